This is an optimization exercise on Yosys and OpenROAD, whose aim is small area, not a production implementation. The RTL was checked by simulation tests, not by an equivalence proof against the original design. Runs are listed by start time; runs that overlapped did not see each other's results, and the first one shown may already differ from the original design. Some runs may be left out. An edit can pass the tests and still lose a function that they never use. No driver is modelled on the clock port, so clocking that relies on it looks cheaper here than on a real chip. Power is estimated from default activity; no workload was simulated.

File: flow/config.mk
export PLATFORM = sky130hd
export DESIGN_NAME = cache
export DESIGN_NICKNAME = cache
export VERILOG_FILES = /design/flow/design.v
export SDC_FILE = /design/flow/constraint.sdc
export NUM_CORES = 8
export LEC_CHECK = 0
export CAP_MARGIN = 20
export CORE_MARGIN = 2
export CORE_UTILIZATION = 40
export SLEW_MARGIN = 40
File: flow/design.v
module cache #(
    localparam ByteOffsetBits = 4,
    localparam IndexBits = 6,
    localparam TagBits = 22,
    localparam NrWordsPerLine = 4,
    localparam NrLines = 64,
    localparam LineSize = 32 * NrWordsPerLine
) (
    input logic clk_i,
    input logic rstn_i,
    input logic [31:0] addr_i,
    input logic read_en_i,
    output logic read_valid_o,
    output logic [31:0] read_word_o,
    output logic [31:0] mem_addr_o,
    output logic mem_read_en_o,
    input logic mem_read_valid_i,
    input logic [LineSize-1:0] mem_read_data_i
);
    logic [TagBits-1:0] tag_mem [0:NrLines-1];       
    logic [LineSize-1:0] data_mem [0:NrLines-1];     
    logic valid_mem [0:NrLines-1];                   
    logic [TagBits-1:0] tag;                         
    logic [IndexBits-1:0] index;                     
    logic [ByteOffsetBits-1:0] offset;               
    assign tag = addr_i[31:10];
    assign index = addr_i[9:4];
    assign offset = addr_i[3:2];
    logic hit;
    assign hit = (valid_mem[index] && (tag_mem[index] == tag) && read_en_i);
    always_comb begin
        if (hit) 
            read_word_o = data_mem[index][offset * 32 +: 32];
	else read_word_o = 32'b0;
    end
    assign read_valid_o = hit;
    assign mem_addr_o = {tag, index, 4'b0};  
    assign mem_read_en_o = !hit;
    always_ff @(posedge clk_i or negedge rstn_i) begin
        if (!rstn_i) begin
            integer i;
            for (i = 0; i < NrLines; i = i + 1) begin
                valid_mem[i] <= 1'b0;
                tag_mem[i] <= {TagBits{1'b0}};
                data_mem[i] <= {LineSize{1'b0}};
            end
        end else if (mem_read_valid_i) begin
            data_mem[index] <= mem_read_data_i;  
            tag_mem[index] <= tag;              
            valid_mem[index] <= 1'b1;           
        end
    end
endmodule
File: flow/run.sh
#!/bin/bash
# synth_recipe.tcl (not shown) runs the flow's synth.tcl, then flattens the netlist and writes it again
# the make line also repeats each setting of config.mk as NAME=value (left out here)
make -C /OpenROAD-flow-scripts/flow DESIGN_CONFIG=/design/flow/config.mk WORK_HOME=/design/flow/orfs CLKGATE_MAP_FILE= SYNTH_SCRIPT=/design/flow/synth_recipe.tcl finish
File: flow/constraint.sdc
create_clock -name core_clock -period 12.0 [get_ports {clk_i}]
set_input_delay 2.4000 -clock core_clock [delete_from_list [all_inputs] [get_ports {clk_i}]]
set_output_delay 2.4000 -clock core_clock [all_outputs]
set_load 0.01 [all_outputs]
==> results of run 1 <==
==> critical path: stages <==
cell and delay, ns:
buf_4 0.53, buf_4 0.43, nand4bb_2 0.58, nor2_4 0.99, buf_4 0.62, buf_4 0.69
a22oi_1 0.26, nand4_1 0.17, nor2_1 0.06, nand4_1 0.31, nand3_1 0.47, a31o_2 0.58
nor4_2 0.68, buf_4 0.25, buf_12 0.10
==> layout make-up <==
class                      instances  area, µm²
inverter                          18       70.1
fill                           91600     565000
clock buffer                    1484      28800
clock inverter                   266       3200
multi-input combinational      17700     162000
antenna                          125        313
timing repair buffer            1442      17500
sequential                      9664     242000
tap                            13700      17200
==> routing by layer <==
metal,GRT usage (%),up-vias,part of all wire [%]
met5,0,-,0.030
met4,24.0,90,7.9
met3,10.8,6927,13
met2,52.4,24600,42
met1,46.8,165000,37
li1,-,113000,-
==> flip-flops by register name (all words and copies together), names as in the netlist <==
register,flops
data_mem,8192
tag_mem,1408
valid_mem,64
==> worst paths after layout <==
check / slack, ns / from / endpoint / cells past startpoint
max: 0.29 / addr_i[6] / read_word_o[20] / 15
min: 0.47 / valid_mem[23]$_DFFE_PN0P_ / valid_mem[23]$_DFFE_PN0P_ / 1
max reg2reg: 10.87 / data_mem[0][20]$_DFFE_PN0P_ / data_mem[0][20]$_DFFE_PN0P_ / 1
min reg2reg: 0.47 / valid_mem[23]$_DFFE_PN0P_ / valid_mem[23]$_DFFE_PN0P_ / 1
max in group asynchronous: 7.52 / rstn_i / data_mem[32][109]$_DFFE_PN0P_ / 8
min in group asynchronous: 1.14 / rstn_i / tag_mem[47][6]$_DFFE_PN0P_ / 1
==> stage by stage <==
step / cells / setup WS [ns] / power, mW / hold WS (ns) / cell area (µm²)
floorplan: 30800 / 4.00 / 43.7 / 0.434 / 416000
CTS: 44300 / 0.695 / 77.3 / 0.470 / 470000
global placement: 42400 / 0.277 / 46.1 / 0.449 / 434000
detailed placement: 42500 / 0.736 / 46.8 / 0.453 / 438000
finish: 44500 / 0.289 / 77.6 / 0.469 / 471000
global route: 44400 / 0.529 / 79.8 / 0.479 / 471000
==> power by group <==
| group | internal (mW) | total [mW] | switching [mW] | leakage [nW] |
|---|---|---|---|---|
| clock network | 17.6 | 31.2 | 13.6 | 15.8 |
| logic | 3.58 | 7.28 | 3.70 | 77.1 |
| registers | 36.9 | 39.1 | 2.24 | 128 |
| total | 58.1 | 77.6 | 19.5 | 221 |
==> kinds of logic (layout without fill, tap and decap cells) <==
| group | count (synthesis) | after routing | synth area share, % |
|---|---|---|---|
| mux | 9215 | 9215 | 25.0 |
| flops | 9664 | 9664 | 58.2 |
| xor+xnor | 6 | 6 | 0.0126 |
| other cells | 1 | 129 | 0.000902 |
| compound gates | 5034 | 5034 | 9.13 |
| simple gates | 3473 | 3473 | 4.42 |
| buf+inv | 3382 | 3210 | 3.21 |
==> synth_stat cells, types with 30 or more instances <==
cell type | count | share of area [%]
dfrtp_1 | 9664 | 58
mux2_2 | 9140 | 25
a22oi_1 | 3188 | 5.8
clkbuf_1 | 2214 | 2.0
nand2_1 | 967 | 0.87
nand4_1 | 848 | 1.3
buf_1 | 761 | 0.69
nand3_1 | 675 | 0.81
o21ai_0 | 497 | 0.60
a221oi_1 | 496 | 1.0
a22o_1 | 491 | 1.0
buf_2 | 342 | 0.41
and3_1 | 265 | 0.40
nor4_1 | 221 | 0.33
nor3_1 | 139 | 0.17
nor2_1 | 117 | 0.11
a21oi_1 | 84 | 0.10
a2111oi_0 | 76 | 0.16
nand2b_1 | 66 | 0.099
or4_1 | 46 | 0.083
mux2i_1 | 43 | 0.10
buf_4 | 37 | 0.067
a221o_1 | 33 | 0.079
mux4_2 | 32 | 0.17
a31o_2 | 30 | 0.063
==> cells in the final DEF (no fill, tap or decap), types with 175 or more instances in the layout <==
master / count
clkbuf_8: 263
a221oi_1: 495
buf_4: 749
clkbuf_1: 254
dfrtp_1: 9664
nand3_1: 675
mux2_2: 9140
nor4_1: 175
nand4_1: 848
buf_12: 313
and3_1: 265
nand2_1: 905
o21ai_0: 497
a22oi_1: 3188
clkbuf_16: 971
a22o_1: 491
==> flow_summary.ini, run 1 <==
[clock_tree]
postCtsHoldBufs = 0
tritoncts = done
clock_sink_count = 9664
clk_path_buf_depth = 5
clock_latency_ns = 1.20
clkSlewWorstSetupHoldPaths_ns = 0.06
cts_made_buffers = 960
cts_resized = 0
cts_setup_buffers = 0
cts_max_level = 6
clk_root_buffer_cell = clkbuf_16

[yosys]
syn_area_mm2 = 0.416
fraction_of_synthesis_flops_using_an_asynchronous_set_or_reset_pin_pct = 100
synth_enable_flop_cells = 0
yosysSeqAreaShare_pct = 58.2
post_synth.cell_area_avg_um2 = 13.5
postSynth.topFlopCell = dfrtp_1
synth.ff_latch_count = 9664
postSynthCellCount = 30800
synth.yosys.warnings = 4
yosys.cell_types.count = 88

[detailed_routing]
drtAntennaViolNets = 0
via_count = 310000
wirelength_um = 1950000
detail_route.iter0.violations = 49200
first_pass_iters = 9
viasPerCell = 6.96
route.detailed.wl_per_inst_um = 43.9
drc_errors = 0

[timing]
setup_tns_ns = 0
maxClockFrequency_ghz = 0.0854
skew_ns = 0
drv_slew = 0
min_period_ns = 11.71
rsz0062_at_grt = false
final.period_utilization_pct = 97.6
finalHoldViolCount = 0
report.final.setup_viol = 0
tightestPinTransition_ns = 1.08
slew_headroom_pct = 28.2

[global_routing]
grt_usage_pct = 36.1
grt_antenna_before_repair = 236
pin_count_of_the_biggest_net_entering_global_routing = 166
vias_in_the_first_global_route = 296000
grt_pass1_wl_um = 2610000
gr-total-overflow = 0

[critical_path]
setup.worst_path.start_class = primary input
critical_path_arrival_ns = 9.31
crit_path_max_fanout = 41
path_class = in2out
end_kind = primary output
cp_data_required_time_ns = 9.60

[die]
cell_rows = 374
fp.dieW_um = 1020
die-height_um = 1020
start_util_pct = 40.1
io-pin-count = 230
core_area_mm2 = 1.04
design.die.area_mm2 = 1.05

[final_layout]
layout-drive-gt1-share_pct = 40.3
area_growth_pct = 13.4
postLayoutCoreUtil_pct = 45.5
final_nets = 30000

[pwr]
power.density_mw_per_mm2 = 165
vdd_ir_drop_max_uv = 163
static-leakage-power_nw = 221

[status]
outcome = complete, no violations

[worst_hold_path]
hold_path.class = reg2reg

[placed_design]
io_buffers = 223
place.detailed.hpwl_um = 1060000
globalplace.congestion = 0.863

[job]
maxCapViolations = 0
==> run 2: changes to the inputs <==
==> flow/design.v (replaced) <==
module cache_o22ai (input logic a1, a2, b1, b2, output logic y);
    assign y = ~((a1 | a2) & (b1 | b2));
endmodule
module cache_a222oi (input logic a1, a2, b1, b2, c1, c2, output logic y);
    assign y = ~((a1 & a2) | (b1 & b2) | (c1 & c2));
endmodule
module cache_nand2 (input logic a, b, output logic y);
    assign y = ~(a & b);
endmodule
module cache_nand4 (input logic a, b, c, d, output logic y);
    assign y = ~(a & b & c & d);
endmodule
module cache_nor2 (input logic a, b, output logic y);
    assign y = ~(a | b);
endmodule
module cache_nand3 (input logic a, b, c, output logic y);
    assign y = ~(a & b & c);
endmodule
module cache_mux64 (input logic [63:0] s, input logic [63:0] d, output logic y);
    logic [21:0] n1;
    logic [5:0] p2;
    logic [2:0] q3;
    for (genvar g = 0; g < 21; g++) begin : g_l1
        cache_a222oi u (.a1(s[3*g]), .a2(d[3*g]), .b1(s[3*g+1]), .b2(d[3*g+1]),
                        .c1(s[3*g+2]), .c2(d[3*g+2]), .y(n1[g]));
    end
    cache_nand2 u_l1_last (.a(s[63]), .b(d[63]), .y(n1[21]));
    for (genvar g = 0; g < 5; g++) begin : g_l2
        cache_nand4 u (.a(n1[4*g]), .b(n1[4*g+1]), .c(n1[4*g+2]), .d(n1[4*g+3]), .y(p2[g]));
    end
    cache_nand2 u_l2_last (.a(n1[20]), .b(n1[21]), .y(p2[5]));
    for (genvar g = 0; g < 3; g++) begin : g_l3
        cache_nor2 u (.a(p2[2*g]), .b(p2[2*g+1]), .y(q3[g]));
    end
    cache_nand3 u_l4 (.a(q3[0]), .b(q3[1]), .c(q3[2]), .y(y));
endmodule
module cache #(
    localparam ByteOffsetBits = 4,
    localparam IndexBits = 6,
    localparam TagBits = 22,
    localparam NrWordsPerLine = 4,
    localparam NrLines = 64,
    localparam LineSize = 32 * NrWordsPerLine
) (
    input logic clk_i,
    input logic rstn_i,
    input logic [31:0] addr_i,
    input logic read_en_i,
    output logic read_valid_o,
    output logic [31:0] read_word_o,
    output logic [31:0] mem_addr_o,
    output logic mem_read_en_o,
    input logic mem_read_valid_i,
    input logic [LineSize-1:0] mem_read_data_i
);
    localparam EntryBits = LineSize + TagBits;    
    logic [TagBits-1:0] tag;
    logic [IndexBits-1:0] index;
    logic [1:0] offset;
    assign tag = addr_i[31:10];
    assign index = addr_i[9:4];
    assign offset = addr_i[3:2];
    logic phase_q;
    always_ff @(posedge clk_i or negedge rstn_i) begin
        if (!rstn_i) phase_q <= 1'b0;
        else phase_q <= ~phase_q;
    end
    logic [NrLines-1:0] sel, we, nwe;
    always_comb begin
        for (int l = 0; l < NrLines; l++) begin
            sel[l] = (index == l[IndexBits-1:0]);
            we[l] = mem_read_valid_i & sel[l];
            nwe[l] = ~we[l];
        end
    end
    logic [EntryBits-1:0] din;
    assign din = {tag, mem_read_data_i} ^ {EntryBits{phase_q}};
    logic [NrLines-1:0] valid_q;
    always_ff @(posedge clk_i or negedge rstn_i) begin
        if (!rstn_i) valid_q <= '0;
        else valid_q <= valid_q | we;
    end
    logic [EntryBits-1:0] entry_q [NrLines];
    logic [EntryBits-1:0] entry_d [NrLines];
    for (genvar l = 0; l < NrLines; l++) begin : g_line
        for (genvar b = 0; b < EntryBits; b++) begin : g_bit
            cache_o22ai u_next (.a1(entry_q[l][b]), .a2(we[l]), .b1(din[b]), .b2(nwe[l]),
                                .y(entry_d[l][b]));
        end
        always_ff @(posedge clk_i) entry_q[l] <= entry_d[l];
    end
    logic [EntryBits-1:0] col;
    for (genvar b = 0; b < EntryBits; b++) begin : g_col
        logic [NrLines-1:0] d;
        for (genvar l = 0; l < NrLines; l++) begin : g_d
            assign d[l] = entry_q[l][b];
        end
        cache_mux64 u_mux (.s(sel), .d(d), .y(col[b]));
    end
    logic valid_sel;
    cache_mux64 u_vmux (.s(sel), .d(valid_q), .y(valid_sel));
    logic [LineSize-1:0] line;
    logic [TagBits-1:0] line_tag;
    assign {line_tag, line} = col ^ {EntryBits{phase_q}};
    logic hit;
    assign hit = valid_sel && (line_tag == tag) && read_en_i;
    assign read_word_o = line[offset * 32 +: 32];
    assign read_valid_o = hit;
    assign mem_addr_o = {tag, index, 4'b0};
    assign mem_read_en_o = !hit;
endmodule
==> flow/flow/run.sh (new file) <==
#!/bin/bash
# Own layout flow: the standard flow (standard.sh) step by step, with
#  - the standard synthesis, unchanged;
#  - small cells only for buffering and sizing in placement and routing, so
#    that repair_design fixes slew and capacitance with buf_1/buf_2 trees;
#  - clock tree synthesis without dummy loads, with larger sink clusters;
#  - port buffers of buf_2.
# Each step's full output goes to a log file of its own in this folder.
set -euo pipefail

P=sky130_fd_sc_hd__
BIG="${P}buf_4 ${P}buf_6 ${P}buf_8 ${P}buf_12 ${P}buf_16 ${P}bufbuf_8 ${P}bufbuf_16 \
${P}clkbuf_4 ${P}clkbuf_8 ${P}clkbuf_16 ${P}clkdlybuf4s15_1 ${P}clkdlybuf4s15_2 \
${P}clkdlybuf4s18_1 ${P}clkdlybuf4s18_2 ${P}clkdlybuf4s25_1 ${P}clkdlybuf4s25_2 \
${P}clkdlybuf4s50_1 ${P}clkdlybuf4s50_2 ${P}dlymetal6s2s_1 ${P}dlymetal6s4s_1 ${P}dlymetal6s6s_1 \
${P}*_8 ${P}*_12 ${P}*_16"

bash standard.sh synth > log_1_synth.txt 2>&1

export BUFFER_PORTS_ARGS="-buffer_cell ${P}buf_2"
export DONT_USE_CELLS="$BIG"
bash standard.sh floorplan > log_2_floorplan.txt 2>&1
bash standard.sh place > log_3_place.txt 2>&1

# CTS may use the clock buffers; its timing repair afterwards sees the same list
export DONT_USE_CELLS="${P}buf_6 ${P}buf_8 ${P}buf_12 ${P}buf_16 ${P}bufbuf_8 ${P}bufbuf_16"
export CTS_ARGS="-sink_clustering_enable -repair_clock_nets -dont_use_dummy_load \
-sink_clustering_size 25 -sink_clustering_max_diameter 80 -buf_list ${P}clkbuf_16"
bash standard.sh cts > log_4_cts.txt 2>&1

export DONT_USE_CELLS="$BIG"
unset CTS_ARGS
bash standard.sh route > log_5_route.txt 2>&1
bash standard.sh finish > log_6_finish.txt 2>&1
==> flow/standard.sh (new file) <==
#!/bin/bash
# synth_recipe.tcl (not shown) runs the flow's synth.tcl, then flattens the netlist and writes it again
# the make line also repeats each setting of config.mk as NAME=value (left out here)
make -C /OpenROAD-flow-scripts/flow DESIGN_CONFIG=/design/flow/config.mk WORK_HOME=/design/flow/orfs CLKGATE_MAP_FILE= SYNTH_SCRIPT=/design/flow/synth_recipe.tcl "${@:-finish}"
==> flow/config.mk (replaced) <==
export PLATFORM = sky130hd
export DESIGN_NAME = cache
export DESIGN_NICKNAME = cache
export VERILOG_FILES = /design/flow/design.v
export SDC_FILE = /design/flow/constraint.sdc
export NUM_CORES = 8
export LEC_CHECK = 0
export CAP_MARGIN = 10
export CORE_MARGIN = 2
export CORE_UTILIZATION = 45
export SLEW_MARGIN = 10
export SYNTH_HIERARCHICAL = 1
export SYNTH_MINIMUM_KEEP_SIZE = 0
removed: flow/run.sh
==> flow_summary.ini, run 2 <==
[status]
outcome = finished with violations
violations = max-slew violations

[placed_design]
io_buffers = 223
globalplace.congestion = 0.914
dpl-instance-area_mm2 = 0.323
place.detailed.hpwl_um = 872000

[final_layout]
mostFrequentLayoutCells = o22ai_1 (9,602), dfxtp_1 (9,600), a222oi_1 (3,171)
final_cell_area_mm2 = 0.334
sequential_cell_area_mm2 = 0.194
area_growth_pct = 12.0
layout-drive-gt1-share_pct = 7.59
layout_commonest_cell = o22ai_1
final_nets = 26500
multi_input_comb_area_mm2 = 0.108
fillers = 58400
max_flop_register = entry_q
largest_registers = entry_q x9600, valid_q x64, phase_q x1
largest_register_ff_count = 9600

[yosys]
yosysSeqAreaShare_pct = 64.9
syn_area_mm2 = 0.298
synth_largest_type_area_fraction_pct = 64.4
yosys.cell_types.count = 36
fraction_of_synthesis_flops_using_an_asynchronous_set_or_reset_pin_pct = 0.673
synth.yosys.warnings = 10
synth_enable_flop_cells = 0
post_synth.cell_area_avg_um2 = 12.1
synth.most_common_cell = o22ai_1
netlist_top_cells_count = o22ai_1 (9,602), dfxtp_1 (9,600), a222oi_1 (3,171)
yosys.area.top_type = dfxtp_1
synth.ff_latch_count = 9665
postSynth.topFlopCell = dfxtp_1
postSynthCellCount = 24800
yosys-top-cells-area = dfxtp_1 (64%), o22ai_1 (20%), a222oi_1 (11%), nand4_1 (1.6%), nor2_1 (0.67%)

[pwr]
power.total_mw = 64.2
vdd_ir_drop_max_uv = 153
power.density_mw_per_mm2 = 192
static-leakage-power_nw = 117

[job]
maxCapViolations = 0

[timing]
slew_headroom_pct = -0.672
finalHoldViolCount = 0
skew_ns = 0.0827
drv_slew = 9
final.period_utilization_pct = 95.9
rsz0062_at_grt = false
report.final.setup_viol = 0
tightestPinTransition_ns = 1.51
maxClockFrequency_ghz = 0.0869
setup_tns_ns = 0
min_period_ns = 11.51

[critical_path]
critical_path_arrival_ns = 9.11
worst_r2r_path_depth = 7
crit_path_max_fanout = 17
cp_data_required_time_ns = 9.60
setup.worst_path.start_class = primary input
end_kind = primary output
path_class = in2out

[detailed_routing]
wirelength_um = 1570000
drc_errors = 0
first_pass_iters = 14
via_count = 297000
drtAntennaViolNets = 0
detail_route.iter0.violations = 67500
route.detailed.wl_per_inst_um = 44.6
viasPerCell = 8.44

[clock_tree]
cts_setup_buffers = 0
clkSlewWorstSetupHoldPaths_ns = 0.03
cts_max_level = 5
tritoncts = done
cts_made_buffers = 456
clk_path_buf_depth = 4
clock_latency_ns = 1.17
postCtsHoldBufs = 0
cts_resized = 0
clk_root_buffer_cell = clkbuf_16
clock_sink_count = 9665

[global_routing]
vias_in_the_first_global_route = 273000
pin_count_of_the_biggest_net_entering_global_routing = 107
grt_usage_pct = 44.1
gr-total-overflow = 0
grt_antenna_before_repair = 152
grt_pass1_wl_um = 2140000

[worst_hold_path]
min_delay_path_depth = 1
hold_path.class = reg2reg

[die]
design.die.area_mm2 = 0.670
fp.dieW_um = 818
cell_rows = 299
die-height_um = 818
start_util_pct = 45.1
io-pin-count = 230
core_area_mm2 = 0.662
## run 2: layout make-up
type                       instances  area share (%)
timing repair buffer            1148            2.79
tap                             8729            3.27
clock buffer                     456            3.41
inverter                          73           0.227
antenna                          126          0.0943
multi-input combinational      15000            32.2
sequential                      9665            58.0
## run 2: metrics by stage
step / worst slack [ns] / cells / utilization, % / hold WS (ns)
floorplan: 0.00352 / 24800 / - / 0.421
global placement: 1.38 / 34600 / 48.8 / 0.428
detailed placement: 1.41 / 34600 / 48.8 / 0.436
CTS: 1.40 / 35000 / 50.5 / 0.444
global route: 1.03 / 35000 / 50.5 / 0.451
finish: 0.487 / 35100 / 50.5 / 0.444
## run 2: cells by family after synthesis
| kind of cell | Yosys count | synth area share, % |
|---|---|---|
| AND/OR/NAND/NOR | 1928 | 3.20 |
| multiplexers | 33 | 0.245 |
| buffers and inverters | 148 | 0.237 |
| other | 1 | 0.00126 |
| AO/OA/AOI/OAI | 12800 | 30.8 |
| flip-flops | 9665 | 64.9 |
| XOR/XNOR | 197 | 0.578 |
## run 2: power by group
group	total, mW	internal (mW)	switching (mW)
clock network	17.1	6.76	10.3
registers	40.8	37.8	2.98
logic	6.24	2.94	3.30
total	64.2	47.5	16.6
## run 2: worst paths after layout
check,from,to,slack (ns)
setup reg to reg,phase_q$_DFF_PN0_,entry_q[11][29]$_DFF_P_,6.37
setup / recovery,addr_i[8],read_word_o[26],0.49
hold / removal,entry_q[5][57]$_DFF_P_,entry_q[5][57]$_DFF_P_,0.44
hold reg to reg,entry_q[5][57]$_DFF_P_,entry_q[5][57]$_DFF_P_,0.44
min in group asynchronous,rstn_i,valid_q[57]$_DFF_PN0_,1.07
max in group asynchronous,rstn_i,phase_q$_DFF_PN0_,9.59
## run 2: critical path: stages
cell and delay [ns]:
buf_2 0.25, nand2_1 0.97, nor2_4 0.51, buf_4 0.44, buf_4 0.38, a222oi_1 1.26, nand4_1 0.75, nor2_1 0.60
nand3_1 0.35, mux4_2 0.71, xnor2_1 0.20, buf_2 0.18
## run 2: metal layers
metal | global-route usage, % | part of all wire [%]
met1 | 53.0 | 34
met2 | 61.2 | 39
met3 | 19.5 | 17
met4 | 34.2 | 9.7
met5 | 0.591 | 0.071
## run 2: per-module statistics from Yosys, one instance, submodules excluded, a selection
module        area, µm²  flip-flops and latches  cells inside  copies in the design
cache_nand3        5.00                       0             1                   151
cache_nor2         3.75                       0             1                   453
cache_nand2        3.75                       0             1                   302
cache_a222oi       10.0                       0             1                  3171
cache_nand4        6.26                       0             1                   755
cache            198000                    9665         10300                     1
cache_o22ai        6.26                       0             1                  9600
==> run 3: changes to the inputs <==
--- a/flow/design.v
+++ b/flow/design.v
@@ -60,11 +60,6 @@
     assign tag = addr_i[31:10];
     assign index = addr_i[9:4];
     assign offset = addr_i[3:2];
-    logic phase_q;
-    always_ff @(posedge clk_i or negedge rstn_i) begin
-        if (!rstn_i) phase_q <= 1'b0;
-        else phase_q <= ~phase_q;
-    end
     logic [NrLines-1:0] sel, we, nwe;
     always_comb begin
         for (int l = 0; l < NrLines; l++) begin
@@ -74,7 +69,7 @@
         end
     end
     logic [EntryBits-1:0] din;
-    assign din = {tag, mem_read_data_i} ^ {EntryBits{phase_q}};
+    assign din = {tag, mem_read_data_i};
     logic [NrLines-1:0] valid_q;
     always_ff @(posedge clk_i or negedge rstn_i) begin
         if (!rstn_i) valid_q <= '0;
@@ -82,12 +77,17 @@
     end
     logic [EntryBits-1:0] entry_q [NrLines];
     logic [EntryBits-1:0] entry_d [NrLines];
+    logic [NrLines-1:0] pol_q, pol_d;
     for (genvar l = 0; l < NrLines; l++) begin : g_line
         for (genvar b = 0; b < EntryBits; b++) begin : g_bit
             cache_o22ai u_next (.a1(entry_q[l][b]), .a2(we[l]), .b1(din[b]), .b2(nwe[l]),
                                 .y(entry_d[l][b]));
         end
-        always_ff @(posedge clk_i) entry_q[l] <= entry_d[l];
+        cache_nand2 u_pol (.a(pol_q[l]), .b(nwe[l]), .y(pol_d[l]));
+        always_ff @(posedge clk_i) begin
+            entry_q[l] <= entry_d[l];
+            pol_q[l] <= pol_d[l];
+        end
     end
     logic [EntryBits-1:0] col;
     for (genvar b = 0; b < EntryBits; b++) begin : g_col
@@ -97,14 +97,19 @@
         end
         cache_mux64 u_mux (.s(sel), .d(d), .y(col[b]));
     end
-    logic valid_sel;
+    logic valid_sel, pol_sel;
     cache_mux64 u_vmux (.s(sel), .d(valid_q), .y(valid_sel));
-    logic [LineSize-1:0] line;
-    logic [TagBits-1:0] line_tag;
-    assign {line_tag, line} = col ^ {EntryBits{phase_q}};
-    logic hit;
-    assign hit = valid_sel && (line_tag == tag) && read_en_i;
-    assign read_word_o = line[offset * 32 +: 32];
+    cache_mux64 u_pmux (.s(sel), .d(pol_q), .y(pol_sel));
+    logic [LineSize-1:0] line_raw;
+    logic [TagBits-1:0] tag_raw;
+    assign {tag_raw, line_raw} = col;
+    logic tag_eq0, tag_eq1, hit;
+    assign tag_eq0 = (tag_raw == tag);
+    assign tag_eq1 = (tag_raw == ~tag);
+    assign hit = valid_sel && (pol_sel ? tag_eq1 : tag_eq0) && read_en_i;
+    logic [31:0] word_raw;
+    assign word_raw = line_raw[offset * 32 +: 32];
+    assign read_word_o = word_raw ^ {32{pol_sel}};
     assign read_valid_o = hit;
     assign mem_addr_o = {tag, index, 4'b0};
     assign mem_read_en_o = !hit;
==> flow/run.sh (new file) <==
#!/bin/bash
# synth_recipe.tcl (not shown) runs the flow's synth.tcl, then flattens the netlist and writes it again
# the make line also repeats each setting of config.mk as NAME=value (left out here)
make -C /OpenROAD-flow-scripts/flow DESIGN_CONFIG=/design/flow/config.mk WORK_HOME=/design/flow/orfs CLKGATE_MAP_FILE= SYNTH_SCRIPT=/design/flow/synth_recipe.tcl finish
--- a/flow/config.mk
+++ b/flow/config.mk
@@ -5,9 +5,11 @@
 export SDC_FILE = /design/flow/constraint.sdc
 export NUM_CORES = 8
 export LEC_CHECK = 0
-export CAP_MARGIN = 10
+export CAP_MARGIN = 20
 export CORE_MARGIN = 2
 export CORE_UTILIZATION = 45
-export SLEW_MARGIN = 10
+export CTS_CLUSTER_DIAMETER = 80
+export CTS_CLUSTER_SIZE = 25
+export SLEW_MARGIN = 20
 export SYNTH_HIERARCHICAL = 1
 export SYNTH_MINIMUM_KEEP_SIZE = 0
removed: flow/flow/run.sh
removed: flow/standard.sh
==> flow_summary.ini, run 3 <==
[status]
outcome = finished with violations
violations = max-slew violations

[global_routing]
grt_antenna_before_repair = 137
pin_count_of_the_biggest_net_entering_global_routing = 129
gr-total-overflow = 0
vias_in_the_first_global_route = 269000
grt_pass1_wl_um = 2060000
grt_usage_pct = 41.9

[detailed_routing]
route.detailed.wl_per_inst_um = 42.0
viasPerCell = 8.12
via_count = 289000
detail_route.iter0.violations = 60300
first_pass_iters = 15
drc_errors = 0
drtAntennaViolNets = 0
wirelength_um = 1490000

[die]
io-pin-count = 230
fp.dieW_um = 819
die-height_um = 819
design.die.area_mm2 = 0.671
start_util_pct = 45.1
cell_rows = 299
core_area_mm2 = 0.663

[yosys]
yosys.cell_types.count = 44
area_fraction_in_compound_gates_after_synthesis_pct = 30.9
yosys-top-cells-area = dfxtp_1 (65%), o22ai_1 (20%), a222oi_1 (11%), nand4_1 (1.6%), nor2_1 (0.68%)
yosys.area.top_type = dfxtp_1
synth.ff_latch_count = 9728
yosysSeqAreaShare_pct = 65.3
postSynthCellCount = 24800
synth.yosys.warnings = 10
synth_enable_flop_cells = 0
synth_xor_area_share_pct = 0.126
post_synth_fa_ha_maj_area_fraction_pct = 0
synth_largest_type_area_fraction_pct = 64.7
yosys.area_share.simple_pct = 3.30
fraction_of_synthesis_flops_using_an_asynchronous_set_or_reset_pin_pct = 0.658
synth.most_common_cell = dfxtp_1
synth_top_family_by_area = compound AO/OA/AOI/OAI gates
multiplexer_share_of_the_synthesized_area_pct = 0.241
syn_area_mm2 = 0.299
netlist_top_cells_count = dfxtp_1 (9,664), o22ai_1 (9,602), a222oi_1 (3,195)
postSynth.topFlopCell = dfxtp_1
post_synth.cell_area_avg_um2 = 12.1

[critical_path]
highest_cell_delay_on_the_worst_timing_path_ns = 0.92
critPathTopFamily = simple AND/OR/NAND/NOR gates
worst_setup_path_startpoint = addr_i[6]
timing.critical_path.mode_cell = nand3_1
crit_chain = clkdlybuf4s50_1, nor2_1, nand3_1, nor2_4, buf_4, buf_4, a222oi_1, nand4_1, nor2_1, nand3_1, nand3_1, a211oi_2, nand3_1, clkdlybuf4s50_1
end_kind = primary output
path_class = in2out
cp_data_required_time_ns = 9.60
rr_startpoint = entry_q[43][142]$_DFF_P_
setup.worst_path.start_class = primary input
crit_path_top_delay_cell = nor2_4
crit_path_max_fanout = 42
worstPathBufferInverterCount = 4
critical_path_arrival_ns = 9.30

[placed_design]
io_buffers = 223
globalplace.congestion = 0.912
place.detailed.hpwl_um = 838000
number_of_placed_cells_counting_well_taps = 34800

[timing]
finalHoldViolCount = 0
min_period_ns = 11.70
maxClockFrequency_ghz = 0.0854
rsz0062_at_grt = false
final.period_utilization_pct = 97.5
skew_ns = 0
tightestPinTransition_ns = 1.64
drv_slew = 67
slew_headroom_pct = -9.03
setup_tns_ns = 0
report.final.setup_viol = 0
timing.hold.ws_ns = 0.398

[clock_tree]
clock_latency_ns = 1.18
cts_made_buffers = 453
cts_setup_buffers = 0
clock_sink_count = 9728
cts_max_level = 5
cts_resized = 0
tritoncts = done
clk_root_buffer_cell = clkbuf_16
postCtsHoldBufs = 0
clk_path_buf_depth = 4
clkSlewWorstSetupHoldPaths_ns = 0.09

[pwr]
vdd_ir_drop_max_uv = 151
power.density_mw_per_mm2 = 197
power.total_mw = 66.1
static-leakage-power_nw = 119

[final_layout]
mostFrequentLayoutCells = dfxtp_1 (9,664), o22ai_1 (9,602), a222oi_1 (3,195)
largest_register_ff_count = 9600
area_growth_pct = 12.5
largest_registers = entry_q x9600, pol_q x64, valid_q x64
final-instance-count-excl-fill = 35600
fillers = 58500
layout_commonest_cell = dfxtp_1
final_nets = 26500
layout-drive-gt1-share_pct = 7.42
max_flop_register = entry_q

[job]
maxCapViolations = 0

[worst_hold_path]
worstHoldStart = pol_q[27]$_DFF_P_
hold_path.class = reg2reg
==> run 3: path summary, 6_finish.rpt <==
check,endpoint,slack (ns),cells after the start
max in group asynchronous,valid_q[35]$_DFF_PN0_,9.52,2
min in group asynchronous,valid_q[3]$_DFF_PN0_,1.12,1
setup reg to reg,entry_q[43][142]$_DFF_P_,11.15,1
setup / recovery,mem_read_en_o,0.30,14
hold / removal,pol_q[27]$_DFF_P_,0.40,1
hold reg to reg,pol_q[27]$_DFF_P_,0.40,1
==> run 3: logic make-up after synthesis <==
kind of cell              count (synthesis)
DFF                                    9728
xor gates and xnor gates                 43
AOI/OAI and AO/OA                     12800
buffers and inverters                   134
other                                     1
muxes                                    32
and+or+nand+nor                        2005
==> run 3: where the power goes <==
group	total (mW)	internal, mW	switching [mW]
Combinational	6.48	3.05	3.43
Sequential	41.0	38.1	2.97
Clock	18.6	7.73	10.8
==> run 3: through the flow <==
| step | worst slack, ns | util [%] | instance area, µm² |
|---|---|---|---|
| floorplan | 0.0110 | - | 299000 |
| global placement | 0.846 | 48.6 | 322000 |
| detailed placement | 0.842 | 48.6 | 322000 |
| CTS | 0.837 | 50.7 | 336000 |
| global route | 0.627 | 50.7 | 336000 |
| finish | 0.296 | 50.8 | 336000 |
==> run 3: area by class of cell <==
class	count	area [µm²]	share of cell area (%)
sequential	9728	195000	58.0
timing repair buffer	1193	10900	3.25
inverter	76	771	0.229
antenna	137	343	0.102
multi-input combinational	14900	104000	31.0
tap	8879	11100	3.30
clock inverter	118	1680	0.498
clock buffer	542	12100	3.60
==> run 3: per-module statistics from Yosys, one instance, submodules excluded, excerpt <==
module        cells inside  area, µm²
cache_o22ai              1       6.26
cache_nor2               1       3.75
cache                10200     198000
cache_nand3              1       5.00
cache_a222oi             1       10.0
cache_nand2              1       3.75
cache_nand4              1       6.26
==> run 3: routing by layer <==
| layer | part of all wire [%] | vias to the layer above | routed length (µm) | track usage (%) |
|---|---|---|---|---|
| met3 | 16 | 6173 | 233000 | 16.6 |
| met4 | 8.8 | 87 | 131000 | 30.3 |
| met5 | 0.053 | - | 795 | 0.261 |
| met2 | 40 | 25600 | 604000 | 59.4 |
| li1 | - | 113000 | - | - |
| met1 | 35 | 144000 | 525000 | 51.7 |
==> run 4: changes to the inputs <==
==> flow/design.v (replaced) <==
module cache_a222oi (input logic a1, a2, b1, b2, c1, c2, output logic y);
    assign y = ~((a1 & a2) | (b1 & b2) | (c1 & c2));
endmodule
module cache_a21oi (input logic a1, a2, b1, output logic y);
    assign y = ~((a1 & a2) | b1);
endmodule
module cache_nand2 (input logic a, b, output logic y);
    assign y = ~(a & b);
endmodule
module cache_nand4 (input logic a, b, c, d, output logic y);
    assign y = ~(a & b & c & d);
endmodule
module cache_nor2 (input logic a, b, output logic y);
    assign y = ~(a | b);
endmodule
module cache_nand3 (input logic a, b, c, output logic y);
    assign y = ~(a & b & c);
endmodule
module cache_mux64 (input logic [63:0] s, input logic [63:0] d, output logic y);
    logic [21:0] n1;
    logic [5:0] p2;
    logic [2:0] q3;
    for (genvar g = 0; g < 21; g++) begin : g_l1
        cache_a222oi u (.a1(s[3*g]), .a2(d[3*g]), .b1(s[3*g+1]), .b2(d[3*g+1]),
                        .c1(s[3*g+2]), .c2(d[3*g+2]), .y(n1[g]));
    end
    cache_nand2 u_l1_last (.a(s[63]), .b(d[63]), .y(n1[21]));
    for (genvar g = 0; g < 5; g++) begin : g_l2
        cache_nand4 u (.a(n1[4*g]), .b(n1[4*g+1]), .c(n1[4*g+2]), .d(n1[4*g+3]), .y(p2[g]));
    end
    cache_nand2 u_l2_last (.a(n1[20]), .b(n1[21]), .y(p2[5]));
    for (genvar g = 0; g < 3; g++) begin : g_l3
        cache_nor2 u (.a(p2[2*g]), .b(p2[2*g+1]), .y(q3[g]));
    end
    cache_nand3 u_l4 (.a(q3[0]), .b(q3[1]), .c(q3[2]), .y(y));
endmodule
module cache #(
    localparam ByteOffsetBits = 4,
    localparam IndexBits = 6,
    localparam TagBits = 22,
    localparam NrWordsPerLine = 4,
    localparam NrLines = 64,
    localparam LineSize = 32 * NrWordsPerLine
) (
    input logic clk_i,
    input logic rstn_i,
    input logic [31:0] addr_i,
    input logic read_en_i,
    output logic read_valid_o,
    output logic [31:0] read_word_o,
    output logic [31:0] mem_addr_o,
    output logic mem_read_en_o,
    input logic mem_read_valid_i,
    input logic [LineSize-1:0] mem_read_data_i
);
    localparam NrPairs = 75;
    localparam TagPairs = TagBits / 2;
    logic [TagBits-1:0] tag;
    logic [IndexBits-1:0] index;
    logic [1:0] offset;
    assign tag = addr_i[31:10];
    assign index = addr_i[9:4];
    assign offset = addr_i[3:2];
    logic [NrPairs-1:0] x_in, y_in, bus1;
    always_comb begin
        for (int h = 0; h < 2; h++) begin
            for (int j = 0; j < 32; j++) begin
                x_in[32*h + j] = mem_read_data_i[64*h + j];
                y_in[32*h + j] = mem_read_data_i[64*h + 32 + j];
            end
        end
        for (int i = 0; i < TagPairs; i++) begin
            x_in[64 + i] = tag[2*i];
            y_in[64 + i] = tag[2*i + 1];
        end
    end
    assign bus1 = y_in & {NrPairs{mem_read_valid_i}};
    logic pend_q;
    logic [IndexBits-1:0] pend_idx_q;
    logic [NrPairs-1:0] wb_q;
    always_ff @(posedge clk_i or negedge rstn_i) begin
        if (!rstn_i) pend_q <= 1'b0;
        else pend_q <= mem_read_valid_i;
    end
    always_ff @(posedge clk_i) begin
        pend_idx_q <= index;
        wb_q <= x_in;
    end
    logic [NrLines-1:0] sel, w1, w2, hold;
    always_comb begin
        for (int l = 0; l < NrLines; l++) begin
            sel[l] = (index == l[IndexBits-1:0]);
            w1[l] = mem_read_valid_i & sel[l];
            w2[l] = pend_q & (pend_idx_q == l[IndexBits-1:0]) & ~w1[l];
            hold[l] = ~(w1[l] | w2[l]);
        end
    end
    logic [NrLines-1:0] valid_q;
    always_ff @(posedge clk_i or negedge rstn_i) begin
        if (!rstn_i) valid_q <= '0;
        else valid_q <= valid_q | w1;
    end
    logic [NrPairs-1:0] a_q [NrLines];
    logic [NrPairs-1:0] b_q [NrLines];
    logic [NrPairs-1:0] a_d [NrLines];
    logic [NrLines-1:0] ra_q, rb_q, ra_d;
    for (genvar l = 0; l < NrLines; l++) begin : g_line
        for (genvar p = 0; p < NrPairs; p++) begin : g_pair
            cache_a222oi u_next (.a1(b_q[l][p]), .a2(hold[l]), .b1(bus1[p]), .b2(sel[l]),
                                 .c1(wb_q[p]), .c2(w2[l]), .y(a_d[l][p]));
        end
        cache_a21oi u_ref (.a1(rb_q[l]), .a2(hold[l]), .b1(w1[l]), .y(ra_d[l]));
        always_ff @(posedge clk_i) begin
            a_q[l] <= a_d[l];
            b_q[l] <= a_q[l];
            ra_q[l] <= ra_d[l];
            rb_q[l] <= ra_q[l];
        end
    end
    logic [NrPairs-1:0] col_a, col_b;
    for (genvar p = 0; p < NrPairs; p++) begin : g_col
        logic [NrLines-1:0] da, db;
        for (genvar l = 0; l < NrLines; l++) begin : g_d
            assign da[l] = a_q[l][p];
            assign db[l] = b_q[l][p];
        end
        cache_mux64 u_mux_a (.s(sel), .d(da), .y(col_a[p]));
        cache_mux64 u_mux_b (.s(sel), .d(db), .y(col_b[p]));
    end
    logic valid_sel, ref_a, ref_b;
    cache_mux64 u_vmux (.s(sel), .d(valid_q), .y(valid_sel));
    cache_mux64 u_ramux (.s(sel), .d(ra_q), .y(ref_a));
    cache_mux64 u_rbmux (.s(sel), .d(rb_q), .y(ref_b));
    logic k0, k1, bypass;
    assign k1 = ref_a;
    assign k0 = ~(ref_a ^ ref_b);
    assign bypass = pend_q & (pend_idx_q == index);
    logic [31:0] u, v, wbw, word_rot, word_byp;
    assign u = offset[1] ? col_a[63:32] : col_a[31:0];
    assign v = offset[1] ? col_b[63:32] : col_b[31:0];
    assign wbw = offset[1] ? wb_q[63:32] : wb_q[31:0];
    logic pick_v, flip;
    assign pick_v = offset[0] ^ k0;
    assign flip = k1 ^ (offset[0] & k0);
    assign word_rot = (pick_v ? v : u) ^ {32{flip}};
    assign word_byp = offset[0] ? ~u : wbw;
    assign read_word_o = bypass ? word_byp : word_rot;
    logic [TagPairs-1:0] ta, tb;
    assign ta = col_a[NrPairs-1:64];
    assign tb = col_b[NrPairs-1:64];
    logic [TagPairs-1:0] tx, ty;
    always_comb begin
        for (int i = 0; i < TagPairs; i++) begin
            tx[i] = tag[2*i];
            ty[i] = tag[2*i + 1];
        end
    end
    logic m0, m1, m2, m3, mb, match;
    assign m0 = (ta == tx) && (tb == ty);        
    assign m1 = (ta == ~ty) && (tb == tx);       
    assign m2 = (ta == ~tx) && (tb == ~ty);      
    assign m3 = (ta == ty) && (tb == ~tx);       
    assign mb = (wb_q[NrPairs-1:64] == tx) && (ta == ~ty);
    always_comb begin
        if (bypass) match = mb;
        else case ({k1, k0})
            2'd0: match = m0;
            2'd1: match = m1;
            2'd2: match = m2;
            default: match = m3;
        endcase
    end
    logic hit;
    assign hit = valid_sel && match && read_en_i;
    assign read_valid_o = hit;
    assign mem_addr_o = {tag, index, 4'b0};
    assign mem_read_en_o = !hit;
endmodule
==> flow/flow/run.sh (new file) <==
#!/bin/bash
# Own layout flow: the standard flow (standard.sh), step by step, with
#  - the standard synthesis, unchanged;
#  - port buffers of buf_2;
#  - clock tree synthesis without dummy loads and with larger sink clusters.
# Each step's full output goes to a log file of its own in this folder.
set -euo pipefail
P=sky130_fd_sc_hd__

bash standard.sh synth > log_1_synth.txt 2>&1

export BUFFER_PORTS_ARGS="-buffer_cell ${P}buf_2"
bash standard.sh floorplan > log_2_floorplan.txt 2>&1
bash standard.sh place > log_3_place.txt 2>&1

export CTS_ARGS="-sink_clustering_enable -repair_clock_nets -dont_use_dummy_load \
-sink_clustering_size 25 -sink_clustering_max_diameter 80 -buf_list ${P}clkbuf_16"
bash standard.sh cts > log_4_cts.txt 2>&1
unset CTS_ARGS

bash standard.sh route > log_5_route.txt 2>&1
bash standard.sh finish > log_6_finish.txt 2>&1
==> flow/standard.sh (new file) <==
#!/bin/bash
# synth_recipe.tcl (not shown) runs the flow's synth.tcl, then flattens the netlist and writes it again
# the make line also repeats each setting of config.mk as NAME=value (left out here)
make -C /OpenROAD-flow-scripts/flow DESIGN_CONFIG=/design/flow/config.mk WORK_HOME=/design/flow/orfs CLKGATE_MAP_FILE= SYNTH_SCRIPT=/design/flow/synth_recipe.tcl "${@:-finish}"
--- a/flow/config.mk
+++ b/flow/config.mk
@@ -8,8 +8,6 @@
 export CAP_MARGIN = 20
 export CORE_MARGIN = 2
 export CORE_UTILIZATION = 45
-export CTS_CLUSTER_DIAMETER = 80
-export CTS_CLUSTER_SIZE = 25
-export SLEW_MARGIN = 20
+export SLEW_MARGIN = 30
 export SYNTH_HIERARCHICAL = 1
 export SYNTH_MINIMUM_KEEP_SIZE = 0
removed: flow/run.sh
==> flow_summary.ini, run 4 <==
[yosys]
multiplexer_share_of_the_synthesized_area_pct = 0.491
yosys.area.top_type = dfxtp_1
yosys.area_share.simple_pct = 3.72
synth.ff_latch_count = 9874
synth_enable_flop_cells = 0
yosysSeqAreaShare_pct = 67.5
postSynth.topFlopCell = dfxtp_1
synth_top_family_by_area = compound AO/OA/AOI/OAI gates
post_synth_fa_ha_maj_area_fraction_pct = 0.0171
synth.most_common_cell = dfxtp_1
yosys.cell_types.count = 36
post_synth.cell_area_avg_um2 = 14.3
synth_largest_type_area_fraction_pct = 66.9
netlist_top_cells_count = dfxtp_1 (9,809), a222oi_1 (8,013), nand4_1 (779)
area_fraction_in_compound_gates_after_synthesis_pct = 27.7
yosys-top-cells-area = dfxtp_1 (67%), a222oi_1 (27%), nand4_1 (1.7%), nor2_1 (0.81%), dfrtp_1 (0.55%)
postSynthCellCount = 20600
synth.yosys.warnings = 12
fraction_of_synthesis_flops_using_an_asynchronous_set_or_reset_pin_pct = 0.658
syn_area_mm2 = 0.293
synth_xor_area_share_pct = 0.293

[timing]
slew_headroom_pct = 17.0
skew_ns = 0.179
tightestPinTransition_ns = 1.25
min_period_ns = 10.79
report.final.setup_viol = 0
final.period_utilization_pct = 89.9
setup_tns_ns = 0
drv_slew = 0
finalHoldViolCount = 0
maxClockFrequency_ghz = 0.0927
rsz0062_at_grt = false

[detailed_routing]
drc_errors = 0
first_pass_iters = 15
drtAntennaViolNets = 0
route.detailed.wl_per_inst_um = 45.2
viasPerCell = 8.41
via_count = 259000
detail_route.iter0.violations = 84200
wirelength_um = 1390000

[worst_hold_path]
hold_path.class = reg2reg
min_delay_path_depth = 0

[die]
start_util_pct = 45.2
io-pin-count = 230
design.die.area_mm2 = 0.658
cell_rows = 296
die-height_um = 811
core_area_mm2 = 0.650
fp.dieW_um = 811

[critical_path]
cp_data_required_time_ns = 9.60
timing.critical_path.to = read_word_o[9]
crit_path_max_fanout = 35
worst_r2r_path_depth = 7
worst_setup_path_startpoint = addr_i[4]
end_kind = primary output
path_class = in2out
setup.worst_path.start_class = primary input
crit_path_top_delay_cell = nor2_4
critical_path_arrival_ns = 8.39
ff2ff_setup_slack_ns = 7.19
timing.rr.end = a_q[45][71]$_DFF_P_
crit_chain = buf_2, nor2b_1, nand2_1, nor2_4, a222oi_1, nand4_1, nor2_1, nand3_1, inv_1, ha_1, xnor2_4, buf_12, mux4_2, xnor2_1, nor2_1, a21oi_1, buf_2
worst_path_depth = 17
critPathTopFamily = simple AND/OR/NAND/NOR gates
highest_cell_delay_on_the_worst_timing_path_ns = 0.99
worstPathBufferInverterCount = 4
rr_startpoint = pend_idx_q[1]$_DFF_P_

[clock_tree]
tritoncts = done
cts_max_level = 5
cts_made_buffers = 465
cts_setup_buffers = 0
clk_root_buffer_cell = clkbuf_16
clock_sink_count = 9874
clock_latency_ns = 1.20
clk_path_buf_depth = 4
postCtsHoldBufs = 0
clkSlewWorstSetupHoldPaths_ns = 0.10
cts_resized = 0

[final_layout]
layout_commonest_cell = dfxtp_1
final_nets = 22200
mostFrequentLayoutCells = dfxtp_1 (9,734), a222oi_1 (8,013), nand4_1 (779)
final_cell_area_mm2 = 0.328
area_growth_pct = 11.7
layout-drive-gt1-share_pct = 9.59
largest_registers = a_q x4800, b_q x4800, wb_q x75

[pwr]
power.density_mw_per_mm2 = 200
static-leakage-power_nw = 118
vdd_ir_drop_max_uv = 184

[global_routing]
grt_pass1_wl_um = 1890000
gr-total-overflow = 0
grt_usage_pct = 39.7
pin_count_of_the_biggest_net_entering_global_routing = 107
vias_in_the_first_global_route = 238000
grt_antenna_before_repair = 103

[placed_design]
place.detailed.hpwl_um = 801000
io_buffers = 223
globalplace.congestion = 0.947
dpl-instance-area_mm2 = 0.316

[job]
maxCapViolations = 0

[status]
outcome = complete, no violations
run 4: metrics by stage:
step                      total power [mW]  hold WS [ns]  std cells  setup WS [ns]  utilization [%]
after floorplan                       45.6         0.330      20600         0.0132                -
after global placement                48.2         0.330      30200          0.967             48.5
after CTS                             65.1         0.243      30700           1.64             50.4
after detailed placement              48.5         0.335      30200           1.66             48.6
final                                 65.5         0.242      30800           1.21             50.4
after global routing                  67.3         0.250      30700           1.27             50.4
run 4: final cells by class:
| class | instances | area, µm² |
|---|---|---|
| flip-flops and latches | 9874 | 198000 |
| inverters | 66 | 248 |
| fillers | 55900 | 322000 |
| diodes | 140 | 350 |
| repair buffers | 1095 | 10200 |
| multi-input cells | 10500 | 96200 |
| well taps | 8642 | 10800 |
| clock buffers | 465 | 11600 |
run 4: per-module statistics from Yosys, one instance, submodules excluded, excerpt:
| module | flip-flops and latches | cell area [µm²] |
|---|---|---|
| cache_nand2 | 0 | 3.75 |
| cache | 9874 | 204000 |
| cache_nor2 | 0 | 3.75 |
| cache_nand3 | 0 | 5.00 |
| cache_a222oi | 0 | 10.0 |
| cache_nand4 | 0 | 6.26 |
| cache_a21oi | 0 | 8.76 |
run 4: worst min-delay path by stage:
stage | startpoint | endpoint | slack [ns]
after floorplan | a_q[0][0]$_DFF_P_ | b_q[0][0]$_DFF_P_ | 0.33
after global placement | a_q[3][54]$_DFF_P_ | b_q[3][54]$_DFF_P_ | 0.33
after detailed placement | a_q[51][15]$_DFF_P_ | b_q[51][15]$_DFF_P_ | 0.33
after CTS | a_q[55][28]$_DFF_P_ | b_q[55][28]$_DFF_P_ | 0.24
after global routing | a_q[55][28]$_DFF_P_ | b_q[55][28]$_DFF_P_ | 0.25
final | a_q[55][28]$_DFF_P_ | b_q[55][28]$_DFF_P_ | 0.24
run 4: kinds of logic after synthesis:
| logic type | Yosys count |
|---|---|
| other | 1 |
| xor gates and xnor gates | 96 |
| adders and majority gates | 4 |
| DFF | 9874 |
| muxes | 64 |
| AOI/OAI and AO/OA | 8177 |
| and+or+nand+nor | 2178 |
| buffers and inverters | 166 |
run 4: power by group:
group	internal (mW)	switching, mW
sequential	38.5	3.00
combinational	3.21	3.44
clock	6.88	10.4
run 4: metal layers:
metal	wire length, µm	global-route usage [%]
met5	909	0.592
met4	117000	29.1
met3	234000	15.0
met2	553000	54.4
met1	487000	50.6
==> run 5: changes to the inputs <==
==> flow/design.v: back to that of run 3 <==
==> flow_summary.ini, run 5 <==
[status]
outcome = complete, no violations

[critical_path]
path_class = in2out
highest_cell_delay_on_the_worst_timing_path_ns = 0.98
crit_chain = buf_2, nand2b_2, nor2_4, buf_12, a222oi_1, nand4_1, nor2_1, nand3_1, xnor2_2, nand3_1, or4_1, a211oi_2, and3_1, buf_2
crit_path_max_fanout = 34
critical_path_arrival_ns = 8.62
end_kind = primary output
crit_path_top_delay_cell = nand3_1
ff2ff_setup_slack_ns = 11.16
worstPathBufferInverterCount = 3
timing.rr.end = entry_q[23][39]$_DFF_P_
critPathTopFamily = simple AND/OR/NAND/NOR gates
rr_startpoint = entry_q[23][39]$_DFF_P_
setup.worst_path.start_class = primary input
cp_data_required_time_ns = 9.60
worst_r2r_path_depth = 1

[timing]
rsz0062_at_grt = false
final.period_utilization_pct = 91.9
tightestPinTransition_ns = 1.27
skew_ns = 0
report.final.setup_viol = 0
drv_slew = 0
slew_headroom_pct = 15.6
setup_tns_ns = 0
min_period_ns = 11.02
finalHoldViolCount = 0
maxClockFrequency_ghz = 0.0907
timing.hold.ws_ns = 0.398

[detailed_routing]
viasPerCell = 8.26
drtAntennaViolNets = 0
detail_route.iter0.violations = 65000
wirelength_um = 1520000
route.detailed.wl_per_inst_um = 43.0
first_pass_iters = 17
drc_errors = 0
via_count = 292000

[die]
io-pin-count = 230
start_util_pct = 45.1
fp.dieW_um = 819
core_area_mm2 = 0.663
design.die.area_mm2 = 0.671
die-height_um = 819
cell_rows = 299

[global_routing]
grt_usage_pct = 42.8
gr-total-overflow = 0
vias_in_the_first_global_route = 270000
grt_antenna_before_repair = 165
pin_count_of_the_biggest_net_entering_global_routing = 110
grt_pass1_wl_um = 2090000

[worst_hold_path]
min_delay_path_depth = 1
timing.hold.worst_endpoint = pol_q[61]$_DFF_P_
hold_path.class = reg2reg
worstHoldStart = pol_q[61]$_DFF_P_

[yosys]
postSynthCellCount = 24800
synth.ff_latch_count = 9728
synth.most_common_cell = dfxtp_1
synth_largest_type_area_fraction_pct = 64.7
synth.yosys.warnings = 10
netlist_top_cells_count = dfxtp_1 (9,664), o22ai_1 (9,602), a222oi_1 (3,195)
syn_area_mm2 = 0.299
yosys.area.top_type = dfxtp_1
post_synth.cell_area_avg_um2 = 12.1
synth_enable_flop_cells = 0
postSynth.topFlopCell = dfxtp_1
yosys-top-cells-area = dfxtp_1 (65%), o22ai_1 (20%), a222oi_1 (11%), nand4_1 (1.6%), nor2_1 (0.68%)
yosysSeqAreaShare_pct = 65.3
yosys.cell_types.count = 44
fraction_of_synthesis_flops_using_an_asynchronous_set_or_reset_pin_pct = 0.658

[final_layout]
area_growth_pct = 11.3
largest_register_ff_count = 9600
mostFrequentLayoutCells = dfxtp_1 (9,664), o22ai_1 (9,602), a222oi_1 (3,195)
layout-drive-gt1-share_pct = 6.98
max_flop_register = entry_q
largest_registers = entry_q x9600, pol_q x64, valid_q x64
layout_commonest_cell = dfxtp_1
final_nets = 26500

[clock_tree]
clkSlewWorstSetupHoldPaths_ns = 0.08
tritoncts = done
clk_path_buf_depth = 4
clock_latency_ns = 1.18
clk_root_buffer_cell = clkbuf_16
cts_setup_buffers = 0
cts_made_buffers = 457
cts_resized = 0
cts_max_level = 5
postCtsHoldBufs = 0
clock_sink_count = 9728

[pwr]
power.sequential.fraction_pct = 63.6
vdd_ir_drop_max_uv = 156
static-leakage-power_nw = 118
power_switching_share_pct = 25.9
share_comb_of_total_power_pct = 9.9
power.net_switching_mw = 16.7
power.density_mw_per_mm2 = 194
p_clk_share_pct = 26.5
internal_power_mw = 47.8

[placed_design]
io_buffers = 223
place.detailed.hpwl_um = 841000
globalplace.congestion = 0.918

[job]
maxCapViolations = 0
-- run 5: cell count changes after synthesis, sizes merged, moves of 66 or more --
| cell | before | now |
|---|---|---|
| nor2 | 635 | 540 |
| nor3 | 76 | 8 |
| o22ai | 0 | 9602 |
| nand2 | 338 | 446 |
| and2 | 75 | 0 |
| dfxtp | 9809 | 9664 |
| nand2b | 6 | 72 |
| a222oi | 8013 | 3195 |
| a21oi | 160 | 0 |
-- run 5: cell type report --
| class | count | area [µm²] |
|---|---|---|
| fill | 58900 | 330000 |
| antenna | 177 | 443 |
| clock buffer | 457 | 11400 |
| sequential | 9728 | 195000 |
| timing repair buffer | 1132 | 9690 |
| multi-input combinational | 14900 | 104000 |
| inverter | 76 | 773 |
| tap | 8879 | 11100 |
-- run 5: kinds of logic after synthesis --
logic type             synth area share (%)
other                               0.00125
multiplexers                          0.241
flip-flops                             65.3
buffers and inverters                 0.211
AO/OA/AOI/OAI                          30.9
XOR/XNOR                              0.126
AND/OR/NAND/NOR                        3.30
-- run 5: per-module statistics from Yosys (local to each module, per instance), a selection --
| module | flip-flops and latches | cells inside | times used | cell area (µm²) |
|---|---|---|---|---|
| cache_nand2 | 0 | 1 | 368 | 3.75 |
| cache_nand3 | 0 | 1 | 152 | 5.00 |
| cache_nor2 | 0 | 1 | 456 | 3.75 |
| cache_a222oi | 0 | 1 | 3192 | 10.0 |
| cache | 9728 | 10200 | 1 | 198000 |
| cache_nand4 | 0 | 1 | 760 | 6.26 |
| cache_o22ai | 0 | 1 | 9600 | 6.26 |
-- run 5: per-layer routing --
layer | vias to the layer above | global-route usage, % | routed length (µm)
met2 | 27200 | 60.3 | 609000
met4 | 88 | 33.0 | 143000
met3 | 7012 | 16.7 | 242000
met1 | 145000 | 52.2 | 525000
li1 | 113000 | - | -
met5 | - | 1.06 | 1280
-- run 5: through the flow --
stage / utilization (%) / setup WS, ns / area (µm²) / std cells / total power [mW]
after global routing: 50.2 / 1.27 / 333000 / 35300 / 66.4
after global placement: 48.4 / 1.48 / 320000 / 34700 / 47.2
after detailed placement: 48.4 / 1.52 / 321000 / 34700 / 47.7
after CTS: 50.1 / 1.50 / 332000 / 35200 / 64.0
after floorplan: - / 0.0110 / 299000 / 24800 / 44.9
final: 50.2 / 0.976 / 333000 / 35400 / 64.5
-- run 5: how the worst max path moves through the flow --
stage	from	end	slack, ns	cells past startpoint
2_1_floorplan	addr_i[7]	read_valid_o	0.01	13
3_3_place_gp	addr_i[9]	read_valid_o	1.48	15
3_5_place_dp	addr_i[9]	read_valid_o	1.52	15
4_1_cts	addr_i[9]	read_valid_o	1.50	15
5_1_grt	addr_i[8]	read_word_o[10]	1.27	13
6_report	addr_i[8]	read_valid_o	0.98	14
-- run 5: power by group through the flow --
stage / Sequential [mW] / Combinational [mW] / Clock, mW
floorplan: 40.9 / 3.92 / 0
global placement: 41.4 / 5.79 / 0
detailed placement: 41.6 / 6.10 / 0
CTS: 40.9 / 6.09 / 17.0
global route: 41.6 / 6.73 / 18.1
finish: 41.1 / 6.38 / 17.1
==> run 6: changes to the inputs <==
==> flow/design.v: back to that of run 4 <==
==> flow/flow/run.sh (replaced) <==
#!/bin/bash
# Own layout flow: the standard flow (standard.sh), step by step, with
#  - the standard synthesis, unchanged;
#  - port buffers of buf_1;
#  - clock tree synthesis without dummy loads and with larger sink clusters;
#  - after global routing, antenna repair with a ratio margin (post_grt.tcl).
# Each step's full output goes to a log file of its own in this folder.
set -euo pipefail
P=sky130_fd_sc_hd__
HERE=$(pwd)

bash standard.sh synth > log_1_synth.txt 2>&1

export BUFFER_PORTS_ARGS="-buffer_cell ${P}buf_1"
bash standard.sh floorplan > log_2_floorplan.txt 2>&1
bash standard.sh place > log_3_place.txt 2>&1

export CTS_ARGS="-sink_clustering_enable -repair_clock_nets -dont_use_dummy_load \
-sink_clustering_size 25 -sink_clustering_max_diameter 80 -buf_list ${P}clkbuf_16"
bash standard.sh cts > log_4_cts.txt 2>&1
unset CTS_ARGS

bash standard.sh "POST_GLOBAL_ROUTE_TCL=$HERE/flow/post_grt.tcl" route > log_5_route.txt 2>&1
bash standard.sh finish > log_6_finish.txt 2>&1
==> flow/flow/post_grt.tcl (new file) <==
# After global routing: fix antenna ratios with a margin, so that detailed
# routing is less likely to leave antenna violations that need another
# routing round.
puts "Extra antenna repair with a ratio margin..."
repair_antennas -ratio_margin 30 -iterations 5
check_placement -verbose
check_antennas
write_guides $::env(RESULTS_DIR)/route.guide
==> flow_summary.ini, run 6 <==
[global_routing]
grt-busiest-layer = met2
grt_util_met1_pct = 50.6
gr-total-overflow = 0
pin_count_of_the_biggest_net_entering_global_routing = 109
globalRouteMet2Util_pct = 54.9
grt_util_met3_pct = 15.8
grt_antenna_before_repair = 111
grt_pass1_wl_um = 1900000
grt_usage_pct = 40.1
vias_in_the_first_global_route = 239000

[timing]
min_period_ns = 11.08
slew_headroom_pct = 13.2
final.period_utilization_pct = 92.3
finalHoldViolCount = 0
tightestPinTransition_ns = 1.30
drv_slew = 0
report.final.setup_viol = 0
skew_ns = 0.133
maxClockFrequency_ghz = 0.0903
setup_tns_ns = 0
timing.hold.ws_ns = 0.256

[detailed_routing]
detail_route.iter0.violations = 90600
viasPerCell = 8.42
via_count = 261000
drtAntennaViolNets = 0
wirelength_um = 1410000
route.detailed.wl_per_inst_um = 45.5
drc_errors = 0
first_pass_iters = 17

[clock_tree]
cts_resized = 0
cts_max_level = 5
clk_root_buffer_cell = clkbuf_16
clock_latency_ns = 1.20
clkSlewWorstSetupHoldPaths_ns = 0.11
tritoncts = done
postCtsHoldBufs = 0
clock_sink_count = 9874
clk_path_buf_depth = 4
cts_setup_buffers = 0
cts_made_buffers = 468

[final_layout]
postLayoutCoreUtil_pct = 50.5
area_growth_pct = 11.7
fillers = 56300
sequential_cell_area_mm2 = 0.198
largest_registers = a_q x4800, b_q x4800, wb_q x75
layout_commonest_cell = dfxtp_1
multi_input_comb_area_mm2 = 0.0963
layout-drive-gt1-share_pct = 8.73
final_nets = 22200
mostFrequentLayoutCells = dfxtp_1 (9,734), a222oi_1 (8,013), nand4_1 (779)

[pwr]
vdd_ir_drop_max_uv = 157
power.net_switching_mw = 16.9
power.density_mw_per_mm2 = 200
share_comb_of_total_power_pct = 10.1
internal_power_mw = 48.7
static-leakage-power_nw = 118
power_switching_share_pct = 25.8
power.sequential.fraction_pct = 63.4
p_clk_share_pct = 26.5

[placed_design]
globalplace.congestion = 0.936
place.detailed.hpwl_um = 815000
io_buffers = 223

[yosys]
yosysSeqAreaShare_pct = 67.5
yosys.area.top_type = dfxtp_1
synth.yosys.warnings = 12
postSynthCellCount = 20600
post_synth.cell_area_avg_um2 = 14.3
fraction_of_synthesis_flops_using_an_asynchronous_set_or_reset_pin_pct = 0.658
synth_enable_flop_cells = 0
yosys.cell_types.count = 36
postSynth.topFlopCell = dfxtp_1
syn_area_mm2 = 0.293
yosys-top-cells-area = dfxtp_1 (67%), a222oi_1 (27%), nand4_1 (1.7%), nor2_1 (0.81%), dfrtp_1 (0.55%)
synth.most_common_cell = dfxtp_1
netlist_top_cells_count = dfxtp_1 (9,809), a222oi_1 (8,013), nand4_1 (779)
synth.ff_latch_count = 9874
synth_largest_type_area_fraction_pct = 66.9

[critical_path]
setup.worst_path.start_class = primary input
end_kind = primary output
critical_path_arrival_ns = 8.68
path_class = in2out
cp_data_required_time_ns = 9.60
crit_path_max_fanout = 26

[die]
start_util_pct = 45.2
core_area_mm2 = 0.650
fp.dieW_um = 811
io-pin-count = 230
die-height_um = 811
design.die.area_mm2 = 0.658
cell_rows = 296

[job]
maxCapViolations = 0

[worst_hold_path]
hold_path.class = reg2reg

[status]
outcome = complete, no violations
-- run 6: changes by cell type in the layout (fill, tap and decap cells not counted), moves of 64 or more --
cell / delta
a21oi_2: +66
a21oi_4: +64
a222oi_1: +4818
and2_2: +67
buf_1: +219
buf_2: -211
buf_4: -71
dfxtp_1: +70
dfxtp_2: +74
diode_2: +87
nand2b_1: -66
nor2_1: +96
o22ai_1: -9602
or2_2: +64
-- run 6: logic make-up after synthesis --
group                    Yosys count  synth area share, %
AO/OA/AOI/OAI                   8177                 27.7
XOR/XNOR                          96                0.293
adder cells (fa/ha/maj)            4               0.0171
buffers and inverters            166                0.294
flip-flops                      9874                 67.5
multiplexers                      64                0.491
other                              1              0.00128
AND/OR/NAND/NOR                 2178                 3.72
-- run 6: final timing paths --
check | startpoint | end | slack [ns] | cells past startpoint
min reg2reg | a_q[55][58]$_DFF_P_ | b_q[55][58]$_DFF_P_ | 0.26 | 0
max in group asynchronous | rstn_i | valid_q[4]$_DFF_PN0_ | 10.03 | 2
max reg2reg | pend_idx_q[1]$_DFF_P_ | a_q[46][35]$_DFF_P_ | 7.23 | 7
min | a_q[55][58]$_DFF_P_ | b_q[55][58]$_DFF_P_ | 0.26 | 0
max | addr_i[5] | read_word_o[14] | 0.92 | 17
min in group asynchronous | rstn_i | valid_q[48]$_DFF_PN0_ | 1.31 | 2
-- run 6: cell type report --
class	count	area share [%]
clock buffers	468	3.57
flip-flops and latches	9874	60.4
inverters	66	0.0756
repair buffers	1124	3.05
multi-input cells	10500	29.4
well taps	8642	3.30
diodes	264	0.202
-- run 6: critical path, stage by stage --
cell	delay [ns]
buf_1	0.39
nor2b_1	0.36
nand2_1	0.53
nor2_4	0.74
a222oi_1	0.16
nand4_1	0.29
nor2_1	0.14
nand3_1	0.42
inv_1	0.13
ha_1	0.74
xnor2_4	0.21
buf_12	0.44
mux4_2	0.40
xnor2_1	0.16
nor2_1	0.07
a21oi_1	0.78
buf_1	0.24
-- run 6: per-stage QoR --
stage	cells	total power, mW	cell area (µm²)	setup WS [ns]
2_1_floorplan	20600	45.6	294000	0.0132
3_3_place_gp	30200	48.2	315000	1.39
3_5_place_dp	30200	48.5	315000	1.39
4_1_cts	30700	65.1	327000	1.38
6_report	31000	65.6	328000	0.920
-- run 6: metal layers --
metal / up-vias / share of wire, % / wire length, µm
met2: 26200 / 40 / 559000
met1: 130000 / 35 / 487000
met4: 74 / 8.5 / 120000
met3: 5154 / 17 / 243000
li1: 99800 / - / -
met5: - / 0.095 / 1340
-- run 6: power by group through the flow --
| stage | Sequential [mW] | Clock (mW) | Combinational [mW] |
|---|---|---|---|
| after CTS | 41.4 | 17.3 | 6.42 |
| final | 41.6 | 17.4 | 6.65 |
| after floorplan | 41.3 | 0 | 4.21 |
| after global placement | 41.9 | 0 | 6.26 |
| after detailed placement | 42.1 | 0 | 6.42 |
-- run 6: Yosys stat by module (local to each module, per instance), excerpt --
module	times used	cells inside
cache	1	10800
cache_nand2	306	1
cache_a21oi	64	1
cache_a222oi	8013	1
cache_nor2	459	1
cache_nand3	153	1
cache_nand4	765	1
==> run 7: changes to the inputs <==
--- a/flow/design.v
+++ b/flow/design.v
@@ -1,8 +1,5 @@
 module cache_a222oi (input logic a1, a2, b1, b2, c1, c2, output logic y);
     assign y = ~((a1 & a2) | (b1 & b2) | (c1 & c2));
-endmodule
-module cache_a21oi (input logic a1, a2, b1, output logic y);
-    assign y = ~((a1 & a2) | b1);
 endmodule
 module cache_nand2 (input logic a, b, output logic y);
     assign y = ~(a & b);
@@ -109,7 +106,7 @@
             cache_a222oi u_next (.a1(b_q[l][p]), .a2(hold[l]), .b1(bus1[p]), .b2(sel[l]),
                                  .c1(wb_q[p]), .c2(w2[l]), .y(a_d[l][p]));
         end
-        cache_a21oi u_ref (.a1(rb_q[l]), .a2(hold[l]), .b1(w1[l]), .y(ra_d[l]));
+        cache_nand2 u_ref (.a(rb_q[l]), .b(hold[l]), .y(ra_d[l]));
         always_ff @(posedge clk_i) begin
             a_q[l] <= a_d[l];
             b_q[l] <= a_q[l];
@@ -132,8 +129,8 @@
     cache_mux64 u_ramux (.s(sel), .d(ra_q), .y(ref_a));
     cache_mux64 u_rbmux (.s(sel), .d(rb_q), .y(ref_b));
     logic k0, k1, bypass;
-    assign k1 = ref_a;
-    assign k0 = ~(ref_a ^ ref_b);
+    assign k1 = ref_b;
+    assign k0 = ref_a ^ ref_b;
     assign bypass = pend_q & (pend_idx_q == index);
     logic [31:0] u, v, wbw, word_rot, word_byp;
     assign u = offset[1] ? col_a[63:32] : col_a[31:0];
--- a/flow/flow/run.sh
+++ b/flow/flow/run.sh
@@ -16,7 +16,7 @@
 bash standard.sh place > log_3_place.txt 2>&1
 
 export CTS_ARGS="-sink_clustering_enable -repair_clock_nets -dont_use_dummy_load \
--sink_clustering_size 25 -sink_clustering_max_diameter 80 -buf_list ${P}clkbuf_16"
+-sink_clustering_size 28 -sink_clustering_max_diameter 90 -buf_list ${P}clkbuf_16"
 bash standard.sh cts > log_4_cts.txt 2>&1
 unset CTS_ARGS
 
==> flow_summary.ini, run 7 <==
[critical_path]
crit_path_max_fanout = 31
worstPathBufferInverterCount = 4
crit_path_top_delay_cell = nor2_4
critPathTopFamily = simple AND/OR/NAND/NOR gates
cp_data_required_time_ns = 9.60
crit_chain = buf_1, nor2b_1, nand2_1, nor2_4, a222oi_1, nand4_1, nor2_1, nand3_1, inv_1, ha_1, xor2_4, buf_12, mux4_2, xnor2_1, nand2_1, o21ai_1, buf_1
highest_cell_delay_on_the_worst_timing_path_ns = 1.02
end_kind = primary output
ff2ff_setup_slack_ns = 7.53
critical_path_arrival_ns = 8.48
timing.rr.end = a_q[37][24]$_DFF_P_
path_class = in2out
worst_r2r_path_depth = 7
setup.worst_path.start_class = primary input
rr_startpoint = pend_idx_q[0]$_DFF_P_

[yosys]
synth.most_common_cell = dfxtp_1
postSynth.topFlopCell = dfxtp_1
netlist_top_cells_count = dfxtp_1 (9,809), a222oi_1 (8,013), nand4_1 (779)
postSynthCellCount = 20600
synth.ff_latch_count = 9874
yosysSeqAreaShare_pct = 67.6
fraction_of_synthesis_flops_using_an_asynchronous_set_or_reset_pin_pct = 0.658
synth_enable_flop_cells = 0
synth_largest_type_area_fraction_pct = 67.0
syn_area_mm2 = 0.293
post_synth.cell_area_avg_um2 = 14.3
yosys.area.top_type = dfxtp_1
synth.yosys.warnings = 12
yosys.cell_types.count = 40
yosys-top-cells-area = dfxtp_1 (67%), a222oi_1 (27%), nand4_1 (1.7%), nor2_1 (0.77%), dfrtp_1 (0.56%)

[pwr]
power.sequential.fraction_pct = 64.3
power.total_mw = 64.6
power.density_mw_per_mm2 = 199
vdd_ir_drop_max_uv = 154
p_clk_share_pct = 25.3
power_switching_share_pct = 26.0
static-leakage-power_nw = 117
internal_power_mw = 47.8
share_comb_of_total_power_pct = 10.4
power.net_switching_mw = 16.8

[detailed_routing]
detail_route.iter0.violations = 88200
drtAntennaViolNets = 0
first_pass_iters = 15
viasPerCell = 8.45
via_count = 260000
wirelength_um = 1400000
drc_errors = 0
route.detailed.wl_per_inst_um = 45.5

[clock_tree]
cts_made_buffers = 409
cts_resized = 0
clkSlewWorstSetupHoldPaths_ns = 0.10
clk_root_buffer_cell = clkbuf_16
clock_latency_ns = 1.17
cts_setup_buffers = 0
tritoncts = done
cts_max_level = 5
clk_path_buf_depth = 4
clock_sink_count = 9874
postCtsHoldBufs = 0

[worst_hold_path]
hold_path.class = reg2reg
worstHoldStart = a_q[34][43]$_DFF_P_
timing.hold.worst_endpoint = b_q[34][43]$_DFF_P_
min_delay_path_depth = 0

[placed_design]
place.detailed.hpwl_um = 791000
number_of_placed_cells_counting_well_taps = 30100
globalplace.congestion = 0.920
io_buffers = 223

[global_routing]
grt_antenna_before_repair = 102
pin_count_of_the_biggest_net_entering_global_routing = 123
gr-total-overflow = 0
vias_in_the_first_global_route = 239000
grt_pass1_wl_um = 1900000
grt_usage_pct = 39.9

[final_layout]
mostFrequentLayoutCells = dfxtp_1 (9,734), a222oi_1 (8,013), nand4_1 (779)
postLayoutCoreUtil_pct = 50.1
largest_registers = a_q x4800, b_q x4800, wb_q x75
layout-drive-gt1-share_pct = 7.87
final-instance-count-excl-fill = 30800
fillers = 56400
layout_commonest_cell = dfxtp_1
final_nets = 22100
area_growth_pct = 11.0

[timing]
report.final.setup_viol = 0
slew_headroom_pct = 13.2
setup_tns_ns = 0
maxClockFrequency_ghz = 0.0919
min_period_ns = 10.88
skew_ns = 0.148
tightestPinTransition_ns = 1.30
timing.hold.ws_ns = 0.270
drv_slew = 0
finalHoldViolCount = 0
final.period_utilization_pct = 90.6

[die]
io-pin-count = 230
cell_rows = 296
design.die.area_mm2 = 0.658
fp.dieW_um = 811
core_area_mm2 = 0.649
start_util_pct = 45.1
die-height_um = 811

[job]
maxCapViolations = 0

[status]
outcome = complete, no violations
==> run 7: changes by cell type after synthesis, sizes merged, moves of 12 or more <==
cell,before,now
nor2,635,604
xnor2,81,62
o21ai,1,33
buf,67,55
clkbuf,33,45
a21oi,160,64
xor2,15,32
nand2,338,425
==> run 7: cell families (layout without fill, tap and decap cells) <==
family,count (synthesis),count (layout),share of synthesized area [%]
DFF,9874,9874,67.6
AOI/OAI and AO/OA,8112,8112,27.5
and+or+nand+nor,2238,2238,3.81
buffers and inverters,167,1518,0.266
xor gates and xnor gates,94,94,0.284
muxes,65,65,0.495
adders and majority gates,4,4,0.0171
other,1,250,0.00128
==> run 7: power groups by stage <==
stage | Clock [mW] | Sequential [mW] | Combinational (mW)
2_1_floorplan | 0 | 41.3 | 4.17
4_1_cts | 16.3 | 41.4 | 6.47
3_5_place_dp | 0 | 42.1 | 6.46
6_report | 16.4 | 41.5 | 6.71
3_3_place_gp | 0 | 41.9 | 6.29
==> run 7: cell type report <==
class	count	area (µm²)	area share, %
Antenna cell	246	616	0.189
Clock buffer	409	10200	3.15
Inverter	67	251	0.0773
Multi-Input combinational cell	10500	95900	29.5
Sequential cell	9874	198000	60.9
Tap cell	8642	10800	3.32
Timing Repair Buffer	1042	9320	2.87
==> run 7: Yosys stat by module (local to each module, per instance), excerpt <==
module        cells inside  cell area (µm²)  copies in the design
cache_nor2               1             3.75                   459
cache_nand2              1             3.75                   370
cache                10800           204000                     1
cache_a222oi             1             10.0                  8013
cache_nand3              1             5.00                   153
cache_nand4              1             6.26                   765
==> run 7: how the worst max path moves through the flow <==
stage,startpoint,end,depth (start not counted)
2_1_floorplan,addr_i[8],read_word_o[10],16
3_3_place_gp,addr_i[9],read_word_o[18],16
3_5_place_dp,addr_i[9],read_word_o[12],16
4_1_cts,addr_i[9],read_word_o[12],16
6_report,addr_i[6],read_word_o[12],17
==> run 7: per-stage QoR <==
stage	setup slack, ns	area, µm²
floorplan	0.0297	293000
global placement	1.15	314000
detailed placement	1.47	314000
CTS	1.45	325000
finish	1.12	325000
==> run 7: metal layers <==
layer	vias to the layer above	GRT usage, %	wire, µm
met1	130000	50.2	484000
li1	99500	-	-
met5	-	0.431	712
met2	26000	56.0	571000
met4	66	29.6	115000
met3	5087	14.6	231000
==> run 8: changes to the inputs <==
--- a/flow/flow/run.sh
+++ b/flow/flow/run.sh
@@ -16,7 +16,7 @@
 bash standard.sh place > log_3_place.txt 2>&1
 
 export CTS_ARGS="-sink_clustering_enable -repair_clock_nets -dont_use_dummy_load \
--sink_clustering_size 28 -sink_clustering_max_diameter 90 -buf_list ${P}clkbuf_16"
+-sink_clustering_size 30 -sink_clustering_max_diameter 90 -buf_list ${P}clkbuf_16"
 bash standard.sh cts > log_4_cts.txt 2>&1
 unset CTS_ARGS
 
--- a/flow/config.mk
+++ b/flow/config.mk
@@ -8,6 +8,6 @@
 export CAP_MARGIN = 20
 export CORE_MARGIN = 2
 export CORE_UTILIZATION = 45
-export SLEW_MARGIN = 30
+export SLEW_MARGIN = 25
 export SYNTH_HIERARCHICAL = 1
 export SYNTH_MINIMUM_KEEP_SIZE = 0
==> flow_summary.ini, run 8 <==
[global_routing]
gr-total-overflow = 0
pin_count_of_the_biggest_net_entering_global_routing = 123
vias_in_the_first_global_route = 239000
grt_usage_pct = 39.9
grt_pass1_wl_um = 1900000
grt_antenna_before_repair = 116

[placed_design]
io_buffers = 223
dpl-instance-area_mm2 = 0.314
number_of_placed_cells_counting_well_taps = 30100
post-place-ws_ns = 1.41
place.detailed.hpwl_um = 791000
globalplace.congestion = 0.920

[timing]
final.period_utilization_pct = 91.2
worst_slack_ns = 1.05
finalHoldViolCount = 0
min_period_ns = 10.95
report.final.setup_viol = 0
drv_slew = 14
setup_tns_ns = 0
slew_headroom_pct = -1.69
maxClockFrequency_ghz = 0.0914
tightestPinTransition_ns = 1.53
skew_ns = 0.130

[yosys]
yosys.area.top_type = dfxtp_1
postSynth.topFlopCell = dfxtp_1
syn_area_mm2 = 0.293
synth_enable_flop_cells = 0
yosys-top-cells-area = dfxtp_1 (67%), a222oi_1 (27%), nand4_1 (1.7%), nor2_1 (0.77%), dfrtp_1 (0.56%)
yosysSeqAreaShare_pct = 67.6
synth.most_common_cell = dfxtp_1
yosys.cell_types.count = 40
synth.yosys.warnings = 12
post_synth.cell_area_avg_um2 = 14.3
synth_largest_type_area_fraction_pct = 67.0
synth.ff_latch_count = 9874
fraction_of_synthesis_flops_using_an_asynchronous_set_or_reset_pin_pct = 0.658
postSynthCellCount = 20600
netlist_top_cells_count = dfxtp_1 (9,809), a222oi_1 (8,013), nand4_1 (779)

[critical_path]
path_class = in2out
critical_path_arrival_ns = 8.55
cp_data_required_time_ns = 9.60
end_kind = primary output
rr_startpoint = pend_idx_q[0]$_DFF_P_
worst_setup_path_startpoint = addr_i[9]
crit_path_max_fanout = 32
setup.worst_path.start_class = primary input

[die]
die-height_um = 811
io-pin-count = 230
design.die.area_mm2 = 0.658
cell_rows = 296
start_util_pct = 45.1
fp.dieW_um = 811
core_area_mm2 = 0.649

[clock_tree]
clk_root_buffer_cell = clkbuf_16
clock_sink_count = 9874
clock_latency_ns = 1.14
cts_resized = 0
cts_setup_buffers = 0
postCtsHoldBufs = 0
tritoncts = done
clk_path_buf_depth = 4
cts_max_level = 5
cts_made_buffers = 390
clkSlewWorstSetupHoldPaths_ns = 0.10

[worst_hold_path]
hold_path.class = reg2reg
worstHoldStart = a_q[50][37]$_DFF_P_

[final_layout]
layout-drive-gt1-share_pct = 7.78
final_cell_area_mm2 = 0.325
fillers = 56400
layout_commonest_cell = dfxtp_1
sequential_cell_area_mm2 = 0.198
largest_registers = a_q x4800, b_q x4800, wb_q x75
final-instance-count-excl-fill = 30700
postLayoutCoreUtil_pct = 50.0
area_growth_pct = 10.8
final_nets = 22100
multi_input_comb_area_mm2 = 0.0959
mostFrequentLayoutCells = dfxtp_1 (9,734), a222oi_1 (8,013), nand4_1 (779)

[pwr]
static-leakage-power_nw = 117
power.density_mw_per_mm2 = 198
vdd_ir_drop_max_uv = 168

[detailed_routing]
detail_route.iter0.violations = 87600
route.detailed.wl_per_inst_um = 45.6
drtAntennaViolNets = 0
m1WireLength_um = 483000
via_count = 259000
wirelength_um = 1400000
topRoutingLayerUsed = met5
routed-wl-met3_um = 233000
viasPerCell = 8.44
wl_met2_um = 565000
drc_errors = 0
first_pass_iters = 15

[job]
maxCapViolations = 0

[status]
violations = max-slew violations
outcome = finished with violations
-- run 8: metrics by stage --
stage / total power [mW] / hold WS, ns
2_1_floorplan: 45.5 / 0.330
3_3_place_gp: 48.2 / 0.330
3_5_place_dp: 48.5 / 0.335
4_1_cts: 63.8 / 0.264
6_report: 64.2 / 0.262
-- run 8: kinds of logic after synthesis --
family / count (synthesis) / share of synthesized area, %
DFF: 9874 / 67.6
AOI/OAI and AO/OA: 8112 / 27.5
and+or+nand+nor: 2238 / 3.81
buffers and inverters: 167 / 0.266
xor gates and xnor gates: 94 / 0.284
muxes: 65 / 0.495
adders and majority gates: 4 / 0.0171
other: 1 / 0.00128
-- run 8: report_power, final --
| group | switching, mW | internal (mW) | leakage, nW | total (mW) |
|---|---|---|---|---|
| logic | 3.55 | 3.16 | 29.3 | 6.71 |
| clock network | 10.1 | 5.85 | 4.81 | 16.0 |
| registers | 2.99 | 38.5 | 82.6 | 41.5 |
| total | 16.7 | 47.5 | 117 | 64.2 |
-- run 8: layout make-up --
| type | instances | share of cell area (%) |
|---|---|---|
| inverter | 67 | 0.0775 |
| multi-input combinational | 10500 | 29.5 |
| tap | 8642 | 3.33 |
| clock buffer | 390 | 3.01 |
| timing repair buffer | 1041 | 2.87 |
| antenna | 208 | 0.160 |
| sequential | 9874 | 61.0 |
-- run 8: per-module statistics from Yosys (local to each module, per instance), excerpt --
module / times used / cells / flops+latches / area, µm²
cache: 1 / 10800 / 9874 / 204000
cache_a222oi: 8013 / 1 / 0 / 10.0
cache_nand2: 370 / 1 / 0 / 3.75
cache_nand3: 153 / 1 / 0 / 5.00
cache_nand4: 765 / 1 / 0 / 6.26
cache_nor2: 459 / 1 / 0 / 3.75
-- run 8: routing by layer --
metal | vias up | track usage (%)
met2 | 25900 | 55.7
met3 | 4979 | 14.6
li1 | 99400 | -
met5 | - | 0.628
met1 | 129000 | 50.2
met4 | 54 | 29.9
-- run 8: final timing paths --
check / endpoint / slack, ns / depth (start not counted)
max: read_word_o[7] / 1.05 / 16
min: b_q[50][37]$_DFF_P_ / 0.26 / 0
max reg2reg: a_q[37][25]$_DFF_P_ / 7.54 / 7
min reg2reg: b_q[50][37]$_DFF_P_ / 0.26 / 0
max in group asynchronous: valid_q[33]$_DFF_PN0_ / 10.03 / 2
min in group asynchronous: valid_q[21]$_DFF_PN0_ / 1.36 / 2
-- run 8: worst max-delay path, cell delays in order --
cell and delay, ns:
buf_1 0.52, nand2_1 0.73, nor2_4 1.03, a222oi_1 0.32, nand4_1 0.18, nor2_1 0.05
nand3_1 0.33, inv_1 0.13, ha_1 0.39, xor2_4 0.20, buf_12 0.39, mux4_2 0.42
xnor2_1 0.14, nand2_1 0.07, o21ai_1 0.72, buf_1 0.25

static timing again, ports no longer ideal:
How much do the figures lean on ideal ports? The routed layouts below were timed once more, with nothing changed but the port constraints.
Step 1 sets driving cells, clkbuf_16 on the clock port and buf_2 on the other inputs (assumed; they add their load-dependent delay and slew).
Step 2 times the ports against the registers' clock, not the clock port: input delays grow and output delays shrink by t, the midpoint of the rising clock arrivals with the driver on.
Slacks: no drivers / after step 1 / after step 2; pairs: no drivers / after step 1.
| run | t (ns) | setup WS [ns] | worst setup path at the end | clock arrival spread, ns | slew at the worst register clock pin (ns) |
|---|---|---|---|---|---|
| run 1 | 1.308 | 0.289 / 0.263 / 0.263 | input to output | 0.146 / 0.146 | 0.07 / 0.07 |
| run 2 | 1.292 | 0.487 / 0.469 / 0.469 | input to output | 0.129 / 0.129 | 0.11 / 0.11 |
| run 3 | 1.315 | 0.296 / 0.273 / 0.273 | input to output | 0.121 / 0.122 | 0.11 / 0.11 |
| run 4 | 1.249 | 1.207 / 1.182 / 1.182 | input to output | 0.186 / 0.186 | 0.10 / 0.10 |
| run 5 | 1.280 | 0.976 / 0.952 / 0.952 | input to output | 0.110 / 0.110 | 0.11 / 0.11 |
| run 6 | 1.277 | 0.920 / 0.891 / 0.891 | input to output | 0.205 / 0.205 | 0.11 / 0.11 |
| run 7 | 1.255 | 1.123 / 1.098 / 1.098 | input to output | 0.154 / 0.154 | 0.11 / 0.11 |
| run 8 | 1.248 | 1.055 / 1.027 / 1.027 | input to output | 0.164 / 0.164 | 0.12 / 0.12 |
For run 6, which loses most, drivers alone change the setup slack by -0.029 ns; drivers and shift together by -0.029 ns.
